From an optimization exercise on the open Yosys and OpenROAD flow, aimed at small area, a short achievable clock period and few clock cycles; shortcuts taken in it are not production practice. Where RTL was checked, it was by simulation tests only, not by an equivalence proof against the original. The runs stand in the order in which they began. Some may have run side by side, so a run need not build on the results above it, and the first need not be the original design. Some runs may be left out. An edit can pass the tests and still lose a function that they never use. For runs 2 to 7, only the layout was checked, not whether the RTL still works. In runs 9 to 12 the design's own scripts or RTL, not TritonCTS, make the clock network. The flow treats the clock pin as an ideal source. Dropping or thinning the clock tree relies on that and would not hold on a real chip.

**flow/run.sh**
```bash
#!/bin/bash
# synth_recipe.tcl (not shown) runs the flow's synth.tcl, then flattens the netlist and writes it again
# the make line also repeats each setting of config.mk as NAME=value (left out here)
make -C /OpenROAD-flow-scripts/flow DESIGN_CONFIG=/design/flow/config.mk WORK_HOME=/design/flow/orfs CLKGATE_MAP_FILE= SYNTH_SCRIPT=/design/flow/synth_recipe.tcl finish
```
**flow/design.v**
```verilog
module multiplicacao (
    input wire clock,
    input wire rst,
    input wire start,
    input [199:0] matrix_a,           
    input signed [199:0] matrix_b,    
    output reg signed [399:0] result_out,   
    output reg done
);
    reg [4:0] index;
    reg [1:0] state;
    reg [7:0] a_elem;
    reg signed [7:0] b_elem;
    reg signed [15:0] products [0:24];
    localparam S_IDLE = 2'd0;
    localparam S_CALC = 2'd1;
    localparam S_DONE = 2'd2;
    integer j;
    always @(posedge clock) begin
        if (rst) begin
            state <= S_IDLE;
            done <= 0;
            result_out <= 0;
            index <= 0;
        end else begin
        case (state)
            S_IDLE: begin
                done <= 0;
                index <= 0;
                if (start) begin
                    state <= S_CALC;
                end else begin
                    state <= S_IDLE;
                end
            end
            S_CALC: begin
                a_elem = matrix_a[(index * 8) +: 8];
                b_elem = matrix_b[(index * 8) +: 8];
                products[index] <= $signed({1'b0, a_elem}) * b_elem;
                if (index == 5'd24) begin
                    state <= S_DONE;
                end
                index <= index + 1;
            end
            S_DONE: begin
                for (j = 0; j < 25; j = j + 1) begin
                    result_out[(j * 16) +: 16] <= products[j];
                end
                done <= 1;
                state <= S_IDLE;
            end
            default: state <= S_IDLE;
        endcase
        end
    end
endmodule
module convolucao(
    input clk,
    input rst,
    input start,
    input [199:0] matriz,
    input signed [199:0] kernel,
    output [199:0] valor,
    output reg done
);
reg start_mul;
wire done_mul;
wire signed [399:0] matriz_mult;
multiplicacao inst_multiplicacao (
    .clock(clk),
    .rst(rst),
    .start(start_mul),
    .matrix_a(matriz),
    .matrix_b(kernel),
    .result_out(matriz_mult),
    .done(done_mul)
);
localparam S_IDLE       = 0;
localparam S_START_MUL  = 1;
localparam S_WAIT_MUL   = 2;
localparam S_STAGE_1    = 3;
localparam S_STAGE_2    = 4;
localparam S_STAGE_3    = 5;
localparam S_STAGE_4    = 6;
localparam S_STAGE_5    = 7;
localparam S_SATURATE   = 8;
localparam S_DONE       = 9;
reg [3:0] state;
reg signed [17:0] sum_stage1 [0:11];
reg signed [18:0] sum_stage2 [0:5];
reg signed [19:0] sum_stage3 [0:2];
reg signed [20:0] sum_stage4 [0:1];
reg signed [21:0] sum_stage5;
reg signed [22:0] final_soma;
reg signed [15:0] products [0:24];
reg [7:0] saturado;
reg [7:0] valor_c;    
assign valor = {96'd0, valor_c, 96'd0};
integer i;
always @(*) begin
    for (i = 0; i < 25; i = i + 1) begin
        products[i] = matriz_mult[(i*16) +: 16];
    end
end
always @(posedge clk) begin
    if (rst) begin
        state <= S_IDLE;
        start_mul <= 0;
        done <= 0;
        valor_c <= 8'd0;
    end else begin
    case (state)
        S_IDLE: begin
            done <= 0;
            if (start) begin
                start_mul <= 1;
                state <= S_START_MUL;
            end
        end
        S_START_MUL: begin
            start_mul <= 0;
            state <= S_WAIT_MUL;
        end
        S_WAIT_MUL: begin
            if (done_mul) begin
                for (i = 0; i < 12; i = i + 1) begin
                    sum_stage1[i] <= products[2*i] + products[2*i + 1];
                end
                state <= S_STAGE_1;
            end
        end
        S_STAGE_1: begin
            for (i = 0; i < 6; i = i + 1) begin
                sum_stage2[i] <= sum_stage1[2*i] + sum_stage1[2*i + 1];
            end
            state <= S_STAGE_2;
        end
        S_STAGE_2: begin
            for (i = 0; i < 3; i = i + 1) begin
                sum_stage3[i] <= sum_stage2[2*i] + sum_stage2[2*i + 1];
            end
            state <= S_STAGE_3;
        end
        S_STAGE_3: begin
            sum_stage4[0] <= sum_stage3[0] + sum_stage3[1];
            sum_stage4[1] <= sum_stage3[2] + products[24];  
            state <= S_STAGE_4;
        end
        S_STAGE_4: begin
            sum_stage5 <= sum_stage4[0] + sum_stage4[1];
            state <= S_STAGE_5;
        end
        S_STAGE_5: begin
            final_soma <= sum_stage5;
            state <= S_SATURATE;
        end
        S_SATURATE: begin
            if (final_soma < 0)
                saturado <= 8'd0;
            else if (final_soma > 255)
                saturado <= 8'd255;
            else
                saturado <= final_soma[7:0];
            state <= S_DONE;
        end
        S_DONE: begin
            valor_c <= saturado;
            done <= 1;
            state <= S_IDLE;
        end
        default: state <= S_IDLE;
    endcase
    end
end
endmodule
module coprocessador(
    input clk,
    input rst,                         
    input start,                       
    input [2:0] tamanho,               
    input [2:0] op,                    
    input [199:0] matriz1,             
    input [199:0] matriz2,             
    output [199:0] matrizresult,       
    output reg overflow,               
    output reg done                    
);
    localparam ESPERA = 2'b00;
    localparam EXECUTA = 2'b01;
    localparam FINALIZA = 2'b10;
    reg [1:0] estado_atual, proximo_estado;
    wire [199:0] matriz_conv;
    reg [7:0] resultado;               
    assign matrizresult = {96'd0, resultado, 96'd0};
    wire conv_done;
    always @(posedge clk) begin
        if (rst)
            estado_atual <= ESPERA;
        else
            estado_atual <= proximo_estado;
    end
    always @(*) begin
        case (estado_atual)
            ESPERA:   proximo_estado = start ? EXECUTA : ESPERA;
            EXECUTA:  proximo_estado = conv_done ? FINALIZA : EXECUTA;
            FINALIZA: proximo_estado = ESPERA;
            default:  proximo_estado = ESPERA;
        endcase
    end
    always @(posedge clk) begin
        if (rst) begin
            resultado <= 0;
            overflow <= 0;
            done <= 0;
        end else begin
            case (estado_atual)
                ESPERA: begin
                    overflow <= 0;
                    done <= 0;
                end
                EXECUTA: begin
                    if (conv_done) begin
                        case (op)
                            3'b101: begin  
                                resultado <= matriz_conv[8*12 +: 8];
                                overflow <= 0;
                            end
                            default: begin
                                resultado <= 0;
                                overflow <= 0;
                            end
                        endcase
                    end
                end
                FINALIZA: begin
                    done <= 1;
                end
                default: ;
            endcase
        end
    end
    convolucao conv_inst (
        .clk(clk),
        .rst(rst),
        .start(start && estado_atual == ESPERA),
        .matriz(matriz1),
        .kernel(matriz2),
        .valor(matriz_conv),
        .done(conv_done)
    );
endmodule
module gerenciador(
    input clk,
    input botao_rst,                
    input [31:0] entrada,           
    output reg [31:0] saida         
    );
    wire flag_HPS = entrada[31];               
    wire reset = botao_rst | entrada[29];      
    reg [199:0] matriz1;
    reg [199:0] matriz2;
    wire [199:0] matriz_C;
    wire overflow;
    wire done;
    reg start;
    coprocessador cop_inst (
        .clk(clk),
        .rst(reset),
        .start(start),
        .tamanho(3'b000),              
        .op(3'b101),                   
        .matriz1(matriz1),             
        .matriz2(matriz2),             
        .matrizresult(matriz_C),       
        .overflow(overflow),
        .done(done)
    );
    localparam ESPERA  = 2'b00;
    localparam LEITURA = 2'b01;
    localparam CALCULO = 2'b10;
    localparam ENVIO   = 2'b11;
    reg [7:0] matrizA [0:24];
    reg [7:0] matrizB [0:24];
    reg [7:0] matrizC12;    
    function [7:0] matrizC;
        input [4:0] j;
        matrizC = (j == 5'd12) ? matrizC12 : 8'd0;
    endfunction
    reg [1:0] estado_atual, proximo_estado;
    reg [4:0] indice;
    reg [4:0] indice_envio;
    reg [3:0] i_envio;
    reg flag;
    reg leu;
    reg carregouC;
    reg disparou;
    wire [7:0] valA = entrada[7:0];
    wire [7:0] valB = entrada[15:8];
    always @(posedge clk) begin
        if (reset)
            estado_atual <= ESPERA;
        else
            estado_atual <= proximo_estado;
    end
    always @(*) begin
        case (estado_atual)
            ESPERA:
                proximo_estado = flag_HPS ? LEITURA : ESPERA;
            LEITURA:
                proximo_estado = flag ? CALCULO : LEITURA;
            CALCULO:
                proximo_estado = carregouC ? ENVIO : CALCULO;
            ENVIO:
                proximo_estado = (i_envio == 8 && entrada[30] && saida[30]) ? ESPERA : ENVIO;
            default:
                proximo_estado = ESPERA;
        endcase
    end
    integer k;
    always @(posedge clk) begin
        if (reset) begin
            flag <= 0;
            saida <= 0;
            indice <= 0;
            leu <= 0;
            i_envio <= 0;
            indice_envio <= 0;
            carregouC <= 0;
            disparou <= 0;
            start <= 0;
        end else begin
            case (estado_atual)
                ESPERA: begin
                    saida <= 0;
                    leu <= 0;
                    indice <= 0;
                    i_envio <= 0;
                    indice_envio <= 0;
                    carregouC <= 0;
                    disparou <= 0;
                    flag <= 0;
                    start <= 0;
                end
                LEITURA: begin
                    if (!leu && flag_HPS) begin
                        matrizA[indice] <= valA;
                        matrizB[indice] <= valB;
                        saida[31] <= 1;
                        leu <= 1;
                    end
                    if (!flag_HPS && leu && !flag) begin
                        if (indice < 24) begin
                            indice <= indice + 1;
                            saida[31] <= 0;
                            leu <= 0;
                        end
                        else begin
                            for (k = 0; k < 25; k = k + 1) begin
                                matriz1[k*8 +: 8] <= matrizA[k];
                                matriz2[k*8 +: 8] <= matrizB[k];
                            end
                            saida[31] <= 0;
                            flag <= 1;
                        end
                    end
                end
                CALCULO: begin
                    start <= !disparou;
                    disparou <= 1;
                    if (done && !carregouC) begin
                        matrizC12 <= matriz_C[12*8 +: 8];
                        saida[29] <= overflow;
                        carregouC <= 1;
                    end
                end
                ENVIO: begin
                    start <= 0;
                    if (i_envio < 8) begin
                        if (!saida[30] & !entrada[30]) begin
                            saida[7:0]   <= matrizC(indice_envio);
                            saida[15:8]  <= matrizC(indice_envio + 5'd1);
                            saida[23:16] <= matrizC(indice_envio + 5'd2);
                            saida[30]    <= 1;
                        end
                        if (entrada[30] & saida[30]) begin
                            saida[30] <= 0;
                            indice_envio <= indice_envio + 3;
                            i_envio <= i_envio + 1;
                        end
                    end else begin
                        if (!saida[30] & !entrada[30]) begin
                            saida[7:0] <= matrizC(5'd24);
                            saida[30]  <= 1;
                        end
                    end
                end
            endcase
        end
    end
endmodule
```
**flow/config.mk**
```make
export PLATFORM = sky130hd
export DESIGN_NAME = gerenciador
export DESIGN_NICKNAME = gerenciador
export VERILOG_FILES = /design/flow/design.v
export SDC_FILE = /design/flow/constraint.sdc
export NUM_CORES = 4
export LEC_CHECK = 0
export CAP_MARGIN = 20
export CORE_MARGIN = 2
export CORE_UTILIZATION = 40
export SLEW_MARGIN = 20
```
**flow/constraint.sdc**
```tcl
create_clock -name core_clock -period 10.0 [get_ports {clk}]
set_input_delay 2.0000 -clock core_clock [delete_from_list [all_inputs] [get_ports {clk}]]
set_output_delay 2.0000 -clock core_clock [all_outputs]
set_load 0.01 [all_outputs]
```
==> results of run 1 <==
worst max-delay path, stage by stage (launching register included):
cell and delay (ps):
dfxtp_4 860, buf_4 420, mux4_2 530, a222oi_1 800, o21a_1 440, or2_2 190
fa_1 450, fa_1 520, inv_1 60, fa_1 530, inv_1 50, fa_1 470
inv_1 40, ha_1 320, nor2b_1 170, o211ai_1 190, nand2_1 100, a41oi_1 290
nor2b_1 380, xnor2_4 330, buf_4 340
cell type report:
| cell class | count | share of cell area, % |
|---|---|---|
| Antenna cell | 4 | 0.00974 |
| Clock buffer | 278 | 5.63 |
| Clock inverter | 126 | 1.52 |
| Inverter | 245 | 0.895 |
| Multi-Input combinational cell | 4254 | 28.6 |
| Sequential cell | 2160 | 58.5 |
| Tap cell | 2992 | 3.64 |
| Timing Repair Buffer | 144 | 1.27 |
stage by stage:
stage / instances / hold WS [ps] / setup WS [ps] / instance area, um2
6_report: 10200 / 369 / 2260 / 103000
5_1_grt: 10200 / 376 / 1840 / 103000
4_1_cts: 10200 / 365 / 1930 / 103000
3_5_place_dp: 9793 / 405 / 1960 / 95300
3_3_place_gp: 9793 / 400 / 1890 / 95300
2_1_floorplan: 6862 / 400 / 453 / 90900
sequential cells by signal, summed over array words and instances (netlist names), 22 cells and up:
| signal | count |
|---|---|
| matrizB | 200 |
| cop_inst.conv_inst.inst_multiplicacao.result_out | 400 |
| matrizA | 200 |
| cop_inst.conv_inst.sum_stage1 | 204 |
| cop_inst.conv_inst.sum_stage4 | 42 |
| cop_inst.conv_inst.sum_stage3 | 60 |
| cop_inst.conv_inst.sum_stage5 | 22 |
| cop_inst.conv_inst.inst_multiplicacao.products | 400 |
| cop_inst.conv_inst.sum_stage2 | 114 |
| matriz1 | 200 |
| saida | 26 |
| matriz2 | 200 |
| cop_inst.conv_inst.final_soma | 22 |
cell usage after synthesis (13+ instances only):
library cell,number,area share [%]
and3_1,30,0.21
a31oi_1,30,0.21
o21bai_1,27,0.22
xor2_1,72,0.69
inv_1,245,1.0
nand3_1,65,0.36
o31ai_1,13,0.11
or3_1,30,0.21
a211oi_1,36,0.30
nand2b_1,47,0.32
nand3b_1,13,0.11
o21a_1,104,0.86
a21o_1,68,0.56
a21boi_0,17,0.14
o2111ai_1,13,0.13
a21oi_1,672,3.7
nor2b_1,63,0.43
nor2_1,445,1.8
or2_2,24,0.17
edfxtp_1,1680,56
buf_1,13,0.054
o31a_1,17,0.16
dfxtp_1,480,11
xnor2_1,245,2.4
o21ai_0,180,0.99
o211ai_1,25,0.21
nor3_1,111,0.61
a2111oi_0,14,0.13
fa_1,61,1.3
nand2_1,1003,4.1
a22oi_1,25,0.21
clkbuf_1,165,0.68
mux4_2,99,2.5
ha_1,474,6.5
mux2i_1,19,0.21
logic make-up after synthesis:
logic type | count (synthesis) | share of synthesized area, %
AO/OA/AOI/OAI | 1385 | 9.40
XOR/XNOR | 317 | 3.06
adder cells (fa/ha/maj) | 535 | 7.87
buffers and inverters | 448 | 1.94
flip-flops | 2160 | 66.1
multiplexers | 130 | 2.82
other | 1 | 0.00413
AND/OR/NAND/NOR | 1881 | 8.80
worst paths after layout:
| check | slack (ps) | to | cells after the start |
|---|---|---|---|
| setup / recovery | 2260 | flip-flop | 20 |
| hold / removal | 370 | matriz1[108] | 0 |
| setup reg to reg | 2260 | flip-flop | 20 |
| hold reg to reg | 370 | matriz1[108] | 0 |
per-layer routing:
layer	share of wire (%)	track usage, %
met1	44	22.2
met2	49	28.6
met3	4.5	2.36
met4	2.6	4.94
met5	0.0082	0
==> flow_metrics.tcl, run 1 <==
set metrics [dict create \
    path_max_fanout 37 \
    seq_area_um2 60100 \
    postCtsSetupBuffers 0 \
    ys_seq_elements 2160 \
    synth_enable_flop_cells 1680 \
    ctsResizeCount 0 \
    multi_input_area_um2 29300 \
    cts_tree "done" \
    slew_viol_final 0 \
    gp_congestion 0.811 \
    r2r_start "cop_inst.conv_inst.inst_multiplicacao.index[0]" \
    startpoint_type "flip-flop" \
    netlist_area_um2 90800 \
    ys.flop_type "edfxtp_1" \
    status "no timing/DRC/antenna violations" \
    row_count 174 \
    cp_data_arrival_time_ps 8410 \
    fin_crit_ps 7740 \
    path_clk_slew_ps 60 \
    core_area_um2 225000 \
    clock_tree.root_cell "clkbuf_16" \
    layout_commonest_cell "edfxtp_1" \
    numCtsBuffers 212 \
    dp_hpwl_um 125000 \
    post-route-period-util_pct 77.4 \
    finalCoreUtilization_pct 45.6 \
    syn_avg_cell_area_um2 13.2 \
    final_nets 7586 \
    end_kind "flip-flop" \
    remaining_drc_errors 0 \
    syn_to_final_growth_pct 13.1 \
    setup_tns_ps 0 \
    overflow 0 \
    port-buffer-count 46 \
    drtAntennaViolNets 0 \
    viasPerCell 5.14 \
    mostFrequentLayoutCells "edfxtp_1, nand2_1, a21oi_1" \
    fillers 19800 \
    synth_cell_type_count 92 \
    finalHoldViolCount 0 \
    rsz0062_at_grt "false" \
    fin_skew_ps 66.4 \
    antenna_found_initial 12 \
    grt_max_degree 210 \
    firstDrtPassIters 5 \
    clockBufferDepth 3 \
    wl_per_cell_um 19.1 \
    fmax_mhz 129 \
    grt_pass1_wl_um 299000 \
    insertion_delay_ps 860 \
    worst_pin_slew_ps 1080 \
    hold_start "matrizA[13][4]" \
    drive_gt1_share_pct 9.10 \
    hold_path.class "reg -> reg" \
    synthCells 6857 \
    grt_util_all_layers_pct 16.7 \
    async_flop_share_pct 0 \
    cts_sinks 2160 \
    grt_pass1_vias 51400 \
    crit_type "reg -> reg" \
    crit_start "cop_inst.conv_inst.inst_multiplicacao.index[0]" \
    synth_seq_area_share_pct 66.1 \
    dieArea_um2 231000 \
    setup_viol_count_final 0 \
    slew_headroom_pct 28.3 \
    vias 52500 \
    cap_viol_max_count 0 \
    ys.warnings.count 9 \
    io_pins 66 \
    totalWireLength_um 195000 \
    die_x_um 481 \
    dieHeight_um 481 \
    htree_num_levels 4 \
    initial_core_util_pct 40.3 \
    ctsHoldBuffers 0 \
    worstPathRequired_ps 10670 \
    drtIter0Drc 3987 \
]
Testbench counts, summed over its fixed seeds: cycles 21,696.
Power of run 1 is not shown: the default activity estimate is doubtful for this run.
==> run 2, diff against run 1 <==
==> flow/design.v (replaced) <==
module gerenciador(
    input clk,
    input botao_rst,
    input [31:0] entrada,
    output [31:0] saida
    );
    wire reset = botao_rst | entrada[29];
    reg        rd;         
    reg        wack;       
    reg        rv;         
    reg [4:0]  wcnt;
    reg [3:0]  rcnt;
    reg [7:0]  dout;       
    reg  [7:0] p;
    reg  [7:0] k;
    reg        v1, v2, f1, f2;
    reg signed [15:0] prod;
    reg signed [20:0] acc;
    wire cap = !rd && !wack && entrada[31];
    always @(posedge clk) begin
        if (reset) begin
            rd <= 1'b0; wack <= 1'b0; rv <= 1'b0;
            wcnt <= 5'd0; rcnt <= 4'd0; dout <= 8'd0;
            v1 <= 1'b0; v2 <= 1'b0;
        end else begin
            v1 <= cap;
            v2 <= v1;
            if (!rd) begin
                if (cap) wack <= 1'b1;
                if (wack && !entrada[31]) begin
                    wack <= 1'b0;
                    if (wcnt == 5'd24) begin
                        wcnt <= 5'd0;
                        rd <= 1'b1;
                        rv <= 1'b1;
                        dout <= 8'd0;
                    end else
                        wcnt <= wcnt + 5'd1;
                end
            end else begin
                if (rv && entrada[30]) begin
                    rv <= 1'b0;
                    if (rcnt == 4'd8) begin
                        rcnt <= 4'd0;
                        rd <= 1'b0;
                    end else
                        rcnt <= rcnt + 4'd1;
                end
                if (!rv && !entrada[30]) begin
                    rv <= 1'b1;
                    if (rcnt == 4'd4)
                        dout <= acc[20] ? 8'd0 : (|acc[19:8]) ? 8'd255 : acc[7:0];
                    else
                        dout <= 8'd0;
                end
            end
        end
    end
    always @(posedge clk) begin
        if (cap) begin
            p <= entrada[7:0];
            k <= entrada[15:8];
        end
        f1 <= (wcnt == 5'd0);
        f2 <= f1;
        prod <= $signed({1'b0, p}) * $signed(k);
        if (v2)
            acc <= (f2 ? 21'sd0 : acc) + prod;
    end
    assign saida = {wack, rv, 22'd0, dout};
endmodule
==> flow_metrics.tcl, run 2 <==
set metrics [dict create \
    remaining_drc_errors 0 \
    cp_top_family "adder cells" \
    grt_max_degree 22 \
    hold_start "f1" \
    place_ws_ps 5520 \
    cp_data_arrival_time_ps 4710 \
    synth.most_common_cell "ha_1" \
    port-buffer-count 30 \
    ys_top_cells_by_area "edfxtp_1, dfxtp_1, ha_1" \
    fmax_mhz 224 \
    core_area_um2 14500 \
    cts_tree "done" \
    drive_gt1_share_pct 4.45 \
    synth_cell_type_count 53 \
    async_flop_share_pct 0 \
    finalHoldViolCount 0 \
    startpoint_type "flip-flop" \
    largest_reg_flops 21 \
    ctsResizeCount 0 \
    synth_enable_flop_cells 37 \
    layout_commonest_cell "ha_1" \
    ys_seq_elements 77 \
    firstDrtPassIters 4 \
    dp_hpwl_um 8770 \
    crit_top_cell "fa_1" \
    slew_headroom_pct 30.9 \
    htree_num_levels 3 \
    path_clk_slew_ps 60 \
    die_x_um 126 \
    hold_path.class "reg -> reg" \
    reg2reg_to "prod[13]" \
    crit_type "reg -> reg" \
    worstHoldEndpoint "f2" \
    end_kind "flip-flop" \
    grt_pass1_vias 4265 \
    cap_viol_max_count 0 \
    dieHeight_um 126 \
    crit_chain "inv_1, nor2_1, fa_1, fa_1, fa_1, inv_1, fa_1, inv_1, ha_1, and4_1, a21oi_1, a21boi_0, nor4_1, a311oi_1" \
    rsz0062_at_grt "false" \
    mostFrequentLayoutCells "ha_1, inv_1, nand2_1" \
    clock_tree.root_cell "clkbuf_16" \
    wl_per_cell_um 13.2 \
    ys.warnings.count 1 \
    totalWireLength_um 11000 \
    worst_pin_slew_ps 1030 \
    row_count 44 \
    path_max_fanout 6 \
    largestRegisters "acc x21, prod x16" \
    final_nets 782 \
    top_register "acc" \
    slew_viol_final 0 \
    vias 4159 \
    antenna_found_initial 0 \
    path_depth 14 \
    dieArea_um2 15900 \
    setup_viol_count_final 0 \
    fin_ws_ps 5530 \
    gp_congestion 0.865 \
    slowest_stage "fa_1" \
    fillers 1406 \
    whs_path_depth 0 \
    worstRegToRegCells 14 \
    ff2ff_setup_slack_ps 5530 \
    fin_skew_ps 9.83 \
    grt_util_all_layers_pct 15.1 \
    syn_to_final_growth_pct 11.3 \
    ctsHoldBuffers 0 \
    diodes 0 \
    status "no timing/DRC/antenna violations" \
    cp_num_buf_inv 3 \
    viasPerCell 4.98 \
    setup_tns_ps 0 \
    fin_crit_ps 4470 \
    postCtsSetupBuffers 0 \
    io_pins 66 \
    worstPathRequired_ps 10250 \
    drtAntennaViolNets 0 \
    netlist_area_um2 5970 \
    ys.flop_type "dfxtp_1" \
    post-route-period-util_pct 44.7 \
    overflow 0 \
    synthTopCellsByCount "ha_1, inv_1, nand2_1" \
    cts_sinks 77 \
    yosys.area.top_type "edfxtp_1" \
    critical-path-max-stage-delay_ps 550 \
    syn_avg_cell_area_um2 9.69 \
    initial_core_util_pct 41.1 \
    grt_pass1_wl_um 19400 \
    numCtsBuffers 9 \
    synth_seq_area_share_pct 32.0 \
    clockBufferDepth 2 \
    yosysTopAreaCellShare_pct 18.6 \
    insertion_delay_ps 350 \
    drtIter0Drc 169 \
    synthCells 616 \
    r2r_start "k[7]" \
]
## run 2: how the worst max path moves through the flow
stage / startpoint / to
final: k[7] / prod[13]
after global routing: k[7] / prod[14]
after CTS: k[7] / prod[13]
after detailed placement: k[7] / prod[13]
after global placement: k[7] / prod[13]
after floorplan: k[7] / prod[14]
## run 2: layout make-up
type | instances | area [um2] | area share, %
Clock buffer | 11 | 243 | 3.65
Clock inverter | 5 | 32.5 | 0.489
Inverter | 60 | 225 | 3.39
Multi-Input combinational cell | 466 | 3690 | 55.5
Sequential cell | 77 | 1910 | 28.8
Tap cell | 184 | 230 | 3.46
Timing Repair Buffer | 32 | 315 | 4.74
## run 2: kinds of logic (layout without fill, tap and decap cells)
family | count (synthesis) | after routing | share of synthesized area (%)
simple gates | 199 | 199 | 17.4
buf+inv | 94 | 108 | 7.52
xor+xnor | 35 | 35 | 5.13
fa+ha+maj | 102 | 102 | 26.2
mux | 2 | 2 | 0.335
other cells | 1 | 22 | 0.0628
flops | 77 | 77 | 32.0
compound gates | 106 | 106 | 11.4
## run 2: per-stage QoR
step	instance area [um2]	util [%]	std cells	hold slack, ps
2_1_floorplan	6050	-	637	310
3_3_place_gp	6370	43.8	819	319
3_5_place_dp	6370	43.8	819	314
4_1_cts	6650	45.7	835	334
5_1_grt	6650	45.7	835	341
6_report	6650	45.7	835	331
## run 2: layer usage
| layer | vias up | track usage [%] | wire length (um) |
|---|---|---|---|
| met1 | 1977 | 18.7 | 5150 |
| met5 | - | 0 | 0 |
| met4 | 0 | 5.95 | 214 |
| met3 | 18 | 3.78 | 375 |
| met2 | 59 | 25.2 | 5270 |
| li1 | 2105 | - | - |
Power of run 2 is not shown: the default activity estimate is doubtful for this run.
==> run 3, diff against run 2 <==
==> flow/design.v (replaced) <==
module gerenciador(
    input clk,
    input botao_rst,
    input [31:0] entrada,
    output [31:0] saida
    );
    wire reset = botao_rst | entrada[29];
    reg        rd;         
    reg        wack;       
    reg        rv;         
    reg [4:0]  cnt;        
    reg [7:0]  dout;       
    reg        clr;        
    reg        phA, phB;   
    wire cap = !rd && !wack && entrada[31];
    reg  [15:0] S;         
    reg  [15:1] C;         
    reg  [4:0]  U;         
    reg  [1:0]  q;         
    localparam [20:0] INIT = 21'h138C80;
    wire [7:0] res = U[4] ? 8'd0 : (|{U[3:0], S[15:8]}) ? 8'd255 : S[7:0];
    always @(posedge clk) begin
        if (reset) begin
            rd <= 1'b0; wack <= 1'b0; rv <= 1'b0;
            cnt <= 5'd0;
            phA <= 1'b0; phB <= 1'b0;
            clr <= 1'b1;
        end else begin
            phA <= cap;
            phB <= phA;
            if (cap) clr <= 1'b0;
            if (!rd) begin
                if (cap) wack <= 1'b1;
                if (wack && !entrada[31]) begin
                    wack <= 1'b0;
                    if (cnt == 5'd24) begin
                        cnt <= 5'd0;
                        rd <= 1'b1;
                        rv <= 1'b1;
                        dout <= 8'd0;
                    end else
                        cnt <= cnt + 5'd1;
                end
            end else begin
                if (rv && entrada[30]) begin
                    rv <= 1'b0;
                    if (cnt == 5'd8) begin
                        cnt <= 5'd0;
                        rd <= 1'b0;
                    end else
                        cnt <= cnt + 5'd1;
                end
                if (!rv && !entrada[30]) begin
                    rv <= 1'b1;
                    if (cnt == 5'd4) begin
                        dout <= res;
                        clr <= 1'b1;
                    end else
                        dout <= 8'd0;
                end
            end
        end
    end
    reg [7:0] p, k;
    always @(posedge clk)
        if (cap) begin
            p <= entrada[7:0];
            k <= entrada[15:8];
        end
    wire [3:0] kA = k[3:0] & {4{phA}};
    wire [2:0] kB = k[6:4] & {3{phB}};
    reg  [15:0] row [0:3];
    integer j, b;
    always @(*) begin
        for (j = 0; j < 4; j = j + 1) begin
            row[j] = 16'd0;
            for (b = 0; b < 16; b = b + 1) begin
                if (b - j >= 0 && b - j <= 7)
                    row[j][b] = row[j][b] | (p[b-j] & kA[j]);
                if (b - j - 4 >= 0 && b - j - 4 <= 7) begin
                    if (j < 3)
                        row[j][b] = row[j][b] | (p[b-j-4] & kB[j]);
                    else
                        row[j][b] = row[j][b] | (phB & ~(k[7] & p[b-7]));
                end
            end
        end
    end
    reg [15:0] s [0:4];
    reg [16:0] c [0:4];
    reg [3:0]  co;
    integer l;
    always @(*) begin
        s[0] = clr ? INIT[15:0] : S;
        c[0] = clr ? 17'd0 : {1'b0, C, 1'b0};
        for (l = 1; l <= 4; l = l + 1) begin
            s[l] = s[l-1] ^ c[l-1][15:0] ^ row[l-1];
            c[l] = {(s[l-1] & c[l-1][15:0]) | (s[l-1] & row[l-1]) | (c[l-1][15:0] & row[l-1]), 1'b0};
            co[l-1] = c[l][16];
        end
    end
    always @(posedge clk) begin
        S <= s[4];
        C <= c[4][15:1];
        q <= clr ? 2'd0 : {(co[0] & co[1]) | (co[0] & co[2]) | (co[0] & co[3]) |
                           (co[1] & co[2]) | (co[1] & co[3]) | (co[2] & co[3]),
                           co[0] ^ co[1] ^ co[2] ^ co[3]};
        U <= clr ? INIT[20:16] : U + {3'd0, q};
    end
    assign saida = {wack, rv, 22'd0, dout};
endmodule
==> flow_metrics.tcl, run 3 <==
set metrics [dict create \
    totalWireLength_um 7590 \
    cp_top_family "simple AND/OR/NAND/NOR gates" \
    remaining_drc_errors 0 \
    viasPerCell 4.72 \
    critical-path-max-stage-delay_ps 550 \
    grt_max_degree 37 \
    grt_pass1_wl_um 13200 \
    yosys.area.top_type "dfxtp_1" \
    ys_seq_elements 70 \
    dieHeight_um 106 \
    htree_num_levels 3 \
    drtAntennaViolNets 0 \
    clock_tree.root_cell "clkbuf_8" \
    fin_crit_ps 3450 \
    cts_sinks 70 \
    cts_tree "done" \
    async_flop_share_pct 0 \
    path_clk_slew_ps 80 \
    diodes 0 \
    syn_avg_cell_area_um2 11.2 \
    dieArea_um2 11300 \
    crit_chain "clkdlybuf4s50_1, nand2b_1, nor3_1, a21oi_1, nor2_1" \
    synthCells 375 \
    setup_viol_count_final 0 \
    vias 2565 \
    fmax_mhz 290 \
    end_kind "flip-flop" \
    insertion_delay_ps 360 \
    cp_num_buf_inv 1 \
    ctsResizeCount 0 \
    mostFrequentLayoutCells "dfxtp_1, fa_1, inv_1" \
    worstPathRequired_ps 10000 \
    slowest_stage "nor2_1" \
    synthTopCellsByCount "dfxtp_1, fa_1, inv_1" \
    post-route-period-util_pct 34.5 \
    cp_data_arrival_time_ps 3450 \
    slew_headroom_pct 52.3 \
    postCtsSetupBuffers 0 \
    ys.warnings.count 4 \
    dp_hpwl_um 5520 \
    clockBufferDepth 2 \
    ys.flop_type "dfxtp_1" \
    synth_enable_flop_cells 24 \
    grt_pass1_vias 2717 \
    antenna_found_initial 0 \
    wl_per_cell_um 14.0 \
    fin_skew_ps 9.20 \
    drive_gt1_share_pct 6.14 \
    hold_path.class "reg -> reg" \
    status "no timing/DRC/antenna violations" \
    row_count 37 \
    final_nets 501 \
    synth_cell_type_count 38 \
    gp_congestion 0.799 \
    synth_seq_area_share_pct 39.2 \
    die_x_um 106 \
    io_pins 66 \
    drtIter0Drc 71 \
    crit_type "in -> reg" \
    initial_core_util_pct 40.9 \
    startpoint_type "input pin" \
    ys_top_cells_by_area "dfxtp_1, fa_1, edfxtp_1" \
    cap_viol_max_count 0 \
    port-buffer-count 30 \
    setup_tns_ps 0 \
    ctsHoldBuffers 0 \
    largestRegisters "S x16, C x12" \
    finalHoldViolCount 0 \
    top_register "S" \
    slew_viol_final 0 \
    path_max_fanout 8 \
    firstDrtPassIters 4 \
    core_area_um2 10200 \
    overflow 0 \
    rsz0062_at_grt "false" \
    numCtsBuffers 9 \
    grt_util_all_layers_pct 15.4 \
    syn_to_final_growth_pct 12.4 \
    worst_pin_slew_ps 715 \
    yosysTopAreaCellShare_pct 22.0 \
    netlist_area_um2 4180 \
    largest_reg_flops 16 \
]
## run 3: cell count changes after synthesis, sizes merged, moves of 10 or more
| cell | before | now |
|---|---|---|
| ha | 64 | 19 |
| and2 | 41 | 4 |
| a21oi | 44 | 9 |
| nand2 | 56 | 23 |
| o21ai | 23 | 2 |
| xor2 | 18 | 1 |
| inv | 60 | 44 |
| and3 | 1 | 14 |
| edfxtp | 37 | 24 |
| nor2 | 28 | 17 |
| nand4 | 10 | 0 |
| xnor2 | 17 | 7 |
## run 3: cell type report
class | instances | area, um2
fillers | 974 | 5530
multi-input cells | 246 | 2220
flip-flops and latches | 70 | 1640
repair buffers | 31 | 308
well taps | 136 | 170
inverters | 44 | 165
clock buffers | 9 | 124
clock inverters | 7 | 72.6
## run 3: cell families after synthesis
family	share of synthesized area [%]
other	0.0897
AOI/OAI and AO/OA	7.87
buffers and inverters	9.51
xor gates and xnor gates	1.68
adders and majority gates	27.7
DFF	39.2
and+or+nand+nor	13.9
## run 3: final timing paths
check              startpoint       to  slack (ps)  cells after the start
setup / recovery  entrada[31]  dout[4]        6550                      5
hold / removal           wack     wack         500                      2
setup reg to reg          phB     S[7]        6560                      7
hold reg to reg          wack     wack         500                      2
## run 3: tightest hold or removal path, delay by kind of cell, from the launching register on
family | cells | cell delay [ps]
AO/OA/AOI/OAI | 1 | 60
AND/OR/NAND/NOR | 1 | 60
flip-flops | 1 | 340
## run 3: layer usage
layer / track usage [%] / part of all wire, %
met2: 24.1 / 46
met1: 20.6 / 47
met5: 0 / 0
met4: 8.46 / 2.5
met3: 2.45 / 4.2
## run 3: metrics by stage
| stage | area, um2 | std cells | hold slack [ps] | util (%) | setup slack (ps) |
|---|---|---|---|---|---|
| floorplan | 4260 | 396 | 467 | - | 6790 |
| global placement | 4510 | 527 | 488 | 44.1 | 6110 |
| detailed placement | 4510 | 527 | 495 | 44.1 | 6100 |
| CTS | 4700 | 543 | 506 | 46.0 | 6500 |
| global route | 4700 | 543 | 543 | 46.0 | 6400 |
| finish | 4700 | 543 | 505 | 46.0 | 6550 |
Power of run 3 is not shown: the default activity estimate is doubtful for this run.
==> run 4, diff against run 3 <==
==> flow/flow/run.sh (new file) <==
#!/bin/bash
# Standard synthesis and layout, with timing repair aimed below the clock period and fast
# port buffers. Each step's output goes to its own log in the work folder.
set -euo pipefail
bash standard.sh synth > synth.log 2>&1
export BUFFER_PORTS_ARGS="-buffer_cell sky130_fd_sc_hd__buf_2"
export SETUP_SLACK_MARGIN=7
bash standard.sh finish > layout.log 2>&1
==> flow/standard.sh (new file) <==
#!/bin/bash
# synth_recipe.tcl (not shown) runs the flow's synth.tcl, then flattens the netlist and writes it again
# the make line also repeats each setting of config.mk as NAME=value (left out here)
make -C /OpenROAD-flow-scripts/flow DESIGN_CONFIG=/design/flow/config.mk WORK_HOME=/design/flow/orfs CLKGATE_MAP_FILE= SYNTH_SCRIPT=/design/flow/synth_recipe.tcl "${@:-finish}"
removed: flow/run.sh
==> flow_metrics.tcl, run 4 <==
set metrics [dict create \
    syn_to_final_growth_pct 11.9 \
    ctsHoldBuffers 0 \
    synth_seq_area_share_pct 39.2 \
    ys_seq_elements 70 \
    final_cell_area_um2 4680 \
    reg2reg_to "S[4]" \
    multi_input_area_um2 2230 \
    dp_hpwl_um 5490 \
    dieArea_um2 11300 \
    fin_crit_ps 2960 \
    mostFrequentLayoutCells "fa_1, dfxtp_1, inv_1" \
    syn_avg_cell_area_um2 11.2 \
    largest_reg_flops 16 \
    layout_commonest_cell "fa_1" \
    worstHoldEndpoint "wack" \
    ff2ff_setup_slack_ps 7040 \
    cp_data_arrival_time_ps 3190 \
    whs_path_depth 2 \
    synthTopCellsByCount "dfxtp_1, fa_1, inv_1" \
    vias 2633 \
    yosys.area.top_type "dfxtp_1" \
    drtAntennaViolNets 0 \
    antenna_found_initial 0 \
    fillers 971 \
    netlist_area_um2 4180 \
    cap_viol_max_count 0 \
    grt_pass1_wl_um 13200 \
    seq_area_um2 1650 \
    row_count 37 \
    port-buffer-count 30 \
    async_flop_share_pct 0 \
    dieHeight_um 106 \
    drtIter0Drc 143 \
    synth_enable_flop_cells 24 \
    postPlaceCellArea_um2 4370 \
    hold_start "wack" \
    path_max_fanout 7 \
    numCtsBuffers 9 \
    fin_skew_ps 12.6 \
    grt_max_degree 37 \
    post-route-period-util_pct 29.6 \
    clockBufferDepth 2 \
    final_nets 512 \
    cts_sinks 70 \
    crit_type "reg -> reg" \
    remaining_drc_errors 0 \
    synth_cell_type_count 38 \
    htree_num_levels 3 \
    path_clk_slew_ps 80 \
    startpoint_type "flip-flop" \
    grt_pass1_vias 2736 \
    r2r_start "p[4]" \
    grt_util_all_layers_pct 15.2 \
    die_x_um 106 \
    drive_gt1_share_pct 17.2 \
    ys_top_cells_by_area "dfxtp_1, fa_1, edfxtp_1" \
    totalWireLength_um 7600 \
    synthCells 375 \
    finalHoldViolCount 0 \
    yosysTopAreaCellShare_pct 22.0 \
    viasPerCell 4.75 \
    wl_per_cell_um 13.7 \
    holdWs_ps 502 \
    ys.flop_type "dfxtp_1" \
    status "no timing/DRC/antenna violations" \
    largestRegisters "S x16, C x12" \
    gp_congestion 0.818 \
    setup_viol_count_final 0 \
    io_pins 66 \
    clock_tree.root_cell "clkbuf_8" \
    diodes 0 \
    rsz0062_at_grt "true" \
    ys.warnings.count 4 \
    top_register "S" \
    setup_tns_ps 0 \
    worstRegToRegCells 7 \
    initial_core_util_pct 40.9 \
    hold_path.class "reg -> reg" \
    cts_tree "done" \
    worstPathRequired_ps 10230 \
    core_area_um2 10200 \
    insertion_delay_ps 350 \
    overflow 0 \
    firstDrtPassIters 5 \
    slew_viol_final 0 \
    end_kind "flip-flop" \
    fmax_mhz 338 \
]
==> run 4: worst max-delay path: stages (launching register included) <==
cell	delay [ps]
edfxtp_1	500
a32o_2	330
fa_1	530
inv_1	50
fa_1	450
fa_1	500
inv_1	50
fa_1	430
==> run 4: what timing repair did <==
action | 4_1_cts | 5_1_grt
resized for setup | 5 | 1
endpoints found under the setup margin | 21 | 6
setup buffers | 2 | 9
==> run 4: area by class of cell <==
| type | count | area share (%) |
|---|---|---|
| multi-input cells | 246 | 47.7 |
| flip-flops and latches | 70 | 35.2 |
| repair buffers | 42 | 5.13 |
| well taps | 136 | 3.64 |
| inverters | 44 | 3.61 |
| clock buffers | 10 | 2.73 |
| clock inverters | 6 | 2.00 |
==> run 4: cell families (layout without fill, tap and decap cells) <==
family,count (synthesis),after routing,synth area share [%]
AOI/OAI and AO/OA,44,44,7.87
adders and majority gates,65,65,27.7
other,1,22,0.0897
xor gates and xnor gates,8,8,1.68
and+or+nand+nor,107,107,13.9
DFF,70,70,39.2
buffers and inverters,80,102,9.51
==> run 4: per-stage QoR <==
| step | worst slack (ps) | util [%] | instances |
|---|---|---|---|
| 2_1_floorplan | 7010 | - | 396 |
| 3_3_place_gp | 6610 | 42.7 | 527 |
| 3_5_place_dp | 6560 | 42.7 | 527 |
| 4_1_cts | 7000 | 45.1 | 545 |
| 5_1_grt | 6970 | 45.8 | 554 |
| 6_report | 7040 | 45.8 | 554 |
==> run 4: worst max-delay path by stage <==
stage | start | endpoint | slack [ps] | cells past startpoint
2_1_floorplan | entrada[29] | dout[0] | 7010 | 3
3_5_place_dp | phB | S[7] | 6560 | 7
3_3_place_gp | phB | S[7] | 6610 | 7
4_1_cts | phB | S[4] | 7000 | 8
6_report | p[4] | S[4] | 7040 | 7
5_1_grt | p[4] | S[4] | 6970 | 7
==> run 4: layer usage <==
layer	global-route usage, %	up-vias	part of all wire (%)
li1	-	1258	-
met1	21.0	1271	45
met2	23.7	94	48
met3	2.45	10	6.0
met4	6.30	0	1.7
met5	0	-	0
Power of run 4 is not shown: the default activity estimate is doubtful for this run.
==> run 5, diff against run 4 <==
--- a/flow/design.v
+++ b/flow/design.v
@@ -37,7 +37,6 @@
                         cnt <= 5'd0;
                         rd <= 1'b1;
                         rv <= 1'b1;
-                        dout <= 8'd0;
                     end else
                         cnt <= cnt + 5'd1;
                 end
@@ -47,16 +46,12 @@
                     if (cnt == 5'd8) begin
                         cnt <= 5'd0;
                         rd <= 1'b0;
+                        clr <= 1'b1;
                     end else
                         cnt <= cnt + 5'd1;
                 end
                 if (!rv && !entrada[30]) begin
                     rv <= 1'b1;
-                    if (cnt == 5'd4) begin
-                        dout <= res;
-                        clr <= 1'b1;
-                    end else
-                        dout <= 8'd0;
                 end
             end
         end
@@ -67,19 +62,19 @@
             p <= entrada[7:0];
             k <= entrada[15:8];
         end
-    wire [3:0] kA = k[3:0] & {4{phA}};
-    wire [2:0] kB = k[6:4] & {3{phB}};
+    wire [3:0] kA = {k[6], k[4], k[2], k[0]} & {4{phA}};
+    wire [2:0] kB = {k[5], k[3], k[1]} & {3{phB}};
     reg  [15:0] row [0:3];
     integer j, b;
     always @(*) begin
         for (j = 0; j < 4; j = j + 1) begin
             row[j] = 16'd0;
             for (b = 0; b < 16; b = b + 1) begin
-                if (b - j >= 0 && b - j <= 7)
-                    row[j][b] = row[j][b] | (p[b-j] & kA[j]);
-                if (b - j - 4 >= 0 && b - j - 4 <= 7) begin
+                if (b - 2*j >= 0 && b - 2*j <= 7)
+                    row[j][b] = row[j][b] | (p[b-2*j] & kA[j]);
+                if (b - 2*j - 1 >= 0 && b - 2*j - 1 <= 7) begin
                     if (j < 3)
-                        row[j][b] = row[j][b] | (p[b-j-4] & kB[j]);
+                        row[j][b] = row[j][b] | (p[b-2*j-1] & kB[j]);
                     else
                         row[j][b] = row[j][b] | (phB & ~(k[7] & p[b-7]));
                 end
@@ -99,6 +94,8 @@
             co[l-1] = c[l][16];
         end
     end
+    always @(posedge clk)
+        dout <= (rd && cnt == 5'd4) ? res : 8'd0;
     always @(posedge clk) begin
         S <= s[4];
         C <= c[4][15:1];
==> flow/flow/run.sh (replaced) <==
#!/bin/bash
# Standard synthesis and layout, with timing repair aimed below the clock period, fast
# port buffers and no dummy clock loads. Each step's output goes to its own log in the
# work folder.
set -euo pipefail
bash standard.sh synth > synth.log 2>&1
export BUFFER_PORTS_ARGS="-buffer_cell sky130_fd_sc_hd__buf_2"
export SETUP_SLACK_MARGIN=7
export CTS_ARGS="-sink_clustering_enable -repair_clock_nets -dont_use_dummy_load"
bash standard.sh finish > layout.log 2>&1
==> flow_metrics.tcl, run 5 <==
set metrics [dict create \
    status "no timing/DRC/antenna violations" \
    cap_viol_max_count 0 \
    end_kind "flip-flop" \
    port-buffer-count 30 \
    totalWireLength_um 6590 \
    yosysTopAreaCellShare_pct 26.7 \
    fmax_mhz 348 \
    setup_tns_ps 0 \
    htree_num_levels 3 \
    worstRegToRegCells 7 \
    startpoint_type "flip-flop" \
    remaining_drc_errors 0 \
    setup_viol_count_final 0 \
    dp_hpwl_um 5170 \
    io_pins 66 \
    r2r_start "phB" \
    ys_seq_elements 70 \
    post-route-period-util_pct 28.7 \
    ff2ff_setup_slack_ps 7130 \
    vias 2447 \
    diodes 0 \
    hold_start "S[4]" \
    wl_per_cell_um 12.6 \
    ys.flop_type "dfxtp_1" \
    synthTopCellsByCount "dfxtp_1, inv_1, fa_1" \
    row_count 36 \
    grt_max_degree 36 \
    drtAntennaViolNets 0 \
    clock_tree.root_cell "clkbuf_8" \
    firstDrtPassIters 4 \
    viasPerCell 4.69 \
    insertion_delay_ps 340 \
    clockBufferDepth 2 \
    grt_util_all_layers_pct 13.2 \
    async_flop_share_pct 0 \
    mostFrequentLayoutCells "dfxtp_1, inv_1, fa_1" \
    worstHoldEndpoint "dout[4]" \
    antenna_found_initial 0 \
    synth_seq_area_share_pct 38.5 \
    path_max_fanout 12 \
    rsz0062_at_grt "false" \
    core_area_um2 9820 \
    grt_pass1_wl_um 11400 \
    crit_type "reg -> reg" \
    syn_to_final_growth_pct 6.67 \
    largest_reg_flops 16 \
    finalHoldViolCount 0 \
    fin_skew_ps 21.7 \
    final_nets 490 \
    syn_avg_cell_area_um2 10.8 \
    cp_data_arrival_time_ps 3070 \
    ctsHoldBuffers 0 \
    synthCells 375 \
    layout_commonest_cell "dfxtp_1" \
    ys.warnings.count 4 \
    top_register "S" \
    largestRegisters "S x16, C x12" \
    netlist_area_um2 4050 \
    grt_pass1_vias 2347 \
    synth_enable_flop_cells 16 \
    cts_sinks 70 \
    whs_path_depth 1 \
    ys_top_cells_by_area "dfxtp_1, fa_1, edfxtp_1" \
    worstPathRequired_ps 10200 \
    dieHeight_um 105 \
    drtIter0Drc 53 \
    postCtsSetupBuffers 0 \
    synth.most_common_cell "dfxtp_1" \
    yosys.area.top_type "dfxtp_1" \
    initial_core_util_pct 41.3 \
    gp_congestion 0.791 \
    slew_viol_final 0 \
    cts_tree "done" \
    overflow 0 \
    dieArea_um2 11000 \
    path_clk_slew_ps 70 \
    synth_cell_type_count 43 \
    drive_gt1_share_pct 13.9 \
    numCtsBuffers 9 \
    fin_crit_ps 2870 \
    reg2reg_to "S[6]" \
    die_x_um 105 \
    hold_path.class "reg -> reg" \
]
## run 5: changes by cell type after synthesis, sizes merged, moves of 5 or more
cell | previous run | this run
a32o | 5 | 0
a32oi | 7 | 0
nand2 | 23 | 14
and3 | 14 | 5
a22oi | 4 | 15
fa | 46 | 34
edfxtp | 24 | 16
ha | 19 | 31
nor2 | 17 | 6
buf | 25 | 32
a22o | 0 | 13
dfxtp | 46 | 54
## run 5: cell families after synthesis
family | Yosys count | synth area share [%]
flip-flops | 70 | 38.5
AO/OA/AOI/OAI | 58 | 10.9
AND/OR/NAND/NOR | 86 | 12.1
XOR/XNOR | 5 | 1.08
adder cells (fa/ha/maj) | 65 | 26.4
other | 1 | 0.0925
buffers and inverters | 90 | 10.9
## run 5: through the flow
stage               setup WS (ps)  hold slack [ps]  area (um2)  cells  util [%]
floorplan                    7020              433        4140    396         -
global placement             6840              449        4180    513      42.5
detailed placement           6820              446        4180    513      42.5
CTS                          7020              473        4310    522      43.9
global route                 7050              483        4320    522      44.0
finish                       7130              465        4320    522      44.0
## run 5: per-layer routing
layer	share of wire [%]	GRT usage, %	wire length, um	vias to the layer above
met5	0	0	0	-
met4	1.4	5.52	93	0
met3	4.1	2.50	273	8
met2	44	18.6	2880	63
met1	51	19.6	3340	1153
li1	-	-	-	1223
## run 5: repair_timing
action                                  CTS  global route
resized for setup                         5             4
endpoints found under the setup margin    6             3
cloned                                    0             0
## run 5: final cells by class
cell class | count | area (um2)
clock buffers | 9 | 124
fillers | 943 | 5500
inverters | 43 | 165
multi-input cells | 236 | 2140
flip-flops and latches | 70 | 1560
well taps | 133 | 166
repair buffers | 31 | 161
## run 5: how the worst max path moves through the flow
stage / startpoint / slack [ps] / depth (start not counted) / endpoint
4_1_cts: phB / 7020 / 7 / S[6]
2_1_floorplan: entrada[29] / 7020 / 4 / cnt[4]
6_report: phB / 7130 / 7 / S[6]
3_3_place_gp: entrada[31] / 6840 / 4 / cnt[2]
5_1_grt: phB / 7050 / 7 / S[6]
3_5_place_dp: entrada[31] / 6820 / 4 / cnt[2]
## run 5: critical path, cell delays in order, from the launching register on
cell	delay (ps)
dfxtp_2	430
and2_4	240
a22oi_2	80
fa_1	560
fa_1	440
fa_1	490
inv_1	50
fa_1	450
Power of run 5 is not shown: the default activity estimate is doubtful for this run.
==> run 6, diff against run 5 <==
--- a/flow/design.v
+++ b/flow/design.v
@@ -81,24 +81,42 @@
             end
         end
     end
-    reg [15:0] s [0:4];
-    reg [16:0] c [0:4];
-    reg [3:0]  co;
-    integer l;
-    always @(*) begin
-        s[0] = clr ? INIT[15:0] : S;
-        c[0] = clr ? 17'd0 : {1'b0, C, 1'b0};
-        for (l = 1; l <= 4; l = l + 1) begin
-            s[l] = s[l-1] ^ c[l-1][15:0] ^ row[l-1];
-            c[l] = {(s[l-1] & c[l-1][15:0]) | (s[l-1] & row[l-1]) | (c[l-1][15:0] & row[l-1]), 1'b0};
-            co[l-1] = c[l][16];
+    wire [15:0] s0 = clr ? INIT[15:0] : S;
+    wire [15:1] c0 = clr ? 15'd0 : C;
+    wire [15:0] sl [0:4];
+    wire [16:0] cl [0:4];
+    wire [3:0]  co;
+    assign sl[0] = s0;
+    assign cl[0] = {1'b0, c0, 1'b0};
+    genvar gl, gb;
+    generate
+        for (gl = 1; gl <= 4; gl = gl + 1) begin : lev
+            assign cl[gl][0] = 1'b0;
+            for (gb = 0; gb < 16; gb = gb + 1) begin : col
+                localparam HASROW = (gb >= 2*(gl-1) && gb <= 2*(gl-1) + 8);
+                localparam HASC = (gb >= 1) && (gb >= gl - 1);
+                if (HASROW && HASC) begin : f
+                    fadd u (.a(sl[gl-1][gb]), .b(cl[gl-1][gb]), .c(row[gl-1][gb]),
+                            .s(sl[gl][gb]), .co(cl[gl][gb+1]));
+                end else if (HASC) begin : h
+                    hadd u (.a(sl[gl-1][gb]), .b(cl[gl-1][gb]),
+                            .s(sl[gl][gb]), .co(cl[gl][gb+1]));
+                end else if (HASROW) begin : hr
+                    hadd u (.a(sl[gl-1][gb]), .b(row[gl-1][gb]),
+                            .s(sl[gl][gb]), .co(cl[gl][gb+1]));
+                end else begin : w
+                    assign sl[gl][gb] = sl[gl-1][gb];
+                    assign cl[gl][gb+1] = 1'b0;
+                end
+            end
+            assign co[gl-1] = cl[gl][16];
         end
-    end
+    endgenerate
     always @(posedge clk)
         dout <= (rd && cnt == 5'd4) ? res : 8'd0;
     always @(posedge clk) begin
-        S <= s[4];
-        C <= c[4][15:1];
+        S <= sl[4];
+        C <= cl[4][15:1];
         q <= clr ? 2'd0 : {(co[0] & co[1]) | (co[0] & co[2]) | (co[0] & co[3]) |
                            (co[1] & co[2]) | (co[1] & co[3]) | (co[2] & co[3]),
                            co[0] ^ co[1] ^ co[2] ^ co[3]};
@@ -106,3 +124,11 @@
     end
     assign saida = {wack, rv, 22'd0, dout};
 endmodule
+module fadd(input a, input b, input c, output s, output co);
+    assign s = a ^ b ^ c;
+    assign co = (a & b) | (a & c) | (b & c);
+endmodule
+module hadd(input a, input b, output s, output co);
+    assign s = a ^ b;
+    assign co = a & b;
+endmodule
--- a/flow/config.mk
+++ b/flow/config.mk
@@ -9,3 +9,5 @@
 export CORE_MARGIN = 2
 export CORE_UTILIZATION = 40
 export SLEW_MARGIN = 20
+export SYNTH_HIERARCHICAL = 1
+export SYNTH_MINIMUM_KEEP_SIZE = 0
==> flow_metrics.tcl, run 6 <==
set metrics [dict create \
    fmax_mhz 342 \
    ys.flop_type "dfxtp_1" \
    slew_viol_final 0 \
    grt_max_degree 37 \
    fin_crit_ps 2920 \
    fin_skew_ps 19.8 \
    end_kind "flip-flop" \
    grt_pass1_wl_um 11000 \
    grt_pass1_vias 2410 \
    syn_to_final_growth_pct 7.52 \
    synth_cell_type_count 44 \
    remaining_drc_errors 0 \
    crit_chain "and2_4, a22o_1, fa_1, fa_1, fa_1, fa_1" \
    layout_commonest_cell "dfxtp_1" \
    setup_tns_ps 0 \
    wl_per_cell_um 12.8 \
    synthCells 339 \
    crit_top_cell "fa_1" \
    final_nets 458 \
    synth_enable_flop_cells 16 \
    largest_reg_flops 16 \
    ys_top_cells_by_area "dfxtp_1, fa_1, edfxtp_1" \
    yosysTopAreaCellShare_pct 27.3 \
    cap_viol_max_count 0 \
    numCtsBuffers 9 \
    hold_path.class "reg -> reg" \
    diodes 0 \
    synthTopCellsByCount "dfxtp_1, fa_1, a22o_1, ha_1" \
    post-route-period-util_pct 29.2 \
    ys_seq_elements 70 \
    dp_hpwl_um 4910 \
    yosys.area.top_type "dfxtp_1" \
    synth_seq_area_share_pct 39.4 \
    slew_headroom_pct 64.0 \
    initial_core_util_pct 40.9 \
    die_x_um 103 \
    mostFrequentLayoutCells "dfxtp_1, fa_1, buf_2" \
    core_area_um2 9680 \
    fillers 946 \
    finalHoldViolCount 0 \
    top_register "S" \
    ctsHoldBuffers 0 \
    crit_type "reg -> reg" \
    cp_top_family "adder cells" \
    synth.most_common_cell "dfxtp_1" \
    firstDrtPassIters 4 \
    insertion_delay_ps 350 \
    slowest_stage "fa_1" \
    io_pins 66 \
    port-buffer-count 30 \
    viasPerCell 4.78 \
    path_clk_slew_ps 80 \
    status "no timing/DRC/antenna violations" \
    cp_data_arrival_time_ps 3150 \
    worstPathRequired_ps 10230 \
    drive_gt1_share_pct 14.8 \
    async_flop_share_pct 0 \
    cp_num_buf_inv 0 \
    drtAntennaViolNets 0 \
    totalWireLength_um 6270 \
    startpoint_type "flip-flop" \
    overflow 0 \
    ys.warnings.count 9 \
    dieArea_um2 10700 \
    antenna_found_initial 0 \
    critical-path-max-stage-delay_ps 520 \
    cts_sinks 70 \
    clockBufferDepth 2 \
    htree_num_levels 3 \
    netlist_area_um2 3960 \
    syn_avg_cell_area_um2 11.7 \
    worst_pin_slew_ps 538 \
    grt_util_all_layers_pct 13.8 \
    vias 2345 \
    rsz0062_at_grt "true" \
    multi_input_area_um2 2200 \
    seq_area_um2 1570 \
    cts_tree "done" \
    row_count 36 \
    gp_congestion 0.810 \
    setup_viol_count_final 0 \
    drtIter0Drc 63 \
    path_max_fanout 9 \
    largestRegisters "S x16, C x12" \
    dieHeight_um 103 \
    clock_tree.root_cell "clkbuf_8" \
]
run 6: repair_timing:
| item | in CTS | in global routing |
|---|---|---|
| gates resized for setup | 5 | 5 |
| pin swaps | 0 | 4 |
| buffers inserted | 0 | 0 |
| setup endpoints to repair | 10 | 21 |
run 6: modules after synthesis, one instance, submodules excluded:
| module | flops+latches | cells | cell area (um2) |
|---|---|---|---|
| gerenciador | 70 | 281 | 2970 |
| fadd | 0 | 1 | 20.0 |
| hadd | 0 | 1 | 12.5 |
run 6: routing by layer:
metal	global-route usage (%)	up-vias	part of all wire [%]
met5	0	-	0
met4	6.07	0	1.6
met3	3.23	9	4.5
met2	21.3	63	45
met1	18.5	1115	49
li1	-	1158	-
run 6: worst paths after layout:
check,startpoint,end,slack [ps],cells past startpoint
max,phA,S[6],7080,6
min,S[4],dout[4],450,1
max reg2reg,phA,S[6],7080,6
min reg2reg,S[4],dout[4],450,1
run 6: metrics by stage:
stage          instance area [um2]  cells  util, %  hold slack, ps  setup slack, ps
2_1_floorplan                 4050    363        -             433             7020
3_3_place_gp                  4110    482     42.5             456             6730
3_5_place_dp                  4110    482     42.5             455             6720
4_1_cts                       4240    491     43.8             462             6960
5_1_grt                       4260    491     44.0             454             6970
6_report                      4260    491     44.0             452             7080
run 6: final cells by class:
class / count / area share, %
multi-input combinational: 239 / 51.6
tap: 133 / 3.91
sequential: 70 / 36.8
clock buffer: 9 / 2.91
inverter: 9 / 0.882
timing repair buffer: 31 / 3.88
run 6: cells by family (layout without fill, tap and decap cells):
group	Yosys count	in the layout	synth area share [%]
adders and majority gates	64	64	27.1
buffers and inverters	54	49	7.46
AOI/OAI and AO/OA	59	59	11.7
xor gates and xnor gates	5	5	1.11
other	1	25	0.0947
DFF	70	70	39.4
and+or+nand+nor	86	86	13.2
Power of run 6 is not shown: the default activity estimate is doubtful for this run.
==> run 7, diff against run 6 <==
--- a/flow/flow/run.sh
+++ b/flow/flow/run.sh
@@ -6,5 +6,5 @@
 bash standard.sh synth > synth.log 2>&1
 export BUFFER_PORTS_ARGS="-buffer_cell sky130_fd_sc_hd__buf_2"
 export SETUP_SLACK_MARGIN=7
-export CTS_ARGS="-sink_clustering_enable -repair_clock_nets -dont_use_dummy_load"
+export CTS_ARGS="-sink_clustering_enable -repair_clock_nets -dont_use_dummy_load -sink_clustering_size 40 -sink_clustering_max_diameter 200"
 bash standard.sh finish > layout.log 2>&1
==> flow_metrics.tcl, run 7 <==
set metrics [dict create \
    ys.warnings.count 9 \
    yosysTopAreaCellShare_pct 27.3 \
    drtAntennaViolNets 0 \
    layout_commonest_cell "dfxtp_1" \
    vias 2345 \
    drtIter0Drc 63 \
    setup_viol_count_final 0 \
    post-route-period-util_pct 29.2 \
    path_max_fanout 9 \
    core_area_um2 9680 \
    largest_reg_flops 16 \
    seq_area_um2 1570 \
    diodes 0 \
    synth_seq_area_share_pct 39.4 \
    syn_avg_cell_area_um2 11.7 \
    io_pins 66 \
    status "no timing/DRC/antenna violations" \
    synth.most_common_cell "dfxtp_1" \
    crit_chain "and2_4, a22o_1, fa_1, fa_1, fa_1, fa_1" \
    firstDrtPassIters 4 \
    worst_pin_slew_ps 538 \
    fin_skew_ps 19.8 \
    htree_num_levels 3 \
    largestRegisters "S x16, C x12" \
    finalHoldViolCount 0 \
    grt_pass1_wl_um 11000 \
    cts_tree "done" \
    initial_core_util_pct 40.9 \
    multi_input_area_um2 2200 \
    instances_no_fill 491 \
    slowest_stage "fa_1" \
    viasPerCell 4.78 \
    die_x_um 103 \
    fin_crit_ps 2920 \
    cp_data_arrival_time_ps 3150 \
    port-buffer-count 30 \
    clock_tree.root_cell "clkbuf_8" \
    top_register "S" \
    grt_util_all_layers_pct 13.8 \
    critical-path-max-stage-delay_ps 520 \
    totalWireLength_um 6270 \
    synth_enable_flop_cells 16 \
    netlist_area_um2 3960 \
    syn_to_final_growth_pct 7.52 \
    ctsHoldBuffers 0 \
    cap_viol_max_count 0 \
    slew_viol_final 0 \
    drive_gt1_share_pct 14.8 \
    yosys.area.top_type "dfxtp_1" \
    ys_top_cells_by_area "dfxtp_1, fa_1, edfxtp_1" \
    numCtsBuffers 9 \
    ys_seq_elements 70 \
    grt_max_degree 37 \
    end_kind "flip-flop" \
    cts_sinks 70 \
    clockBufferDepth 2 \
    worstPathRequired_ps 10230 \
    overflow 0 \
    gp_congestion 0.810 \
    slew_headroom_pct 64.0 \
    dieArea_um2 10700 \
    hold_path.class "reg -> reg" \
    fmax_mhz 342 \
    hold_start "S[4]" \
    async_flop_share_pct 0 \
    fillers 946 \
    dp_hpwl_um 4910 \
    insertion_delay_ps 350 \
    path_clk_slew_ps 80 \
    final_cell_area_um2 4260 \
    synthTopCellsByCount "dfxtp_1, fa_1, a22o_1, ha_1" \
    r2r_start "phA" \
    crit_type "reg -> reg" \
    grt_pass1_vias 2410 \
    row_count 36 \
    mostFrequentLayoutCells "dfxtp_1, fa_1, buf_2" \
    final_nets 458 \
    startpoint_type "flip-flop" \
    synthCells 339 \
    dp_cells 482 \
    synth_cell_type_count 44 \
    remaining_drc_errors 0 \
    dieHeight_um 103 \
    wl_per_cell_um 12.8 \
    antenna_found_initial 0 \
    setup_tns_ps 0 \
    crit_top_cell "fa_1" \
    ys.flop_type "dfxtp_1" \
    postPlaceCellArea_um2 4110 \
    crit_start "phA" \
    rsz0062_at_grt "true" \
]
==> run 7: routing by layer <==
layer	track usage [%]	up-vias	wire (um)	part of all wire (%)
met5	0	-	0	0
met4	6.07	0	99	1.6
met3	3.23	9	284	4.5
met2	21.3	63	2790	45
met1	18.5	1115	3090	49
li1	-	1158	-	-
==> run 7: timing repair <==
action / in CTS / in global routing
hold endpoints to repair: 0 / 0
resized for setup: 5 / 5
buffers inserted: 0 / 0
endpoints found under the setup margin: 10 / 21
pin swaps: 0 / 4
==> run 7: critical path: cells and delay by family (launching register included) <==
kind,cells,cell delay [ps]
compound gates,1,260
fa+ha+maj,4,1990
flops,1,360
simple gates,1,190
==> run 7: per-module statistics from Yosys, one instance, submodules excluded <==
module,times used,flops+latches,cells inside
fadd,35,0,1
gerenciador,1,70,281
hadd,23,0,1
==> run 7: worst paths after layout <==
path,to,slack [ps],depth (start not counted)
hold / removal,dout[4],450,1
hold reg to reg,dout[4],450,1
setup reg to reg,S[6],7080,6
setup / recovery,S[6],7080,6
==> run 7: metrics by stage <==
step	hold WS [ps]	setup WS [ps]	utilization, %
2_1_floorplan	433	7020	-
3_3_place_gp	456	6730	42.5
3_5_place_dp	455	6720	42.5
4_1_cts	462	6960	43.8
5_1_grt	454	6970	44.0
6_report	452	7080	44.0
==> run 7: cell families (layout without fill, tap and decap cells) <==
group,Yosys count,after routing,share of synthesized area (%)
AOI/OAI and AO/OA,59,59,11.7
xor gates and xnor gates,5,5,1.11
adders and majority gates,64,64,27.1
buffers and inverters,54,49,7.46
DFF,70,70,39.4
other,1,25,0.0947
and+or+nand+nor,86,86,13.2
==> run 7: final cells by class <==
class | instances | area share, %
inverter | 9 | 0.882
multi-input combinational | 239 | 51.6
tap | 133 | 3.91
timing repair buffer | 31 | 3.88
clock buffer | 9 | 2.91
sequential | 70 | 36.8
Power of run 7 is not shown: the default activity estimate is doubtful for this run.
==> run 8, diff against run 7 <==
==> flow/design.v (replaced) <==
module gerenciador(
    input clk,
    input botao_rst,
    input [31:0] entrada,
    output [31:0] saida
    );
    wire reset = botao_rst | entrada[29];
    reg        rd;         
    reg        wack;       
    reg        rv;         
    reg [4:0]  cnt;        
    reg [7:0]  dout;       
    reg        clr;        
    reg        phA, phB;   
    wire cap = !rd && !wack && entrada[31];
    reg  [14:0] S;         
    reg  [14:3] C;         
    reg  [5:0]  U;         
    reg  [1:0]  q;         
    localparam [20:0] INIT = 21'h138C80;
    wire [7:0] res = U[5] ? 8'd0 : (|{U[4:0], S[14:8]}) ? 8'd255 : S[7:0];
    always @(posedge clk) begin
        if (reset) begin
            rd <= 1'b0; wack <= 1'b0; rv <= 1'b0;
            cnt <= 5'd0;
            phA <= 1'b0; phB <= 1'b0;
            clr <= 1'b1;
        end else begin
            phA <= cap;
            phB <= phA;
            if (cap) clr <= 1'b0;
            if (!rd) begin
                if (cap) wack <= 1'b1;
                if (wack && !entrada[31]) begin
                    wack <= 1'b0;
                    if (cnt == 5'd24) begin
                        cnt <= 5'd0;
                        rd <= 1'b1;
                        rv <= 1'b1;
                    end else
                        cnt <= cnt + 5'd1;
                end
            end else begin
                if (rv && entrada[30]) begin
                    rv <= 1'b0;
                    if (cnt == 5'd8) begin
                        cnt <= 5'd0;
                        rd <= 1'b0;
                        clr <= 1'b1;
                    end else
                        cnt <= cnt + 5'd1;
                end
                if (!rv && !entrada[30])
                    rv <= 1'b1;
            end
        end
    end
    always @(posedge clk)
        dout <= (rd && cnt == 5'd4) ? res : 8'd0;
    reg [7:0] p;           
    reg [3:0] kA;          
    reg [3:0] kodd;        
    always @(posedge clk) begin
        if (cap) begin
            p <= entrada[7:0];
            kodd <= {entrada[15], entrada[13], entrada[11], entrada[9]};
        end
        kA <= {entrada[14], entrada[12], entrada[10], entrada[8]} & {4{cap}};
    end
    wire [2:0] kB = kodd[2:0] & {3{phB}};
    wire k7 = kodd[3];
    wire [15:0] row0, row1, row2, row3;
    assign row0[0] = (p[0] & kA[0]);
    assign row0[1] = (p[1] & kA[0]) | (p[0] & kB[0]);
    assign row0[2] = (p[2] & kA[0]) | (p[1] & kB[0]);
    assign row0[3] = (p[3] & kA[0]) | (p[2] & kB[0]);
    assign row0[4] = (p[4] & kA[0]) | (p[3] & kB[0]);
    assign row0[5] = (p[5] & kA[0]) | (p[4] & kB[0]);
    assign row0[6] = (p[6] & kA[0]) | (p[5] & kB[0]);
    assign row0[7] = (p[7] & kA[0]) | (p[6] & kB[0]);
    assign row0[8] = (p[7] & kB[0]);
    assign row0[9] = 1'b0;
    assign row0[10] = 1'b0;
    assign row0[11] = 1'b0;
    assign row0[12] = 1'b0;
    assign row0[13] = 1'b0;
    assign row0[14] = 1'b0;
    assign row0[15] = 1'b0;
    assign row1[0] = 1'b0;
    assign row1[1] = 1'b0;
    assign row1[2] = (p[0] & kA[1]);
    assign row1[3] = (p[1] & kA[1]) | (p[0] & kB[1]);
    assign row1[4] = (p[2] & kA[1]) | (p[1] & kB[1]);
    assign row1[5] = (p[3] & kA[1]) | (p[2] & kB[1]);
    assign row1[6] = (p[4] & kA[1]) | (p[3] & kB[1]);
    assign row1[7] = (p[5] & kA[1]) | (p[4] & kB[1]);
    assign row1[8] = (p[6] & kA[1]) | (p[5] & kB[1]);
    assign row1[9] = (p[7] & kA[1]) | (p[6] & kB[1]);
    assign row1[10] = (p[7] & kB[1]);
    assign row1[11] = 1'b0;
    assign row1[12] = 1'b0;
    assign row1[13] = 1'b0;
    assign row1[14] = 1'b0;
    assign row1[15] = 1'b0;
    assign row2[0] = 1'b0;
    assign row2[1] = 1'b0;
    assign row2[2] = 1'b0;
    assign row2[3] = 1'b0;
    assign row2[4] = (p[0] & kA[2]);
    assign row2[5] = (p[1] & kA[2]) | (p[0] & kB[2]);
    assign row2[6] = (p[2] & kA[2]) | (p[1] & kB[2]);
    assign row2[7] = (p[3] & kA[2]) | (p[2] & kB[2]);
    assign row2[8] = (p[4] & kA[2]) | (p[3] & kB[2]);
    assign row2[9] = (p[5] & kA[2]) | (p[4] & kB[2]);
    assign row2[10] = (p[6] & kA[2]) | (p[5] & kB[2]);
    assign row2[11] = (p[7] & kA[2]) | (p[6] & kB[2]);
    assign row2[12] = (p[7] & kB[2]);
    assign row2[13] = 1'b0;
    assign row2[14] = 1'b0;
    assign row2[15] = 1'b0;
    assign row3[0] = 1'b0;
    assign row3[1] = 1'b0;
    assign row3[2] = 1'b0;
    assign row3[3] = 1'b0;
    assign row3[4] = 1'b0;
    assign row3[5] = 1'b0;
    assign row3[6] = (p[0] & kA[3]);
    assign row3[7] = (p[1] & kA[3]) | (phB & ~(k7 & p[0]));
    assign row3[8] = (p[2] & kA[3]) | (phB & ~(k7 & p[1]));
    assign row3[9] = (p[3] & kA[3]) | (phB & ~(k7 & p[2]));
    assign row3[10] = (p[4] & kA[3]) | (phB & ~(k7 & p[3]));
    assign row3[11] = (p[5] & kA[3]) | (phB & ~(k7 & p[4]));
    assign row3[12] = (p[6] & kA[3]) | (phB & ~(k7 & p[5]));
    assign row3[13] = (p[7] & kA[3]) | (phB & ~(k7 & p[6]));
    assign row3[14] = (phB & ~(k7 & p[7]));
    assign row3[15] = 1'b0;
    wire [14:0] s0 = clr ? INIT[14:0] : S;
    wire [14:0] c0 = clr ? 15'd0 : {C, 3'd0};
    wire [15:0] xs, xc;
    wire [15:0] ys, yc;
    wire [15:0] zs, zc;
    wire [15:0] ws, wc;
    hadd a1 (.a(s0[0]), .b(row0[0]), .s(xs[0]), .co(xc[1]));
    hadd a2 (.a(s0[1]), .b(row0[1]), .s(xs[1]), .co(xc[2]));
    hadd a3 (.a(s0[2]), .b(row0[2]), .s(xs[2]), .co(xc[3]));
    fadd a4 (.a(s0[3]), .b(c0[3]), .c(row0[3]), .s(xs[3]), .co(xc[4]));
    fadd a5 (.a(s0[4]), .b(c0[4]), .c(row0[4]), .s(xs[4]), .co(xc[5]));
    fadd a6 (.a(s0[5]), .b(c0[5]), .c(row0[5]), .s(xs[5]), .co(xc[6]));
    fadd a7 (.a(s0[6]), .b(c0[6]), .c(row0[6]), .s(xs[6]), .co(xc[7]));
    fadd a8 (.a(s0[7]), .b(c0[7]), .c(row0[7]), .s(xs[7]), .co(xc[8]));
    fadd a9 (.a(s0[8]), .b(c0[8]), .c(row0[8]), .s(xs[8]), .co(xc[9]));
    hadd a10 (.a(s0[9]), .b(c0[9]), .s(xs[9]), .co(xc[10]));
    hadd a11 (.a(s0[10]), .b(c0[10]), .s(xs[10]), .co(xc[11]));
    hadd a12 (.a(s0[11]), .b(c0[11]), .s(xs[11]), .co(xc[12]));
    hadd a13 (.a(s0[12]), .b(c0[12]), .s(xs[12]), .co(xc[13]));
    hadd a14 (.a(s0[13]), .b(c0[13]), .s(xs[13]), .co(xc[14]));
    hadd a15 (.a(s0[14]), .b(c0[14]), .s(xs[14]), .co(xc[15]));
    hadd a16 (.a(row1[4]), .b(row2[4]), .s(ys[4]), .co(yc[5]));
    hadd a17 (.a(row1[5]), .b(row2[5]), .s(ys[5]), .co(yc[6]));
    fadd a18 (.a(row1[6]), .b(row2[6]), .c(row3[6]), .s(ys[6]), .co(yc[7]));
    fadd a19 (.a(row1[7]), .b(row2[7]), .c(row3[7]), .s(ys[7]), .co(yc[8]));
    fadd a20 (.a(row1[8]), .b(row2[8]), .c(row3[8]), .s(ys[8]), .co(yc[9]));
    fadd a21 (.a(row1[9]), .b(row2[9]), .c(row3[9]), .s(ys[9]), .co(yc[10]));
    fadd a22 (.a(row1[10]), .b(row2[10]), .c(row3[10]), .s(ys[10]), .co(yc[11]));
    hadd a23 (.a(row2[11]), .b(row3[11]), .s(ys[11]), .co(yc[12]));
    hadd a24 (.a(row2[12]), .b(row3[12]), .s(ys[12]), .co(yc[13]));
    hadd a25 (.a(xs[1]), .b(xc[1]), .s(zs[1]), .co(zc[2]));
    fadd a26 (.a(xs[2]), .b(xc[2]), .c(row1[2]), .s(zs[2]), .co(zc[3]));
    fadd a27 (.a(xs[3]), .b(xc[3]), .c(row1[3]), .s(zs[3]), .co(zc[4]));
    fadd a28 (.a(xs[4]), .b(xc[4]), .c(ys[4]), .s(zs[4]), .co(zc[5]));
    fadd a29 (.a(xs[5]), .b(xc[5]), .c(ys[5]), .s(zs[5]), .co(zc[6]));
    fadd a30 (.a(xs[6]), .b(xc[6]), .c(ys[6]), .s(zs[6]), .co(zc[7]));
    fadd a31 (.a(xs[7]), .b(xc[7]), .c(ys[7]), .s(zs[7]), .co(zc[8]));
    fadd a32 (.a(xs[8]), .b(xc[8]), .c(ys[8]), .s(zs[8]), .co(zc[9]));
    fadd a33 (.a(xs[9]), .b(xc[9]), .c(ys[9]), .s(zs[9]), .co(zc[10]));
    fadd a34 (.a(xs[10]), .b(xc[10]), .c(ys[10]), .s(zs[10]), .co(zc[11]));
    fadd a35 (.a(xs[11]), .b(xc[11]), .c(ys[11]), .s(zs[11]), .co(zc[12]));
    fadd a36 (.a(xs[12]), .b(xc[12]), .c(ys[12]), .s(zs[12]), .co(zc[13]));
    fadd a37 (.a(xs[13]), .b(xc[13]), .c(row3[13]), .s(zs[13]), .co(zc[14]));
    fadd a38 (.a(xs[14]), .b(xc[14]), .c(row3[14]), .s(zs[14]), .co(zc[15]));
    hadd a39 (.a(zs[2]), .b(zc[2]), .s(ws[2]), .co(wc[3]));
    hadd a40 (.a(zs[3]), .b(zc[3]), .s(ws[3]), .co(wc[4]));
    hadd a41 (.a(zs[4]), .b(zc[4]), .s(ws[4]), .co(wc[5]));
    fadd a42 (.a(zs[5]), .b(zc[5]), .c(yc[5]), .s(ws[5]), .co(wc[6]));
    fadd a43 (.a(zs[6]), .b(zc[6]), .c(yc[6]), .s(ws[6]), .co(wc[7]));
    fadd a44 (.a(zs[7]), .b(zc[7]), .c(yc[7]), .s(ws[7]), .co(wc[8]));
    fadd a45 (.a(zs[8]), .b(zc[8]), .c(yc[8]), .s(ws[8]), .co(wc[9]));
    fadd a46 (.a(zs[9]), .b(zc[9]), .c(yc[9]), .s(ws[9]), .co(wc[10]));
    fadd a47 (.a(zs[10]), .b(zc[10]), .c(yc[10]), .s(ws[10]), .co(wc[11]));
    fadd a48 (.a(zs[11]), .b(zc[11]), .c(yc[11]), .s(ws[11]), .co(wc[12]));
    fadd a49 (.a(zs[12]), .b(zc[12]), .c(yc[12]), .s(ws[12]), .co(wc[13]));
    fadd a50 (.a(zs[13]), .b(zc[13]), .c(yc[13]), .s(ws[13]), .co(wc[14]));
    hadd a51 (.a(zs[14]), .b(zc[14]), .s(ws[14]), .co(wc[15]));
    wire [3-1:0] co = {xc[15], zc[15], wc[15]};
    wire q1, q0;
    fadd aq (.a(co[0]), .b(co[1]), .c(co[2]), .s(q0), .co(q1));
    always @(posedge clk) begin
        S <= {ws[14], ws[13], ws[12], ws[11], ws[10], ws[9], ws[8], ws[7], ws[6], ws[5], ws[4], ws[3], ws[2], zs[1], xs[0]};
        C <= {wc[14], wc[13], wc[12], wc[11], wc[10], wc[9], wc[8], wc[7], wc[6], wc[5], wc[4], wc[3]};
        q <= clr ? 2'd0 : {q1, q0};
        U <= clr ? INIT[20:15] : U + {4'd0, q};
    end
    assign saida = {wack, rv, 22'd0, dout};
endmodule
module fadd(input a, input b, input c, output s, output co);
    assign s = a ^ b ^ c;
    assign co = (a & b) | (a & c) | (b & c);
endmodule
module hadd(input a, input b, output s, output co);
    assign s = a ^ b;
    assign co = a & b;
endmodule
--- a/flow/flow/run.sh
+++ b/flow/flow/run.sh
@@ -6,5 +6,5 @@
 bash standard.sh synth > synth.log 2>&1
 export BUFFER_PORTS_ARGS="-buffer_cell sky130_fd_sc_hd__buf_2"
 export SETUP_SLACK_MARGIN=7
-export CTS_ARGS="-sink_clustering_enable -repair_clock_nets -dont_use_dummy_load -sink_clustering_size 40 -sink_clustering_max_diameter 200"
+export CTS_ARGS="-sink_clustering_enable -repair_clock_nets -dont_use_dummy_load"
 bash standard.sh finish > layout.log 2>&1
==> flow_metrics.tcl, run 8 <==
set metrics [dict create \
    crit_start "rv" \
    initial_core_util_pct 40.8 \
    async_flop_share_pct 0 \
    ys_seq_elements 70 \
    whs_path_depth 1 \
    dp_hpwl_um 4640 \
    netlist_area_um2 3740 \
    viasPerCell 4.80 \
    ff2ff_setup_slack_ps 7350 \
    fin_crit_ps 2830 \
    rsz0062_at_grt "false" \
    dieHeight_um 101 \
    ys.warnings.count 7 \
    totalWireLength_um 6050 \
    grt_max_degree 36 \
    clock_tree.root_cell "clkbuf_8" \
    path_max_fanout 4 \
    synthCells 321 \
    overflow 0 \
    cts_sinks 70 \
    postCtsSetupBuffers 0 \
    dieArea_um2 10100 \
    ctsHoldBuffers 0 \
    critical-path-max-stage-delay_ps 360 \
    synth_cell_type_count 37 \
    finalHoldViolCount 0 \
    worst_pin_slew_ps 637 \
    slew_headroom_pct 57.4 \
    drtAntennaViolNets 0 \
    top_register "S" \
    crit_type "reg -> out" \
    cts_tree "done" \
    startpoint_type "flip-flop" \
    cp_num_buf_inv 1 \
    grt_pass1_vias 2220 \
    ys_top_cells_by_area "dfxtp_1, fa_1, edfxtp_1" \
    yosysTopAreaCellShare_pct 31.1 \
    hold_start "phA" \
    antenna_found_initial 0 \
    grt_util_all_layers_pct 13.6 \
    port-buffer-count 30 \
    firstDrtPassIters 4 \
    hold_path.class "reg -> reg" \
    path_clk_slew_ps 60 \
    numCtsBuffers 9 \
    drive_gt1_share_pct 14.5 \
    mostFrequentLayoutCells "dfxtp_1, fa_1, buf_2" \
    worstPathRequired_ps 8000 \
    slew_viol_final 0 \
    cap_viol_max_count 0 \
    cp_top_family "flip-flops" \
    synth.most_common_cell "dfxtp_1" \
    setup_viol_count_final 0 \
    r2r_start "phB" \
    vias 2162 \
    syn_avg_cell_area_um2 11.6 \
    worstRegToRegCells 5 \
    setup_tns_ps 0 \
    drtIter0Drc 58 \
    io_pins 66 \
    syn_to_final_growth_pct 6.63 \
    largest_reg_flops 15 \
    fin_skew_ps 31.8 \
    largestRegisters "S x15, C x12" \
    clockBufferDepth 2 \
    synthTopCellsByCount "dfxtp_1, fa_1, a22o_1" \
    insertion_delay_ps 350 \
    fmax_mhz 354 \
    yosys.area.top_type "dfxtp_1" \
    row_count 35 \
    fillers 866 \
    gp_congestion 0.841 \
    grt_pass1_wl_um 10700 \
    core_area_um2 9150 \
    final_nets 432 \
    remaining_drc_errors 0 \
    ctsResizeCount 0 \
    synth_seq_area_share_pct 40.7 \
    wl_per_cell_um 13.4 \
    cp_data_arrival_time_ps 830 \
    worstHoldEndpoint "phB" \
    die_x_um 101 \
    status "no timing/DRC/antenna violations" \
    ys.flop_type "dfxtp_1" \
    reg2reg_to "S[7]" \
    post-route-period-util_pct 28.3 \
    crit_chain "buf_2" \
    slowest_stage "dfxtp_1" \
    diodes 0 \
    synth_enable_flop_cells 12 \
    htree_num_levels 3 \
    layout_commonest_cell "dfxtp_1" \
    end_kind "output pin" \
]
## run 8: cell types whose count changed after synthesis, sizes merged, moves of 5 or more
cell | before | now
inv | 9 | 4
clkbuf | 13 | 19
ha | 28 | 22
buf | 32 | 24
## run 8: stage by stage
step                      util (%)  std cells  cell area [um2]  hold slack, ps  worst slack (ps)
after floorplan                  -        342             3820             406              7070
after global placement        42.2        441             3860             411              6830
after detailed placement      42.2        441             3860             414              6820
after CTS                     43.6        450             3990             429              7150
after global routing          43.6        450             3990             442              7100
final                         43.6        450             3990             426              7170
## run 8: worst max-delay path by stage
stage          cells after the start        end  slack, ps
4_1_cts                            1  saida[30]       7150
2_1_floorplan                      3    kodd[0]       7070
3_3_place_gp                       4       p[0]       6830
3_5_place_dp                       4       p[0]       6820
6_report                           1  saida[30]       7170
5_1_grt                            5     cnt[4]       7100
## run 8: per-module statistics from Yosys (local to each module, per instance)
| module | area, um2 | cells inside | times used | flip-flops and latches |
|---|---|---|---|---|
| gerenciador | 2830 | 269 | 1 | 70 |
| hadd | 12.5 | 1 | 18 | 0 |
| fadd | 20.0 | 1 | 34 | 0 |
## run 8: kinds of logic after synthesis
| kind of cell | after synthesis | share of synthesized area [%] |
|---|---|---|
| other cells | 1 | 0.100 |
| compound gates | 51 | 10.4 |
| buf+inv | 47 | 7.13 |
| fa+ha+maj | 57 | 26.1 |
| flops | 70 | 40.7 |
| mux | 1 | 0.268 |
| simple gates | 88 | 13.9 |
| xor+xnor | 6 | 1.41 |
## run 8: routing by layer
layer / up-vias / GRT usage [%] / wire (um)
li1: 1073 / - / -
met1: 1034 / 19.8 / 3110
met2: 46 / 19.1 / 2560
met3: 9 / 3.26 / 268
met4: 0 / 6.32 / 104
met5: - / 0 / 0
## run 8: cell type report
class / instances / area [um2] / share of cell area (%)
clock buffer: 9 / 124 / 3.11
inverter: 4 / 15.0 / 0.377
tap: 111 / 139 / 3.48
sequential: 70 / 1520 / 38.2
timing repair buffer: 31 / 158 / 3.95
multi-input combinational: 225 / 2030 / 50.9
Testbench counts for the RTL of run 8, summed over its fixed seeds: cycles 13,056.
Power of run 8 is not shown: the default activity estimate is doubtful for this run.
==> run 9, diff against run 8 <==
--- a/flow/design.v
+++ b/flow/design.v
@@ -10,9 +10,15 @@
     reg        rv;         
     reg [4:0]  cnt;        
     reg [7:0]  dout;       
-    reg        clr;        
     reg        phA, phB;   
-    wire cap = !rd && !wack && entrada[31];
+    wire cap  = entrada[31] && !wack && !rd;           
+    wire wend = wack && !entrada[31];                  
+    wire rend = rv && entrada[30];                     
+    wire last = rd ? (cnt == 5'd8) : (cnt == 5'd24);   
+    wire [4:0] cnt_up = last ? 5'd0 : cnt + 5'd1;
+    reg clr;
+    always @(posedge clk)
+        clr <= !rd && !wack && cnt == 5'd0;
     reg  [14:0] S;         
     reg  [14:3] C;         
     reg  [5:0]  U;         
@@ -24,34 +30,14 @@
             rd <= 1'b0; wack <= 1'b0; rv <= 1'b0;
             cnt <= 5'd0;
             phA <= 1'b0; phB <= 1'b0;
-            clr <= 1'b1;
         end else begin
             phA <= cap;
             phB <= phA;
-            if (cap) clr <= 1'b0;
-            if (!rd) begin
-                if (cap) wack <= 1'b1;
-                if (wack && !entrada[31]) begin
-                    wack <= 1'b0;
-                    if (cnt == 5'd24) begin
-                        cnt <= 5'd0;
-                        rd <= 1'b1;
-                        rv <= 1'b1;
-                    end else
-                        cnt <= cnt + 5'd1;
-                end
-            end else begin
-                if (rv && entrada[30]) begin
-                    rv <= 1'b0;
-                    if (cnt == 5'd8) begin
-                        cnt <= 5'd0;
-                        rd <= 1'b0;
-                        clr <= 1'b1;
-                    end else
-                        cnt <= cnt + 5'd1;
-                end
-                if (!rv && !entrada[30])
-                    rv <= 1'b1;
+            wack <= entrada[31] && (wack || !rd);
+            rv <= rd ? !entrada[30] : (wend && last);
+            if (wend || rend) begin
+                cnt <= cnt_up;
+                if (last) rd <= !rd;
             end
         end
     end
@@ -197,7 +183,7 @@
     always @(posedge clk) begin
         S <= {ws[14], ws[13], ws[12], ws[11], ws[10], ws[9], ws[8], ws[7], ws[6], ws[5], ws[4], ws[3], ws[2], zs[1], xs[0]};
         C <= {wc[14], wc[13], wc[12], wc[11], wc[10], wc[9], wc[8], wc[7], wc[6], wc[5], wc[4], wc[3]};
-        q <= clr ? 2'd0 : {q1, q0};
+        q <= {q1, q0};
         U <= clr ? INIT[20:15] : U + {4'd0, q};
     end
     assign saida = {wack, rv, 22'd0, dout};
==> flow/flow/run.sh (replaced) <==
#!/bin/bash
# Standard synthesis and layout, with: timing repair aimed below the clock period, fast port
# buffers, one tie cell for the constant outputs, and a one-level clock tree (flow/clocktree.tcl)
# in place of clock_tree_synthesis. Each step's output goes to its own log in the work folder.
set -euo pipefail
bash standard.sh synth > synth.log 2>&1
export BUFFER_PORTS_ARGS="-buffer_cell sky130_fd_sc_hd__buf_2"
export SETUP_SLACK_MARGIN=7
export SKIP_REPAIR_TIE_FANOUT=1
export PRE_CTS_TCL="$PWD/flow/clocktree.tcl"
export CLK_NBUF=3
bash standard.sh finish > layout.log 2>&1
==> flow/flow/clocktree.tcl (new file) <==
# Clock tree of NBUF clock buffers, each driving the flip-flops of one vertical strip of the
# placement, all driven from the clock port. Replaces clock_tree_synthesis.
set nbuf [expr {[info exists ::env(CLK_NBUF)] ? $::env(CLK_NBUF) : 3}]
set bufcell [expr {[info exists ::env(CLK_BUF)] ? $::env(CLK_BUF) : "sky130_fd_sc_hd__clkbuf_16"}]
set block [ord::get_db_block]
set clknet [$block findNet clk]
set sinks {}
foreach it [$clknet getITerms] {
  set inst [$it getInst]
  set bb [$inst getBBox]
  lappend sinks [list [expr {([$bb xMin] + [$bb xMax]) / 2}] [expr {([$bb yMin] + [$bb yMax]) / 2}] $it]
}
set sinks [lsort -integer -index 0 $sinks]
set n [llength $sinks]
set master [[ord::get_db] findMaster $bufcell]
for {set b 0} {$b < $nbuf} {incr b} {
  set lo [expr {$b * $n / $nbuf}]
  set hi [expr {($b + 1) * $n / $nbuf - 1}]
  set grp [lrange $sinks $lo $hi]
  set sx 0; set sy 0
  foreach s $grp { incr sx [lindex $s 0]; incr sy [lindex $s 1] }
  set cx [expr {$sx / [llength $grp]}]
  set cy [expr {$sy / [llength $grp]}]
  set inst [odb::dbInst_create $block $master "clkbuf_leaf_$b"]
  set net [odb::dbNet_create $block "clknet_leaf_$b"]
  $net setSigType CLOCK
  foreach s $grp {
    set it [lindex $s 2]
    $it disconnect
    $it connect $net
  }
  [$inst findITerm A] connect $clknet
  [$inst findITerm X] connect $net
  $inst setLocation $cx $cy
  $inst setPlacementStatus PLACED
  puts "clock buffer $b: [llength $grp] sinks at $cx $cy"
}
proc clock_tree_synthesis {args} { puts "clock_tree_synthesis replaced by clocktree.tcl" }
==> flow_metrics.tcl, run 9 <==
set metrics [dict create \
    status "no timing/DRC/antenna violations" \
    cap_viol_max_count 0 \
    ys.flop_type "dfxtp_1" \
    core_area_um2 9200 \
    overflow 0 \
    crit_type "in -> reg" \
    initial_core_util_pct 41.0 \
    finalHoldViolCount 0 \
    netlist_area_um2 3770 \
    slowest_stage "o21ai_2" \
    drive_gt1_share_pct 13.4 \
    ys.warnings.count 7 \
    totalWireLength_um 5920 \
    ctsResizeCount 0 \
    path_clk_slew_ps 80 \
    synth_seq_area_share_pct 40.4 \
    fin_crit_ps 2790 \
    insertion_delay_ps 150 \
    wl_per_cell_um 14.0 \
    row_count 35 \
    cp_data_arrival_time_ps 2830 \
    worstRegToRegCells 5 \
    die_x_um 101 \
    drtAntennaViolNets 0 \
    post-route-period-util_pct 27.9 \
    firstDrtPassIters 4 \
    synth_cell_type_count 37 \
    path_max_fanout 8 \
    port-buffer-count 30 \
    ff2ff_setup_slack_ps 7360 \
    worstPathRequired_ps 10040 \
    cp_num_buf_inv 1 \
    yosysTopAreaCellShare_pct 30.8 \
    grt_max_degree 34 \
    dieArea_um2 10200 \
    mostFrequentLayoutCells "dfxtp_1, fa_1, buf_2" \
    end_kind "flip-flop" \
    gp_congestion 0.775 \
    fmax_mhz 359 \
    grt_util_all_layers_pct 12.2 \
    synthCells 323 \
    ctsHoldBuffers 0 \
    yosys.area.top_type "dfxtp_1" \
    postCtsSetupBuffers 0 \
    largestRegisters "S x15, C x12" \
    synthTopCellsByCount "dfxtp_1, fa_1, a22o_1" \
    synth_enable_flop_cells 12 \
    grt_pass1_vias 2047 \
    remaining_drc_errors 0 \
    synth.most_common_cell "dfxtp_1" \
    viasPerCell 4.95 \
    dieHeight_um 101 \
    cp_top_family "compound AO/OA/AOI/OAI gates" \
    largest_reg_flops 15 \
    slew_viol_final 0 \
    dp_hpwl_um 4560 \
    fin_skew_ps 7.26 \
    final_nets 406 \
    rsz0062_at_grt "false" \
    vias 2100 \
    startpoint_type "input pin" \
    whs_path_depth 1 \
    setup_viol_count_final 0 \
    critical-path-max-stage-delay_ps 240 \
    setup_tns_ps 0 \
    antenna_found_initial 0 \
    top_register "S" \
    hold_path.class "reg -> reg" \
    ys_top_cells_by_area "dfxtp_1, fa_1, edfxtp_1" \
    drtIter0Drc 71 \
    io_pins 66 \
    path_depth 5 \
    async_flop_share_pct 0 \
    fillers 896 \
    syn_to_final_growth_pct 2.69 \
    diodes 0 \
    syn_avg_cell_area_um2 11.7 \
    grt_pass1_wl_um 10300 \
    layout_commonest_cell "dfxtp_1" \
    ys_seq_elements 70 \
    crit_chain "buf_2, nand2b_4, a21o_1, o21ai_2, nor2_1" \
]
[run 9: cell types whose count changed after synthesis, moves of 3 or more]
cell	previous run	this run
and2_1	12	9
xnor2_1	2	5
inv_1	4	8
and3_1	4	9
o21ai_0	5	1
[run 9: metrics by stage]
stage | setup WS [ps] | hold WS (ps) | utilization, % | std cells | cell area (um2)
global route | 7140 | 458 | 42.1 | 424 | 3870
detailed placement | 7020 | 422 | 41.2 | 421 | 3790
finish | 7210 | 435 | 42.1 | 424 | 3870
floorplan | 7290 | 406 | - | 323 | 3770
global placement | 7050 | 411 | 41.2 | 421 | 3790
CTS | 7020 | 422 | 42.1 | 424 | 3870
[run 9: cell families (layout without fill, tap and decap cells)]
family	count (synthesis)	in the layout	synth area share, %
xor+xnor	8	8	1.86
buf+inv	52	42	7.97
compound gates	48	48	10.1
mux	1	1	0.266
flops	70	70	40.4
fa+ha+maj	57	57	25.9
other cells	1	1	0.0996
simple gates	86	86	13.4
[run 9: cell type report]
cell class / instances / area (um2) / share of cell area (%)
flip-flops and latches: 70 / 1520 / 39.3
multi-input cells: 201 / 1940 / 50.3
repair buffers: 31 / 158 / 4.08
plain buffers: 3 / 75.1 / 1.94
inverters: 8 / 30.0 / 0.776
well taps: 111 / 139 / 3.59
[run 9: modules after synthesis (local to each module, per instance)]
module,flip-flops and latches,cells inside
gerenciador,70,271
fadd,0,1
hadd,0,1
[run 9: path summary, 6_finish.rpt]
| kind | startpoint | end |
|---|---|---|
| setup / recovery | entrada[31] | cnt[0] |
| hold / removal | phA | phB |
| setup reg to reg | phB | S[7] |
| hold reg to reg | phA | phB |
[run 9: layer usage]
layer / track usage, % / share of wire [%]
met2: 18.8 / 42
met4: 0.936 / 1.1
met3: 0.832 / 4.1
met1: 19.7 / 53
met5: 0 / 0
[run 9: worst reg2reg max path, cell delays in order (launching register included)]
cell and delay (ps):
dfxtp_1 530, and2_1 330, a22o_1 210, fa_1 460, fa_1 520, fa_1 540
Testbench counts for the RTL of run 9, summed over its fixed seeds: cycles 13,056.
Power of run 9 is not shown: the default activity estimate is doubtful for this run.
==> run 10, diff against run 9 <==
--- a/flow/design.v
+++ b/flow/design.v
@@ -46,8 +46,9 @@
     reg [7:0] p;           
     reg [3:0] kA;          
     reg [3:0] kodd;        
+    wire load = !wack && !rd;
     always @(posedge clk) begin
-        if (cap) begin
+        if (load) begin
             p <= entrada[7:0];
             kodd <= {entrada[15], entrada[13], entrada[11], entrada[9]};
         end
--- a/flow/flow/run.sh
+++ b/flow/flow/run.sh
@@ -5,7 +5,7 @@
 set -euo pipefail
 bash standard.sh synth > synth.log 2>&1
 export BUFFER_PORTS_ARGS="-buffer_cell sky130_fd_sc_hd__buf_2"
-export SETUP_SLACK_MARGIN=7
+export SETUP_SLACK_MARGIN=7.27
 export SKIP_REPAIR_TIE_FANOUT=1
 export PRE_CTS_TCL="$PWD/flow/clocktree.tcl"
 export CLK_NBUF=3
==> flow_metrics.tcl, run 10 <==
set metrics [dict create \
    setup_tns_ps 0 \
    diodes 0 \
    grt_max_degree 34 \
    synth_compound_area_share_pct 10.1 \
    mostFrequentLayoutCells "dfxtp_1, fa_1, buf_2" \
    synth_top_family_by_area "adder cells" \
    synth_enable_flop_cells 12 \
    drtAntennaViolNets 0 \
    remaining_drc_errors 0 \
    drive_gt1_share_pct 15.8 \
    synthMuxAreaShare_pct 0.266 \
    finalCoreUtilization_pct 42.6 \
    post-route-period-util_pct 26.8 \
    syn_avg_cell_area_um2 11.7 \
    die_x_um 101 \
    final_nets 409 \
    port-buffer-count 30 \
    path_max_fanout 6 \
    grt_pass1_vias 2160 \
    multi_input_area_um2 1950 \
    fillers 878 \
    yosysTopAreaCellShare_pct 30.9 \
    ys_top_cells_by_area "dfxtp_1, fa_1, edfxtp_1" \
    core_area_um2 9200 \
    io_pins 66 \
    firstDrtPassIters 4 \
    layout_commonest_cell "dfxtp_1" \
    finalHoldViolCount 0 \
    drtIter0Drc 86 \
    largestRegisters "S x15, C x12" \
    grt_util_all_layers_pct 13.2 \
    startpoint_type "input pin" \
    worstPathRequired_ps 10050 \
    slew_viol_final 0 \
    fin_crit_ps 2680 \
    hold_path.class "reg -> reg" \
    synth_cell_type_count 36 \
    holdWs_ps 434 \
    crit_type "in -> reg" \
    setup_viol_count_final 0 \
    syn_to_final_growth_pct 4.19 \
    instances_no_fill 427 \
    row_count 35 \
    totalWireLength_um 6320 \
    vias 2126 \
    fin_skew_ps 6.09 \
    insertion_delay_ps 160 \
    dieHeight_um 101 \
    rsz0062_at_grt "false" \
    dp_hpwl_um 4870 \
    synthCells 322 \
    viasPerCell 4.98 \
    ys.warnings.count 7 \
    fmax_mhz 373 \
    yosys.area.top_type "dfxtp_1" \
    antenna_found_initial 0 \
    grt_pass1_wl_um 11000 \
    synthAdderAreaFrac_pct 26.0 \
    largest_reg_flops 15 \
    overflow 0 \
    wl_per_cell_um 14.8 \
    dp_cells 421 \
    synth_xor_area_share_pct 1.86 \
    cp_data_arrival_time_ps 2730 \
    netlist_area_um2 3760 \
    synth.most_common_cell "dfxtp_1" \
    synthSimpleGateAreaFrac_pct 13.3 \
    top_register "S" \
    path_clk_slew_ps 90 \
    gp_congestion 0.835 \
    dieArea_um2 10200 \
    ys_seq_elements 70 \
    ctsHoldBuffers 0 \
    async_flop_share_pct 0 \
    synth_seq_area_share_pct 40.5 \
    synthTopCellsByCount "dfxtp_1, fa_1, a22o_1" \
    cap_viol_max_count 0 \
    ys.flop_type "dfxtp_1" \
    end_kind "flip-flop" \
    status "no timing/DRC/antenna violations" \
    seq_area_um2 1520 \
    initial_core_util_pct 40.9 \
]
==> run 10: cell types whose count changed after synthesis <==
cell      before  now
a21boi_0       1    2
a21boi_1       1    0
and2_1         9    8
==> run 10: kinds of logic after synthesis <==
family,Yosys count
other cells,1
flops,70
fa+ha+maj,57
buf+inv,52
compound gates,48
xor+xnor,8
mux,1
simple gates,85
==> run 10: per-module statistics from Yosys (local to each module, per instance) <==
module / times used / flops+latches
gerenciador: 1 / 70
fadd: 34 / 0
hadd: 18 / 0
==> run 10: stage by stage <==
step / worst slack, ps / instance area, um2
3_5_place_dp: 7040 / 3790
6_report: 7320 / 3920
3_3_place_gp: 7040 / 3790
4_1_cts: 7150 / 3900
5_1_grt: 7270 / 3920
2_1_floorplan: 7300 / 3760
==> run 10: per-layer routing <==
layer | part of all wire, % | GRT usage, % | wire length (um) | up-vias
met4 | 0.86 | 1.25 | 54 | 0
met5 | 0 | 0 | 0 | -
li1 | - | - | - | 1047
met2 | 43 | 20.1 | 2720 | 45
met3 | 4.5 | 1.46 | 285 | 9
met1 | 52 | 21.1 | 3250 | 1025
==> run 10: critical path, cell delays in order <==
cell and delay [ps]:
buf_8 100, nand2b_4 150, a21o_1 200, o21ai_4 200
nor2_1 70
==> run 10: final timing paths <==
kind / depth (start not counted) / from / slack [ps] / end
hold / removal: 1 / phA / 430 / phB
hold reg to reg: 1 / phA / 430 / phB
setup / recovery: 5 / entrada[31] / 7320 / cnt[2]
setup reg to reg: 5 / clr / 7420 / S[7]
==> run 10: cell type report <==
class | count | area share, %
multi-input combinational | 200 | 49.8
sequential | 70 | 38.9
timing repair buffer | 35 | 5.05
tap | 111 | 3.55
buffer | 3 | 1.92
inverter | 8 | 0.767
==> run 10: timing repair <==
item | in CTS | in global routing
pin swaps | 5 | 1
setup buffers | 1 | 2
resized for setup | 6 | 2
hold endpoints to repair | 0 | 0
endpoints found under the setup margin | 7 | 11
Testbench counts for the RTL of run 10, summed over its fixed seeds: cycles 13,056.
Power of run 10 is not shown: the default activity estimate is doubtful for this run.
==> run 11, diff against run 10 <==
--- a/flow/design.v
+++ b/flow/design.v
@@ -14,11 +14,12 @@
     wire cap  = entrada[31] && !wack && !rd;           
     wire wend = wack && !entrada[31];                  
     wire rend = rv && entrada[30];                     
-    wire last = rd ? (cnt == 5'd8) : (cnt == 5'd24);   
-    wire [4:0] cnt_up = last ? 5'd0 : cnt + 5'd1;
+    localparam [4:0] N0 = 5'd1, N4 = 5'd18, N8 = 5'd12, N24 = 5'd29;
+    wire last = rd ? (cnt == N8) : (cnt == N24);       
+    wire [4:0] cnt_up = last ? N0 : {cnt[3:0], cnt[4] ^ cnt[2]};
     reg clr;
     always @(posedge clk)
-        clr <= !rd && !wack && cnt == 5'd0;
+        clr <= !rd && !wack && cnt == N0;
     reg  [14:0] S;         
     reg  [14:3] C;         
     reg  [5:0]  U;         
@@ -28,7 +29,7 @@
     always @(posedge clk) begin
         if (reset) begin
             rd <= 1'b0; wack <= 1'b0; rv <= 1'b0;
-            cnt <= 5'd0;
+            cnt <= N0;
             phA <= 1'b0; phB <= 1'b0;
         end else begin
             phA <= cap;
@@ -42,7 +43,7 @@
         end
     end
     always @(posedge clk)
-        dout <= (rd && cnt == 5'd4) ? res : 8'd0;
+        dout <= (rd && cnt == N4) ? res : 8'd0;
     reg [7:0] p;           
     reg [3:0] kA;          
     reg [3:0] kodd;        
--- a/flow/flow/run.sh
+++ b/flow/flow/run.sh
@@ -4,7 +4,7 @@
 # in place of clock_tree_synthesis. Each step's output goes to its own log in the work folder.
 set -euo pipefail
 bash standard.sh synth > synth.log 2>&1
-export BUFFER_PORTS_ARGS="-buffer_cell sky130_fd_sc_hd__buf_2"
+export BUFFER_PORTS_ARGS="-buffer_cell sky130_fd_sc_hd__buf_1"
 export SETUP_SLACK_MARGIN=7.27
 export SKIP_REPAIR_TIE_FANOUT=1
 export PRE_CTS_TCL="$PWD/flow/clocktree.tcl"
==> flow_metrics.tcl, run 11 <==
set metrics [dict create \
    status "no timing/DRC/antenna violations" \
    path_clk_slew_ps 90 \
    synthAdderAreaFrac_pct 25.8 \
    fin_ws_ps 7310 \
    cp_top_family "flip-flops" \
    yosys.area.top_type "dfxtp_1" \
    fin_skew_ps 4.16 \
    firstDrtPassIters 4 \
    worstPathRequired_ps 8000 \
    largest_reg_flops 15 \
    synthMuxAreaShare_pct 0 \
    ys.warnings.count 7 \
    cp_num_buf_inv 1 \
    syn_avg_cell_area_um2 11.6 \
    slowest_stage "dfxtp_2" \
    synth_cell_type_count 36 \
    synthSimpleGateAreaFrac_pct 14.2 \
    cp_data_arrival_time_ps 690 \
    cap_viol_max_count 0 \
    setup_tns_ps 0 \
    crit_start "wack" \
    grt_pass1_wl_um 10500 \
    initial_core_util_pct 40.5 \
    instances_no_fill 422 \
    layout_commonest_cell "dfxtp_1" \
    rsz0062_at_grt "false" \
    crit_type "reg -> out" \
    ys_top_cells_by_area "dfxtp_1, fa_1, edfxtp_1" \
    yosysTopAreaCellShare_pct 31.5 \
    r2r_start "phB" \
    dp_hpwl_um 4460 \
    slew_viol_final 0 \
    io_pins 66 \
    synth_top_family_by_area "adder cells" \
    wl_per_cell_um 14.0 \
    vias 2083 \
    largestRegisters "S x15, C x12" \
    syn_to_final_growth_pct 3.70 \
    grt_util_all_layers_pct 12.5 \
    startpoint_type "flip-flop" \
    synth_xor_area_share_pct 0.950 \
    dp_cells 417 \
    end_kind "output pin" \
    grt_pass1_vias 2053 \
    antenna_found_initial 0 \
    hold_start "phA" \
    hold_path.class "reg -> reg" \
    overflow 0 \
    path_max_fanout 4 \
    top_register "S" \
    slew_headroom_pct 36.9 \
    mostFrequentLayoutCells "dfxtp_1, fa_1, buf_1" \
    setup_viol_count_final 0 \
    diodes 0 \
    critical-path-max-stage-delay_ps 380 \
    synthTopCellsByCount "dfxtp_1, fa_1, a22o_1" \
    ys_seq_elements 70 \
    crit_chain "buf_1" \
    row_count 35 \
    async_flop_share_pct 0 \
    insertion_delay_ps 150 \
    fin_crit_ps 2690 \
    dieHeight_um 100 \
    totalWireLength_um 5890 \
    place_ws_ps 7020 \
    final_nets 402 \
    viasPerCell 4.94 \
    dieArea_um2 10000 \
    worst_pin_slew_ps 944 \
    core_area_um2 9110 \
    drive_gt1_share_pct 6.11 \
    synth.most_common_cell "dfxtp_1" \
    die_x_um 100 \
    post-route-period-util_pct 26.9 \
    ys.flop_type "dfxtp_1" \
    drtIter0Drc 93 \
    holdWs_ps 432 \
    remaining_drc_errors 0 \
    grt_max_degree 34 \
    synth_compound_area_share_pct 10.5 \
    drtAntennaViolNets 0 \
    netlist_area_um2 3690 \
    synth_enable_flop_cells 12 \
    fmax_mhz 372 \
    gp_congestion 0.757 \
    synth_seq_area_share_pct 41.2 \
    port-buffer-count 30 \
    synthCells 317 \
    finalHoldViolCount 0 \
]
run 11: cell types whose count changed after synthesis, moves of 4 or more:
cell and delta:
inv_1 -4, nand2_1 +4, xnor2_1 -4, nor2_1 -4
run 11: per-module statistics from Yosys, one instance, submodules excluded:
module,cell area [um2],times used,cells inside
fadd,20.0,34,1
gerenciador,2780,1,265
hadd,12.5,18,1
run 11: routing by layer:
layer	global-route usage [%]	routed length [um]	vias up
li1	-	-	1044
met5	0	0	-
met3	0.696	279	2
met4	0.843	41	0
met1	21.2	3090	982
met2	18.5	2480	55
run 11: stage by stage:
| step | utilization, % | instance area (um2) |
|---|---|---|
| floorplan | - | 3710 |
| global placement | 40.7 | 3710 |
| detailed placement | 40.8 | 3720 |
| CTS | 42.0 | 3820 |
| global route | 42.0 | 3820 |
| finish | 42.0 | 3820 |
run 11: final cells by class:
type                    count  area [um2]
plain buffers               3        75.1
inverters                   4        15.0
well taps                 111         139
repair buffers             34         154
fillers                   891        5280
multi-input cells         200        1920
flip-flops and latches     70        1520
run 11: kinds of logic after synthesis:
group,after synthesis
fa+ha+maj,55
other cells,1
compound gates,50
simple gates,90
flops,70
xor+xnor,4
buf+inv,47
run 11: path summary, 6_finish.rpt:
| kind | end | slack, ps | depth (start not counted) |
|---|---|---|---|
| worst max-delay path | saida[31] | 7310 | 1 |
| worst max register to register | S[5] | 7470 | 5 |
| worst min register to register | phB | 430 | 1 |
| worst min-delay path | phB | 430 | 1 |
run 11: timing repair:
action	CTS	global route
setup endpoints to repair	7	11
hold buffers	0	0
pin swaps	3	2
buffers inserted	2	0
gates resized for setup	5	3
Testbench counts for the RTL of run 11, summed over its fixed seeds: cycles 13,056.
Power of run 11 is not shown: the default activity estimate is doubtful for this run.
==> run 12, diff against run 11 <==
--- a/flow/flow/run.sh
+++ b/flow/flow/run.sh
@@ -4,7 +4,8 @@
 # in place of clock_tree_synthesis. Each step's output goes to its own log in the work folder.
 set -euo pipefail
 bash standard.sh synth > synth.log 2>&1
-export BUFFER_PORTS_ARGS="-buffer_cell sky130_fd_sc_hd__buf_1"
+export BUFFER_PORTS_ARGS="-inputs -buffer_cell sky130_fd_sc_hd__buf_2"
+export PRE_GLOBAL_PLACE_TCL="$PWD/flow/ports.tcl"
 export SETUP_SLACK_MARGIN=7.27
 export SKIP_REPAIR_TIE_FANOUT=1
 export PRE_CTS_TCL="$PWD/flow/clocktree.tcl"
==> flow/flow/ports.tcl (new file) <==
# Output ports get a stronger buffer than the input ports (run before global placement's
# buffer_ports, which then buffers only the inputs).
buffer_ports -outputs -buffer_cell sky130_fd_sc_hd__buf_4
==> flow_metrics.tcl, run 12 <==
set metrics [dict create \
    slew_headroom_pct 38.2 \
    totalWireLength_um 5900 \
    startpoint_type "input pin" \
    fin_crit_ps 2700 \
    initial_core_util_pct 40.5 \
    crit_type "in -> reg" \
    core_area_um2 9110 \
    worstPathRequired_ps 10090 \
    firstDrtPassIters 4 \
    final_nets 391 \
    mostFrequentLayoutCells "dfxtp_1, fa_1, a22o_1" \
    async_flop_share_pct 0 \
    wl_per_cell_um 14.4 \
    largest_reg_flops 15 \
    yosys.area.top_type "dfxtp_1" \
    syn_to_final_growth_pct 3.09 \
    hold_start "phA" \
    row_count 35 \
    drive_gt1_share_pct 12.0 \
    layout_commonest_cell "dfxtp_1" \
    end_kind "flip-flop" \
    largestRegisters "S x15, C x12" \
    post-route-period-util_pct 27.0 \
    ys.warnings.count 7 \
    r2r_start "phB" \
    vias 2072 \
    insertion_delay_ps 150 \
    grt_max_degree 34 \
    fmax_mhz 370 \
    worst_pin_slew_ps 924 \
    synth.most_common_cell "dfxtp_1" \
    finalHoldViolCount 0 \
    drtAntennaViolNets 0 \
    wl_met2_um 2660 \
    seq_area_um2 1520 \
    hold_path.class "reg -> reg" \
    dp_hpwl_um 4590 \
    rsz0062_at_grt "true" \
    synth_seq_area_share_pct 41.2 \
    fillers 869 \
    viasPerCell 5.04 \
    dieArea_um2 10000 \
    slew_viol_final 0 \
    yosysTopAreaCellShare_pct 31.5 \
    synthCells 317 \
    ff2ff_setup_slack_ps 7480 \
    overflow 0 \
    port-buffer-count 30 \
    io_pins 66 \
    remaining_drc_errors 0 \
    highest_layer "met4" \
    met1Wirelength_um 2980 \
    dieHeight_um 100 \
    gp_congestion 0.801 \
    multi_input_area_um2 1920 \
    path_clk_slew_ps 80 \
    antenna_found_initial 0 \
    cp_data_arrival_time_ps 2790 \
    synth_enable_flop_cells 12 \
    setup_tns_ps 0 \
    ys.flop_type "dfxtp_1" \
    diodes 0 \
    status "no timing/DRC/antenna violations" \
    cap_viol_max_count 0 \
    reg2reg_to "S[5]" \
    ys_top_cells_by_area "dfxtp_1, fa_1, edfxtp_1" \
    netlist_area_um2 3690 \
    setup_viol_count_final 0 \
    worstHoldEndpoint "phB" \
    grt_pass1_vias 2128 \
    whs_path_depth 1 \
    die_x_um 100 \
    drtIter0Drc 67 \
    grt_util_all_layers_pct 12.7 \
    fin_skew_ps 6.69 \
    worstRegToRegCells 5 \
    path_max_fanout 7 \
    syn_avg_cell_area_um2 11.6 \
    top_register "S" \
    grt_pass1_wl_um 10600 \
    ys_seq_elements 70 \
    synth_cell_type_count 36 \
    synthTopCellsByCount "dfxtp_1, fa_1, a22o_1" \
    dr_wl_met3_um 201 \
]
==> run 12: changes by cell type in the layout (fill, tap and decap cells not counted) <==
cell	before	now
dfxtp_2	2	1
buf_1	29	0
buf_2	0	19
dfxtp_1	56	57
buf_4	4	3
==> run 12: worst max path at each step <==
stage               end  slack, ps   startpoint
floorplan            rd       7250  entrada[31]
global placement     rd       7070  entrada[31]
detailed placement   rd       7040  entrada[31]
CTS                  rd       7110  entrada[31]
global route         rd       7260  entrada[31]
finish               rd       7300  entrada[31]
==> run 12: routing by layer <==
| metal | up-vias | track usage [%] |
|---|---|---|
| li1 | 1023 | - |
| met3 | 5 | 0.696 |
| met4 | 0 | 1.05 |
| met2 | 46 | 20.4 |
| met1 | 998 | 19.8 |
| met5 | - | 0 |
==> run 12: layout make-up <==
class	count	area share, %
sequential	70	40.0
buffer	3	1.97
inverter	4	0.395
tap	111	3.65
timing repair buffer	23	3.49
multi-input combinational	200	50.4
==> run 12: cells by family (layout without fill, tap and decap cells) <==
kind of cell | after synthesis | count (layout) | synth area share [%]
simple gates | 90 | 90 | 14.2
flops | 70 | 70 | 41.2
fa+ha+maj | 55 | 55 | 25.8
xor+xnor | 4 | 4 | 0.950
buf+inv | 47 | 30 | 7.23
other cells | 1 | 1 | 0.102
compound gates | 50 | 50 | 10.5
==> run 12: what timing repair did <==
item / CTS / global route
pin swaps: 4 / 1
resized for setup: 4 / 2
endpoints found under the setup margin: 7 / 11
hold buffers: 0 / 0
buffers inserted: 1 / 0
==> run 12: modules after synthesis, one instance, submodules excluded <==
module       times used  area, um2  flip-flops and latches
gerenciador           1       2780                      70
fadd                 34       20.0                       0
hadd                 18       12.5                       0
==> run 12: critical path: stages <==
cell	delay, ps
buf_8	100
nand2b_4	130
and2_4	140
or3_1	300
a21oi_1	120
==> run 12: metrics by stage <==
stage | hold WS, ps | instances | setup slack [ps] | utilization [%] | area [um2]
final | 433 | 411 | 7300 | 41.7 | 3800
after global routing | 478 | 411 | 7260 | 41.7 | 3800
after CTS | 416 | 411 | 7110 | 41.7 | 3800
after detailed placement | 416 | 407 | 7040 | 40.7 | 3710
after global placement | 415 | 406 | 7070 | 40.6 | 3700
after floorplan | 406 | 317 | 7250 | - | 3710
Power of run 12 is not shown: the default activity estimate is doubtful for this run.

## static timing again, ports no longer ideal
No port has a modelled driver above. Below, the same layouts with a new extraction and two added sets of constraints. Step 1 sets driving cells, clkbuf_16 on the clock port and buf_2 on the other inputs (assumed; they add their load-dependent delay and slew). Step 2 moves the port delays by t, midway between the first and last clock arrival at a register: inputs arrive t later, outputs are due t later. That takes back most of the time a late clock gives input paths. Slacks: ideal / step 1 / step 2; pairs: ideal / step 1.
| run | shift t [ns] | setup WS [ns] | worst setup path at the end | latest minus earliest clock arrival (ns) | worst data-port slew with drivers (ns) |
|---|---|---|---|---|---|
| run 1 | 0.907 | 2.260 / 2.260 / 2.260 | register to register | 0.068 / 0.067 | 0.10 |
| run 2 | 0.383 | 5.532 / 5.532 / 5.532 | register to register | 0.010 / 0.010 | 0.03 |
| run 3 | 0.387 | 6.548 / 6.557 / 6.171 | input to register | 0.009 / 0.009 | 0.03 |
| run 4 | 0.372 | 7.041 / 7.041 / 6.754 | input to register | 0.012 / 0.013 | 0.03 |
| run 5 | 0.357 | 7.127 / 7.108 / 6.827 | input to register | 0.022 / 0.022 | 0.04 |
| run 6 | 0.372 | 7.077 / 7.076 / 6.868 | input to register | 0.019 / 0.020 | 0.03 |
| run 7 | 0.372 | 7.077 / 7.076 / 6.868 | input to register | 0.019 / 0.020 | 0.03 |
| run 8 | 0.366 | 7.173 / 7.140 / 6.835 | input to register | 0.032 / 0.032 | 0.03 |
| run 9 | 0.213 | 7.214 / 7.195 / 7.045 | input to register | 0.008 / 0.008 | 0.03 |
| run 10 | 0.216 | 7.321 / 7.265 / 7.125 | input to register | 0.006 / 0.006 | 0.05 |
| run 11 | 0.212 | 7.313 / 7.254 / 7.133 | input to register | 0.005 / 0.004 | 0.05 |
| run 12 | 0.214 | 7.297 / 7.320 / 7.106 | input to register | 0.007 / 0.007 | 0.05 |
After both steps setup and hold are still met in every run listed. The setup slack of run 3, which loses most, moves by +0.009 ns with the drivers and by -0.377 ns with both steps.
